This design comes from an exercise in tuning for small area and a short achievable clock period on the open sky130 flow, not from production work. The RTL was checked by simulation tests, not by an equivalence proof against the original design. Order is by start time. A run may have started before the one above it ended, and the first run may already hold edits. Some runs may be left out. An edit can pass the tests and still lose a function that they never use. Power is estimated from default activity; no workload was simulated.

## flow/design.v

```verilog
module mux_2_x_1
	#(parameter N = 4)
	(input [N - 1 : 0] a, b, input logic s, output [N - 1 : 0] z);
	assign z = s ? b : a;
endmodule
module full_adder(input x, y, c_in, output s, c_out);
	assign s = (x ^ y) ^ c_in;
	assign c_out = (y & c_in) | (x & y) | (x & c_in);
endmodule 
module adder
 #(parameter N = 16)
 (input logic [N - 1 : 0] a, b, input carry_in, output logic [N - 1 : 0] s, output carry_out);	
   logic [N - 1:0] carry_arr;
   genvar i;
   generate for(i = 0; i < N; i = i + 1)
     begin: generate_N_bit_Adder
		if(i == 0) 
			full_adder f(a[0], b[0], carry_in, s[0], carry_arr[0]);
		else
			full_adder f(a[i], b[i], carry_arr[i - 1], s[i], carry_arr[i]);
     end
	  assign carry_out = carry_arr[N - 1];
   endgenerate
endmodule  
module n_mux
	#(parameter N = 32, M = $clog2(N))
	(input logic [N-1:0] a, input logic [M-1:0] b, output logic c);
	assign c = a[b];
endmodule 
module ror
  #(parameter N = 32, M = $clog2(N))
  (input logic  [N-1:0] a, input logic [M-1:0] b, output logic [N-1:0] c);
  logic [N-1:0] temp[N];
  assign temp[0] = a;
  genvar i;
   generate for(i = 0; i < N; i = i + 1)
     begin: generate_N_bit_ror
	    n_mux #(N) mux1(temp[i], b, c[i]);
		 if (i != N - 1) 
		   assign temp[i + 1] = {temp[i][0], temp[i][N-1:1]};
		 end
   endgenerate
endmodule 
module asl
	#(parameter N = 4)
	(input logic [N - 1 : 0] a, b, output logic [N - 1 : 0] z);
	assign z = a << b;
endmodule
module asr
	#(parameter N = 4)
	(input logic signed [N - 1 : 0] a, input logic [N - 1 : 0] b, output logic signed [N - 1 : 0] z);
	assign z = a >>> b;
endmodule
module lsr
	#(parameter N = 4)
	(input logic [N - 1 : 0] a, b, output logic [N - 1 : 0] z);
	assign z = a >> b;
endmodule
module mux_4_x_1
	#(parameter N = 33)
	(input [N - 1 : 0] a, b, c, d, input logic [1:0] selec, output logic [N - 1 : 0] z);
	logic [N - 1 : 0] m0, m1;
	mux_2_x_1 #(N) mux0(a, b, selec[0], m0);
	mux_2_x_1 #(N) mux1(c, d, selec[0], m1);
	mux_2_x_1 #(N) mux2(m0, m1, selec[1], z);
endmodule 
module mux_8_x_1
	#(parameter N = 4)
	(input logic [N - 1 :0] d0, d1, d2, d3, d4, d5, d6, d7, input logic [2:0] s, output logic [N - 1 : 0] z);
	logic [N - 1 : 0] m0, m1, m2, m3, m4, m5;
	mux_2_x_1 #(N) mux0(d0, d1, s[0], m0);
	mux_2_x_1 #(N) mux1(d2, d3, s[0], m1);
	mux_2_x_1 #(N) mux2(d4, d5, s[0], m2);
	mux_2_x_1 #(N) mux3(d6, d7, s[0], m3);
	mux_2_x_1 #(N) mux4(m0, m1, s[1], m4);
	mux_2_x_1 #(N) mux5(m2, m3, s[1], m5);
	mux_2_x_1 #(N) mux6(m4, m5, s[2], z);
endmodule
module add_sub_module
	#(parameter N = 4)
	(input [N - 1 : 0] a, b, input logic s, output [N - 1 : 0] z, output carry_out);
	logic [N - 1 : 0] m0;
	mux_2_x_1 #(N) mux0(b, ~b, s, m0);
	adder #(N) fa(a, m0, s, z, carry_out);
endmodule
module arithmetic_module
	#(parameter N = 4)
	(input logic [N - 1 : 0] a, b, input s, output logic [N - 1 : 0] d0, d1, d2, d3, output carry_out, msb_result);
	logic [N - 1 : 0] sum_wire;
	add_sub_module #(N) adder(a, b, s, sum_wire, carry_out);		
	assign msb_result = sum_wire[N - 1];	
	assign d0 = sum_wire;
	assign d1 = sum_wire;
	asl #(N) shift_left_a (a, b, d2);
	asr #(N) shift_right_a (a, b, d3);
endmodule 
module logic_module
	#(parameter N = 4)
	(input logic [N - 1 : 0] a, b, output logic [N : 1 - 0] d0, d1, d2, d3, d4, d5, d6);
	assign d0 = a & b;
	assign d1 = a | b;
	assign d2 = a ^ b;
	assign d3 = ~a;
	asl #(N) shift_left_a (a, b, d4);
	lsr #(N) shift_rigth_a (a, b, d5);
	ror #(N) rotate_right(a, b[4:0], d6);
endmodule
module flag_module	
	#(parameter N = 4)
	(input a, b, msb_sum, carry_out, input logic [N - 1 : 0] r, input logic [3:0] s, output logic [3:0] z);
	assign z[3] = r[N - 1];
	assign z[2] = &(~r);
	assign z[1] = ~s[3] & carry_out & ~s[2] & ~s[1];
	assign z[0] = ~s[3] & (a ^ msb_sum) & (~(a ^ b ^ s[0])) & ~s[2] & ~s[1];
endmodule 
module combinational_circuit_module
	#(parameter N = 4)
	(input logic [N - 1 : 0] a, b, input [3:0] s, output logic [N - 1 : 0] z, output logic carry_out, msb_sum);
	logic [N - 1 : 0] d0, d1, d4, d5;
	logic [N - 1 : 0] d8, d9, d10, d11, d12, d13, d14;
	logic [N - 1 : 0] m0, m1;
	arithmetic_module #(N) arithmetic (a, b, s[0], d0, d1, d4, d5, carry_out, msb_sum);
	logic_module #(N) logic_m (a, b, d8, d9, d10, d11, d12, d13, d14);
	mux_8_x_1 #(N) mux8_0 (d0, d1, 0, 0, d4, d5, 0, 0, s[2:0], m0);
	mux_8_x_1 #(N) mux8_1 (d8, d9, d10, d11, d12, d13, d14, 0, s[2:0], m1);
	mux_2_x_1 #(N) mux2_0 (m0, m1, s[3], z);	
endmodule 
module ALU
	#(parameter N = 4)
	(input logic [N - 1 : 0] a, b, input logic [3:0] s, output logic [N - 1 : 0] z, output logic [3:0] flags);
	logic carry_out, msb_sum;
	combinational_circuit_module #(N) comb_circuit (a, b, s, z, carry_out, msb_sum);
	flag_module #(N) flag_mod (a[N - 1], b[N - 1], msb_sum, carry_out, z, s, flags);
endmodule 
module extend(input logic [23:0] imm, input logic [1:0] imm_src,
				  output logic [31:0] imm_ext);
  logic [31:0] imm_dp, imm_j, imm_mem, imm_dp_0, imm_dp_0_ror, imm_sh;
  assign imm_dp_0[31:8] = 24'b0;
  assign imm_dp_0[7:0] = imm[7:0];  
  assign imm_j = {{6{imm[23]}}, imm[23:0], 2'b00};
  assign imm_mem[31:12] = 20'b0;
  assign imm_mem[11:0] = imm[11:0];
  assign imm_sh[31:5] = 27'b0;
  assign imm_sh[4:0] = imm[11:7];
  ror #(32) rotate(imm_dp_0, {imm[11:8], 1'b0}, imm_dp_0_ror); 
  mux_4_x_1 #(32) mux1(imm_dp_0_ror, imm_mem, imm_j, imm_sh, imm_src, imm_ext);
endmodule 
module register_file(input logic clk, rst,
							input logic we3,
							input logic [3:0] ra1, ra2, ra3,
							input logic [31:0] wd3, r15,
							output logic [31:0] rd1, rd2);
  logic [31:0] rf[14:0];
  always_ff @(posedge clk)
	 begin
		if (rst) rf[ra3] <= 'b0;
		else 
			begin
			  if (we3) rf[ra3] <= wd3;
			end		
		end    	 
  assign rd1 = (ra1 == 4'b1111) ? r15 : rf[ra1];
  assign rd2 = (ra2 == 4'b1111) ? r15 : rf[ra2];
endmodule 
module flip_flop_D	
	#(parameter N = 4)
	(input logic clk, reset, enb, input logic [N-1:0] d, output logic [N-1:0] q);
	always_ff @(posedge clk)
		begin
		if (reset) q <= 'b0;
		else 
			begin
			if (enb) q <= d;
			else q <= q;
			end		
		end
endmodule
module flip_flop_D_cu	
	#(parameter N = 4)
	(input logic clk, reset, enb, input logic [N-1:0] d, output logic [N-1:0] q);
	always_ff @(posedge clk)
		begin
		if (reset) q <= 'b0;
		else 
			begin
			if (enb) q <= d;
			else q <= q;
			end		
		end
endmodule
module data_path(input logic clk, rst,
					  input logic pc_src, reg_write, mem_reg, alu_src, sh_src, mov_src, mvn_src,
					  input logic [1:0] imm_src, reg_src,
					  input logic [3:0] alu_control,
					  input logic [31:0] instruction, read_data,
					  output logic [3:0] alu_flags,
					  output logic [31:0] pc, direction, write_data);
  logic carry_out, carry_out1;
  logic [3:0] a1, a2, a1_p, a2_p;
  logic [31:0] rd1, rd2, pc_mux, pc_plus_4, pc_plus_8, imm_ext, read_data_mux, rd2_mux, rd1_pp, rd1_p;
  adder #(32) adder1(pc, 32'h00000004, 1'b0, pc_plus_4, carry_out);
  adder #(32) adder2(pc_plus_4, 32'h00000004, 1'b0, pc_plus_8, carry_out1);
  mux_2_x_1 #(32) mux0(pc_plus_4, read_data_mux, pc_src, pc_mux);
  mux_2_x_1 #(32) mux1(direction, read_data, mem_reg, read_data_mux);
  flip_flop_D #(32) ff(clk, rst, 1'b1, pc_mux, pc);  
  mux_2_x_1 #(4) mux_a1_p(instruction[19:16], 4'b1111, reg_src[0], a1_p);
  mux_2_x_1 #(4) mux_a2_p(instruction[3:0], instruction[15:12], reg_src[1], a2_p);
  mux_2_x_1 #(4) mux_a1(a1_p, instruction[3:0], sh_src, a1);
  mux_2_x_1 #(4) mux_a2(a2_p, instruction[11:8], sh_src, a2);
  register_file rf(clk, rst, reg_write, a1, a2, instruction[15:12], read_data_mux, pc_plus_8, rd1, rd2);
  extend ext(instruction[23:0], imm_src, imm_ext);  
  mux_2_x_1 #(32) mux_rd2(rd2, imm_ext, alu_src, rd2_mux);
  mux_2_x_1 #(32) mux_rd1_p(rd1, 32'b0, mov_src, rd1_p);
  mux_2_x_1 #(32) mux_rd_pp(rd1_p, rd2_mux, mvn_src, rd1_pp);
  ALU #(32) alu(rd1_pp, rd2_mux, alu_control, direction, alu_flags);
  assign write_data = rd2;
endmodule 
module alu_deco(input logic [3:0] cmd, output logic [3:0] alu_control);
	always_comb
		case(cmd)		
			4'b0000: 
				alu_control = 4'b1000;				
			4'b0001:
				alu_control = 4'b1010;	
			4'b0010:
				alu_control = 4'b0001;
			4'b0100:
				alu_control = 4'b0000;
			4'b1010:
				alu_control = 4'b0001;
			4'b1011:
				alu_control = 4'b0000;
			4'b1100:
				alu_control = 4'b1001;
			4'b1111:
				alu_control = 4'b1011;
		default:
				alu_control = 4'b0000;			
		endcase
endmodule 
module alu_shift_deco(input logic [1:0] sh, output logic [3:0] alu_control);
	always_comb
		case(sh)		
			2'b00: 
				alu_control = 4'b1100;				
			2'b01:
				alu_control = 4'b1101;	
			2'b10:
				alu_control = 4'b0011;
			2'b11:
				alu_control = 4'b1110;
		default:
				alu_control = 4'b1100;			
		endcase
endmodule 
module deco(input logic i, input logic [3:0] cmd, input logic [1:0] sh, op, output logic [3:0] alu_control);
	logic [3:0] deco0_w, deco1_w, mux0_w, mux_1_w;
	logic shift, dp, mov;
	assign shift = cmd[3] & cmd[2] & ~cmd[1] & cmd[0];
   assign dp = ~op[1] & ~op[0];
	assign mov = shift & i & dp;
	alu_deco deco0(cmd, deco0_w);
	alu_shift_deco deco1(sh, deco1_w);
	mux_2_x_1 #(4) mux0(deco0_w, deco1_w, shift, mux0_w);
	mux_2_x_1 #(4) mux1(4'b0, mux0_w, dp, mux_1_w);
	mux_2_x_1 #(4) mux2(mux_1_w, 4'b0, mov, alu_control);
endmodule 
module cond_check(input logic [3:0] cond, input logic [3:0] flags, output logic cond_ex);
	logic neg, zero, _carry, overflow, ge;
	assign {neg, zero, _carry, overflow} = flags;
	assign ge = (neg == overflow);
	always_comb
		case(cond)
			4'b0000: cond_ex = zero;  
			4'b0001: cond_ex = ~zero;  
			4'b0010: cond_ex = _carry;  
			4'b0011: cond_ex = ~_carry;  
			4'b0100: cond_ex = neg;  
			4'b0101: cond_ex = ~neg;  
			4'b0110: cond_ex = overflow;  
			4'b0111: cond_ex = ~overflow;  
			4'b1000: cond_ex = _carry & ~zero;  
			4'b1001: cond_ex = ~(_carry & ~zero);  
			4'b1010: cond_ex = ge;  
			4'b1011: cond_ex = ~ge;  
			4'b1100: cond_ex = ~zero & ge;  
			4'b1101: cond_ex = ~(~zero & ge);  
			4'b1110: cond_ex = 1'b1;  
		default: cond_ex = 1'b0;  
		endcase
endmodule 
module cond_logic_cu(input logic clk, reset,
							input logic pc_src, reg_write, mem_write, no_write,
							input logic [1:0] flag_write,
							input logic [3:0] cond, alu_flags,
							output logic pc_src_p, reg_write_p, mem_write_p);
  logic [1:0] flag_write_p;
  logic [3:0] flags;
  logic cond_ex;
  flip_flop_D_cu #(2) ff0(clk, reset, flag_write_p[1], alu_flags[3:2], flags[3:2]);
  flip_flop_D_cu #(2) ff1(clk, reset, flag_write_p[0], alu_flags[1:0], flags[1:0]);
  cond_check cc(cond, flags, cond_ex);
  assign flag_write_p = flag_write & {2{cond_ex}};
  assign reg_write_p = reg_write & cond_ex & ~no_write;
  assign mem_write_p = mem_write & cond_ex;
  assign pc_src_p = pc_src & cond_ex;
endmodule 
module decoder_cu(input logic sh_imm,
						input logic [1:0] op, sh,
						input logic [5:0] funct,
						input logic [3:0] rd,
						output logic pc_src, reg_write, mem_write, mem_reg, alu_src, no_write, sh_src, mov_src, mvn_src,
						output logic [1:0] flag_write, imm_src, reg_src,
						output logic [3:0] alu_control);
  logic mem, rd_15, dp, branch, imm_src_p, shift, mvn;
  logic [1:0] flag_write_previous;
  assign mem = ~op[1] & op[0];
  assign rd_15 = rd[3] & rd[2] & rd[1] & rd[0];
  assign dp = ~op[1] & ~op[0];
  assign branch = op[1] & ~op[0];  
  assign shift = funct[4] & funct[3] & ~funct[2] & funct[1];
  assign mvn = funct[4] & funct[3] & funct[2] & funct[1];
  assign mem_reg = mem & funct[0];
  assign mem_write = mem & ~funct[0];
  assign alu_src = (~(dp & ~funct[5])) | ((funct[4] & funct[3] & ~funct[2] & funct[1]) & ~sh_imm & dp);
  assign reg_write = dp | mem_reg;
  assign pc_src = branch | (rd_15 & reg_write);
  assign imm_src_p = (funct[4] & funct[3] & ~funct[2] & funct[1]) & ~funct[5];
  assign imm_src[1] = op[1] | (~op[0] & imm_src_p);
  assign imm_src[0] = op[0] | (~op[1] & imm_src_p); 
  assign reg_src[0] = branch;
  assign reg_src[1] = mem_write;
  assign flag_write_previous[1] = funct[0];
  assign flag_write_previous[0] = funct[0] & ~(alu_control[3]); 
  mux_2_x_1 #(2) mux_flags(2'b0, flag_write_previous, dp, flag_write);
  deco deco0(funct[5], funct[4:1], sh, op, alu_control);
  assign no_write = ((funct[4] & ~funct[3] & funct[2] & ~funct[1]) | (funct[4] & ~funct[3] & funct[2] & funct[1])) & dp;
  assign sh_src = (shift & dp) | (mvn & dp);
  assign mov_src = shift & funct[5] & dp;
  assign mvn_src = mvn & dp & funct[5];  
endmodule 
module control_unit(input logic clk, reset, 
						  input logic sh_imm,
						  input logic [1:0] sh,
						  input logic [3:0] alu_flags,
						  input logic [31:12] instr,
						  output logic reg_write, alu_src, mem_write, mem_reg, pc_src, sh_src, mov_src, mvn_src,
						  output logic [1:0] reg_src, imm_src,
						  output logic [3:0] alu_control);
  logic [1:0] flag_write;
  logic pc_src_p, reg_write_p, mem_write_p, no_write;
  decoder_cu decoder(sh_imm, instr[27:26], sh, instr[25:20], instr[15:12], pc_src_p, reg_write_p, mem_write_p,
							mem_reg, alu_src, no_write, sh_src, mov_src, mvn_src, flag_write, imm_src, reg_src, alu_control);
  cond_logic_cu cl(clk, reset, pc_src_p, reg_write_p, mem_write_p, no_write, flag_write, instr[31:28], 
						 alu_flags, pc_src, reg_write, mem_write);
endmodule 
module processor(input logic clk,
					  input logic rst,
					  input logic [31:0] instruction, read_data,
					  output logic [31:0] pc, direction, write_data,
					  output logic mem_write);
  logic [3:0] alu_flags, alu_control;
  logic [1:0] reg_src, imm_src;
  logic reg_write, alu_src, mem_reg, pc_src, sh_src, mov_src, mvn_src;
  control_unit cu(clk, rst, instruction[4], instruction[6:5], alu_flags, instruction[31:12], reg_write, alu_src, mem_write,
						mem_reg, pc_src, sh_src, mov_src, mvn_src, reg_src, imm_src, alu_control);
  data_path path(clk, rst, pc_src, reg_write, mem_reg, alu_src, sh_src, mov_src, mvn_src, imm_src, reg_src,
					  alu_control, instruction, read_data, alu_flags, pc, direction, write_data);
endmodule 
```

## flow/run.sh

```bash
#!/bin/bash
# synth_recipe.tcl (not shown) runs the flow's synth.tcl, then flattens the netlist and writes it again
# the make line also repeats each setting of config.mk as NAME=value (left out here)
make -C /OpenROAD-flow-scripts/flow DESIGN_CONFIG=/design/flow/config.mk WORK_HOME=/design/flow/orfs CLKGATE_MAP_FILE= SYNTH_SCRIPT=/design/flow/synth_recipe.tcl finish
```

## flow/config.mk

```make
export PLATFORM = sky130hd
export DESIGN_NAME = processor
export DESIGN_NICKNAME = processor
export VERILOG_FILES = /design/flow/design.v
export SDC_FILE = /design/flow/constraint.sdc
export NUM_CORES = 4
export LEC_CHECK = 0
export CAP_MARGIN = 20
export CORE_MARGIN = 2
export CORE_UTILIZATION = 40
export SLEW_MARGIN = 20
```

## flow/constraint.sdc

```tcl
create_clock -name core_clock -period 30.0 [get_ports {clk}]
set_input_delay 6.0000 -clock core_clock [delete_from_list [all_inputs] [get_ports {clk}]]
set_output_delay 6.0000 -clock core_clock [all_outputs]
set_load 0.01 [all_outputs]
```

==> results of run 1 <==
==> worst min-delay path, stage by stage (launching register included) <==
cell,delay [ns]
dfxtp_1,0.33
nand2_1,0.06
a21oi_1,0.05
==> area by class of cell <==
cell class | instances | area, sq um | share of cell area (%)
diodes | 22 | 55.1 | 0.121
clock buffers | 76 | 1560 | 3.44
clock inverters | 32 | 256 | 0.565
inverters | 122 | 458 | 1.01
multi-input cells | 3352 | 22900 | 50.3
flip-flops and latches | 516 | 15100 | 33.3
well taps | 1287 | 1610 | 3.55
repair buffers | 409 | 3490 | 7.68
==> final timing paths <==
path / endpoint / slack, ns / depth (start not counted) / start
worst max-delay path: direction[31] / 0.48 / 54 / instruction[21]
worst min-delay path: cu.cl.ff1.q[1]$_SDFFE_PP0P_ / 0.48 / 2 / cu.cl.ff1.q[1]$_SDFFE_PP0P_
worst max register to register: path.rf.rf[9][31]$_DFFE_PP_ / 13.10 / 45 / path.ff.q[2]$_SDFF_PP0_
worst min register to register: cu.cl.ff1.q[1]$_SDFFE_PP0P_ / 0.48 / 2 / cu.cl.ff1.q[1]$_SDFFE_PP0P_
==> routing by layer <==
metal | up-vias | wire length (um)
met5 | - | 549
met2 | 4344 | 95100
met3 | 1169 | 39100
li1 | 17300 | -
met4 | 18 | 23600
met1 | 21000 | 82900
==> stage by stage <==
stage / utilization (%) / cell area [sq um]
6_report: 46.0 / 45400
5_1_grt: 46.0 / 45400
4_1_cts: 45.8 / 45200
3_5_place_dp: 44.0 / 43400
3_3_place_gp: 44.0 / 43400
2_1_floorplan: - / 40000
==> power groups by stage <==
stage	Combinational, mW	Clock [mW]	Sequential (mW)
6_report	1.19	0.694	0.811
5_1_grt	1.19	0.720	0.812
4_1_cts	1.10	0.694	0.810
3_5_place_dp	1.09	0	0.825
3_3_place_gp	1.10	0	0.825
2_1_floorplan	0.546	0	0.822
==> state kept, by name, summed over array words and instances, names as in the netlist <==
signal,count
cu.cl.ff0.q,2
cu.cl.ff1.q,2
path.ff.q,32
path.rf.rf,480
==> cell usage after synthesis, types with 25 or more instances <==
master | n | area share, %
o21ai_1 | 36 | 0.45
ha_1 | 127 | 4.0
fa_1 | 31 | 1.6
and3_1 | 98 | 1.5
clkbuf_1 | 165 | 1.5
nand2_1 | 388 | 3.6
nor2b_1 | 27 | 0.42
buf_1 | 33 | 0.31
nor2_1 | 309 | 2.9
a22oi_1 | 39 | 0.73
a31oi_1 | 65 | 1.0
o211ai_1 | 62 | 1.2
o21ai_0 | 307 | 3.8
nor3_1 | 131 | 1.6
a32oi_1 | 37 | 0.81
inv_1 | 117 | 1.1
a211oi_1 | 180 | 3.4
a21oi_1 | 345 | 4.3
nor4_1 | 33 | 0.52
a221oi_1 | 44 | 0.96
o22ai_1 | 67 | 1.0
nand3_1 | 177 | 2.2
buf_4 | 67 | 1.3
mux2_2 | 26 | 0.73
nand4_1 | 28 | 0.44
buf_2 | 137 | 1.7
a21o_1 | 44 | 0.83
dfxtp_1 | 36 | 1.8
mux2i_1 | 127 | 3.2
edfxtp_1 | 480 | 36
xnor2_1 | 36 | 0.79
a211o_1 | 25 | 0.55
==> cell families after synthesis <==
group / Yosys count / synth area share (%)
buf+inv: 536 / 6.32
mux: 170 / 4.77
xor+xnor: 39 / 0.855
compound gates: 1656 / 28.6
flops: 516 / 37.9
fa+ha+maj: 158 / 5.53
simple gates: 1329 / 16.1
==> out/summary.txt, run 1 <==
Nets = 4684
CP dominant cell by count = fa_1
Setup TNS = 0 ns
1st-iter DRT viols = 8777
routing usage on met3 = 20.4%
Routed Antenna Nets = 0
worst path arrival time = 23.52 ns
CTS Hold Bufs = 0
CTS clk-pin slew, worst paths = 0.05 ns
RSZ-0062 raised after global routing = false
Synth Net Count = 4628
gp weighted congestion = 1.13
DR vias = 43800
first-pass GRT wire length = 329000 um
Synth warnings = 9
PnR worst setup slack = 0.484 ns
commonest cells after routing, fill and taps aside = edfxtp_1 (480), nand2_1 (384), a21oi_1 (340)
Crit path max-delay family = adder cells
die area = 0.102 sq mm
Post-Syn Area = 0.0400 sq mm
Via density = 7.52
Final Skew = 0.0560 ns
ys async rst share = 0%
post-CTS setup buffer count = 0
dpl ws = 0.616 ns
total gr overflow = 0
Yosys cell types = 120
Worst-Margin Slew = 1.28 ns
CTS-repair resized insts = 0
Die X = 320 um
DRT Pass-1 Iters = 9
CP Launch Type = primary input
die height = 320 um
Clk network pwr share = 25.7%
Clock Sinks = 516
Mean Syn Cell Area = 9.08 sq um
final wirelength = 241000 um
layout cells sized above 1 = 12.0%
largest net degree at the start of global routing = 86
core region area = 0.0987 sq mm
IO Pins = 163
CP required = 24.00 ns
clock root buffer = clkbuf_16
most common cell after layout, fill and taps aside = edfxtp_1
crit path kind = in2out
Buf+Inv Stages, Crit Path = 11
Detail Placement HPWL = 171000 um
count of input and output buffers = 162
combinational power share = 44.2%
cts bufs inserted = 59
vias in the first global route = 40000
initial antenna violation count = 24
number of flops mapped to enable cells by yosys = 480
crit-path max FO = 36
status = finished clean
# DRC = 0
Final Hold Viols = 0
fin crit share = 98.4%
Final Slew Violations = 0
Initial Utilization = 40.5%
Seq cells post-synth = 516
met2 Usage GRT = 63.2%
worst hold path type = reg2reg
Layout Cells excl Fill = 5816
busiest grt layer = met2
Lkg Pwr = 16.4 nW
Critical Path Slowest Stage Cell = clkdlybuf4s50_1
dominant synthesized flop cell = edfxtp_1
endpoint type of the worst setup path = output port
Slowest Stage Delay on Critical Path = 0.63 ns
Worst VDD drop = 0.0475 mV
final-layout fill cell count = 9436
Seq pwr share = 30.1%
Cells after Synth = 4404
max_cap viols = 0
Site Rows = 115
WL/cell = 41.5 um
clk latency of the worst-skew pair = 0.70 ns
internal power = 1.52 mW
gr usage total = 45.6%
routing usage on met1 = 54.5%
sequential area share after synthesis = 37.9%
H-tree levels = 2
post-layout power = 2.70 mW
dpl cells = 5682
Worst slew margin = 12.2%
CTS tree = built
Switching Share = 43.6%
Final setup viols = 0
hold_ws = 0.484 ns
Longest Clk Path Bufs = 3
minimum clock period = 29.52 ns
area grow syn2layout = 13.6%
fmax = 33.9 MHz
Net Switching = 1.18 mW
pwr dens = 59.4 mW/mm^2
==> inputs of run 2 (changes only) <==
==> flow/design.v (replaced) <==
module processor(input logic clk,
                 input logic rst,
                 input logic [31:0] instruction, read_data,
                 output logic [31:0] pc, direction, write_data,
                 output logic mem_write);
  logic [3:0] cond, cmd, rn, rd, rs, rm;
  logic [1:0] op, sh;
  logic       ibit, sbit, sh_reg;
  assign cond   = instruction[31:28];
  assign op     = instruction[27:26];
  assign ibit   = instruction[25];
  assign cmd    = instruction[24:21];
  assign sbit   = instruction[20];
  assign rn     = instruction[19:16];
  assign rd     = instruction[15:12];
  assign rs     = instruction[11:8];
  assign sh     = instruction[6:5];
  assign sh_reg = instruction[4];
  assign rm     = instruction[3:0];
  logic dp, mem, br, load, store, is_shift, is_mvn, sh_src, mov_imm, mvn_imm;
  logic alu_src, no_write, shift_reg_op;
  assign dp       = (op == 2'b00);
  assign mem      = (op == 2'b01);
  assign br       = (op == 2'b10);
  assign load     = mem & sbit;
  assign store    = mem & ~sbit;
  assign is_shift = (cmd == 4'b1101);
  assign is_mvn   = (cmd == 4'b1111);
  assign sh_src   = dp & (is_shift | is_mvn);
  assign mov_imm  = dp & is_shift & ibit;
  assign mvn_imm  = dp & is_mvn & ibit;
  assign alu_src  = ~dp | ibit | (is_shift & ~sh_reg);
  assign no_write = dp & ((cmd == 4'b1010) | (cmd == 4'b1011));
  assign shift_reg_op = dp & is_shift & ~ibit;
  logic op_sub, op_and, op_eor, op_orr, op_not, op_lsl, op_lsr, op_ror, op_add, op_cv;
  assign op_sub = dp & ~is_shift & ((cmd == 4'b0010) | (cmd == 4'b1010));
  assign op_and = dp & ~is_shift & (cmd == 4'b0000);
  assign op_eor = dp & ~is_shift & (cmd == 4'b0001);
  assign op_orr = dp & ~is_shift & (cmd == 4'b1100);
  assign op_not = dp & ~is_shift & (cmd == 4'b1111);
  assign op_lsl = shift_reg_op & (sh == 2'b00);
  assign op_lsr = shift_reg_op & (sh == 2'b01);
  assign op_ror = shift_reg_op & (sh == 2'b11);
  assign op_add = ~(op_sub | op_and | op_eor | op_orr | op_not | shift_reg_op);
  assign op_cv  = ~(op_and | op_eor | op_orr | op_not | op_lsl | op_lsr | op_ror);
  logic flag_n, flag_z, flag_c, flag_v, cond_ex, ge;
  assign ge = (flag_n == flag_v);
  always_comb
    case (cond)
      4'b0000: cond_ex = flag_z;
      4'b0001: cond_ex = ~flag_z;
      4'b0010: cond_ex = flag_c;
      4'b0011: cond_ex = ~flag_c;
      4'b0100: cond_ex = flag_n;
      4'b0101: cond_ex = ~flag_n;
      4'b0110: cond_ex = flag_v;
      4'b0111: cond_ex = ~flag_v;
      4'b1000: cond_ex = flag_c & ~flag_z;
      4'b1001: cond_ex = ~(flag_c & ~flag_z);
      4'b1010: cond_ex = ge;
      4'b1011: cond_ex = ~ge;
      4'b1100: cond_ex = ~flag_z & ge;
      4'b1101: cond_ex = ~(~flag_z & ge);
      4'b1110: cond_ex = 1'b1;
      default: cond_ex = 1'b0;
    endcase
  logic [31:0] pc_plus_4, pc_plus_8;
  logic [28:0] pc_hi_inc;
  assign pc_hi_inc = pc[31:3] + 29'd1;
  assign pc_plus_8 = {pc_hi_inc, pc[2:0]};
  assign pc_plus_4 = pc[2] ? {pc_hi_inc, 1'b0, pc[1:0]} : {pc[31:3], 1'b1, pc[1:0]};
  logic [31:0] rf [0:14];
  logic [3:0]  a1, a2;
  logic [15:0] sel1, sel2;
  logic [31:0] rd1, rd2;
  assign a1 = sh_src ? rm : (br ? 4'b1111 : rn);
  assign a2 = sh_src ? rs : (store ? rd : rm);
  assign sel1 = 16'b1 << a1;
  assign sel2 = 16'b1 << a2;
  logic [31:0] g1 [0:4];
  logic [31:0] g2 [0:4];
  genvar gi, gj;
  generate
    for (gi = 0; gi < 5; gi++) begin : g_rd
      for (gj = 0; gj < 32; gj++) begin : g_bit
        ao222n c1(sel1[3*gi], rf[3*gi][gj], sel1[3*gi+1], rf[3*gi+1][gj], sel1[3*gi+2], rf[3*gi+2][gj], g1[gi][gj]);
        ao222n c2(sel2[3*gi], rf[3*gi][gj], sel2[3*gi+1], rf[3*gi+1][gj], sel2[3*gi+2], rf[3*gi+2][gj], g2[gi][gj]);
      end
    end
  endgenerate
  assign rd1 = ~(g1[0] & g1[1] & g1[2] & g1[3] & g1[4]) | ({32{sel1[15]}} & pc_plus_8);
  assign rd2 = ~(g2[0] & g2[1] & g2[2] & g2[3] & g2[4]) | ({32{sel2[15]}} & pc_plus_8);
  logic [31:0] imm_rot, imm_ext, imm8_ext;
  assign imm8_ext = {24'b0, instruction[7:0]};
  assign imm_rot  = {imm8_ext, imm8_ext} >> {instruction[11:8], 1'b0};
  assign imm_ext = mem ? {20'b0, instruction[11:0]}
                 : br  ? {{6{instruction[23]}}, instruction[23:0], 2'b00}
                 : (dp & ~(is_shift & ~ibit)) ? imm_rot
                 : {27'b0, instruction[11:7]};
  logic [31:0] a, b, bx, sum, rot, shres, res;
  logic [32:0] sum_full;
  logic [4:0]  n, r;
  logic        big, cout, ovf;
  logic [31:0] thermo, mask;
  assign b  = alu_src ? imm_ext : rd2;
  assign a  = mvn_imm ? b : (mov_imm ? 32'b0 : rd1);
  assign bx = op_sub ? ~b : b;
  assign sum_full = {1'b0, a} + {1'b0, bx} + {32'b0, op_sub};
  assign sum  = sum_full[31:0];
  assign cout = sum_full[32];
  assign ovf  = (a[31] ^ sum[31]) & ~(a[31] ^ b[31] ^ op_sub);
  assign n   = b[4:0];
  assign big = |b[31:5];
  assign r   = op_lsl ? (5'd0 - n) : n;
  logic [31:0] lv [0:5];
  assign lv[0] = a;
  generate
    for (gi = 0; gi < 5; gi++) begin : g_rot
      for (gj = 0; gj < 32; gj++) begin : g_bit
        mux2n m(lv[gi][gj], lv[gi][(gj + (1 << gi)) % 32], r[gi], lv[gi + 1][gj]);
      end
    end
  endgenerate
  assign rot = ~lv[5];
  assign thermo = ~32'b0 << n;
  assign mask = {32{op_ror}} | ({32{~big}} & (({32{op_lsl}} & thermo) | ({32{op_lsr}} & (~32'b0 >> n))));
  assign shres = rot & mask;
  assign res = ({32{op_add | op_sub}} & sum)
             | ({32{op_and}} & (a & b))
             | ({32{op_eor}} & (a ^ b))
             | ({32{op_orr}} & (a | b))
             | ({32{op_not}} & ~a)
             | ({32{op_lsl | op_lsr | op_ror}} & shres);
  assign direction = res;
  logic        we, pc_src, fw_nz, fw_cv;
  logic [31:0] wd;
  assign we     = (dp | load) & cond_ex & ~no_write;
  assign pc_src = (br | ((rd == 4'b1111) & (dp | load))) & cond_ex;
  assign fw_nz  = dp & sbit & cond_ex;
  assign fw_cv  = fw_nz & op_cv;
  assign wd     = load ? read_data : res;
  generate
    for (gi = 0; gi < 15; gi++) begin : g_wr
      always_ff @(posedge clk)
        if (we && rd == gi) rf[gi] <= wd;
    end
  endgenerate
  always_ff @(posedge clk)
    if (rst) pc <= 32'b0;
    else pc <= pc_src ? wd : pc_plus_4;
  always_ff @(posedge clk)
    if (rst) begin
      flag_n <= 1'b0;
      flag_z <= 1'b0;
      flag_c <= 1'b0;
      flag_v <= 1'b0;
    end else begin
      if (fw_nz) begin
        flag_n <= res[31];
        flag_z <= ~|res;
      end
      if (fw_cv) begin
        flag_c <= (op_add | op_sub) & cout;
        flag_v <= (op_add | op_sub) & ovf;
      end
    end
  assign write_data = rd2;
  assign mem_write  = store & cond_ex;
endmodule
module ao222n(input logic a0, b0, a1, b1, a2, b2, output logic y);
  assign y = ~((a0 & b0) | (a1 & b1) | (a2 & b2));
endmodule
module mux2n(input logic d0, d1, s, output logic y);
  assign y = ~(s ? d1 : d0);
endmodule
--- a/flow/config.mk
+++ b/flow/config.mk
@@ -9,3 +9,4 @@
 export CORE_MARGIN = 2
 export CORE_UTILIZATION = 40
 export SLEW_MARGIN = 20
+export SYNTH_HIERARCHICAL = 1
==> run 2 against run 1 <==
- non-clock buffer count shrank 143
- core utilization grew 0.93 points
- register-to-register slack gained 8.2 ns
- routed wire length shrank 36%
- total power shrank 12%
- via count shrank 32%
- sequential power grew about 10%
- sequential cell count is the same
- largest cell class unchanged
==> out/summary.txt, run 2 <==
max reg flops = 480 (unchanged)
CTS tree = built
Buf+Inv Stages, Crit Path = 6 (-5)
pwr dens = 64.3 mW/mm^2 (+8.2%)
Slowest Stage Delay on Critical Path = 0.82 ns (+0.19 ns)
clk latency of the worst-skew pair = 0.59 ns (-0.11 ns)
most common cell after layout, fill and taps aside = edfxtp_1
vias in the first global route = 27900 (-30%)
Die X = 286 um (-11%)
top routing layer used = met5
Synth Net Count = 3022 (-35%)
critical path depth = 29 (-46%)
Layout Utilization = 46.9% (+0.93 points)
ys async rst share = 0% (unchanged)
die height = 286 um (-11%)
Worst-Margin Slew = 1.25 ns (-0.0275 ns)
commonest cells after routing, fill and taps aside = edfxtp_1 (480), a222oi_1 (320), mux2i_1 (211)
Post-synth top cells = edfxtp_1 (480), a222oi_1 (320), nor2_1 (223)
area fraction of the dominant cell type after synthesis = 45.3% (+9.2 points)
Final Skew = 0.0276 ns (-0.0284 ns)
DRT Pass-1 Iters = 14 (+5)
core region area = 0.0789 sq mm (-20%)
Routed Antenna Nets = 0 (unchanged)
CP required = 24.00 ns (about the same)
RSZ-0062 raised after global routing = false
endpoint type of the worst setup path = output port
top-count cell post-synth = edfxtp_1
Site Rows = 103 (-10%)
die area = 0.0818 sq mm (-20%)
Clock Sinks = 516 (unchanged)
CP Launch Type = primary input
Yosys cell types = 109 (-9.2%)
Worst R2R Setup Slack = 21.28 ns (+8.18 ns)
met3 routed WL = 19800 um (-49%)
CTS Hold Bufs = 0 (unchanged)
Setup TNS = 0 ns (unchanged)
count of input and output buffers = 162 (unchanged)
Nets = 3207 (-32%)
cts bufs inserted = 48 (-19%)
1st-iter DRT viols = 6520 (-26%)
dominant synthesized flop cell = edfxtp_1
Most flops, register = rf
Final Hold Viols = 0 (unchanged)
worst path arrival time = 15.64 ns (-7.88 ns)
clock root buffer = clkbuf_16
max_cap viols = 0 (unchanged)
DR vias = 29800 (-32%)
Seq cells post-synth = 516 (unchanged)
area grow syn2layout = 16.4%
Placement Cell Area = 0.0354 sq mm (-19%)
fmax = 46.2 MHz (+36%)
layout cells sized above 1 = 10.9% (-1.1 points)
Worst VDD drop = 0.0496 mV (+4.4%)
CTS clk-pin slew, worst paths = 0.07 ns (+0.02 ns)
gp weighted congestion = 1.04 (-8.0%)
total gr overflow = 0 (unchanged)
Initial Utilization = 40.3% (-0.15 points)
Via density = 7.21 (-4.2%)
final instance area = 0.0370 sq mm (-18%)
largest net degree at the start of global routing = 61 (-29%)
status = finished clean
Post-Syn Area = 0.0318 sq mm (-20%)
gr usage total = 36.2% (-9.3 points)
Detail Placement HPWL = 109000 um (-36%)
CP startpoint = instruction[27]
post-layout power = 2.38 mW (-12%)
first-pass GRT wire length = 213000 um (-35%)
worst hold path type = reg2reg
Final setup viols = 0 (unchanged)
wl on met1 = 56800 um (-32%)
Longest Clk Path Bufs = 3 (unchanged)
dominant cell type by area after synthesis = edfxtp_1
number of flops mapped to enable cells by yosys = 480 (unchanged)
Mean Syn Cell Area = 11.1 sq um (+23%)
# DRC = 0 (unchanged)
Synth warnings = 13 (+4)
sequential area share after synthesis = 47.6% (+9.7 points)
Worst R2R End = flag_z$_SDFFE_PP0P_
IO Pins = 163 (unchanged)
final wirelength = 154000 um (-36%)
H-tree levels = 2 (unchanged)
initial antenna violation count = 8 (-67%)
FF-to-FF path depth = 24 (-47%)
Crit path max-delay family = compound AO/OA/AOI/OAI gates
crit-path max FO = 40 (+11%)
PnR worst setup slack = 8.36 ns (+7.88 ns)
post-CTS setup buffer count = 0 (unchanged)
Layout Cells excl Fill = 4127 (-29%)
routed wl met2 = 67800 um (-29%)
Critical Path Slowest Stage Cell = a221oi_1
worst r2r src = pc[3]$_SDFFE_PP0P_
CTS-repair resized insts = 0 (unchanged)
Worst slew margin = 15.7% (+3.6 points)
Final Slew Violations = 0 (unchanged)
Lkg Pwr = 12.7 nW (-22%)
dpl cells = 4038 (-29%)
crit path kind = in2out
hold_ws = 0.473 ns (-0.0105 ns)
minimum clock period = 21.64 ns (-7.88 ns)
WL/cell = 37.3 um (-10%)
top cells by area, synth = edfxtp_1 (45%), a222oi_1 (10%), mux2i_1 (6.6%)
dpl ws = 8.63 ns (+8.01 ns)
Top Registers = rf: 480 flops, pc: 32 flops
Cells after Synth = 2855 (-35%)
fin crit share = 72.1% (-26 points)
crit path to = direction[26]
run 2: cell count changes after synthesis, sizes merged, moves of 90 or more:
cell    previous run  this run
a211oi           184        57
a21oi            348       101
a222oi             5       320
buf              249        48
nand2            392       194
nand3            179        71
nor2             315       225
nor3             139        46
o21ai            344       126
run 2: worst min path at each step:
stage	from	to	slack, ns	depth (start not counted)
detailed placement	flag_c$_SDFFE_PP0P_	flag_c$_SDFFE_PP0P_	0.47	2
CTS	flag_c$_SDFFE_PP0P_	flag_c$_SDFFE_PP0P_	0.48	2
global route	flag_c$_SDFFE_PP0P_	flag_c$_SDFFE_PP0P_	0.52	2
finish	flag_c$_SDFFE_PP0P_	flag_c$_SDFFE_PP0P_	0.47	2
floorplan	flag_c$_SDFFE_PP0P_	flag_c$_SDFFE_PP0P_	0.44	2
global placement	flag_c$_SDFFE_PP0P_	flag_c$_SDFFE_PP0P_	0.46	2
run 2: power breakdown:
part	internal, mW	switching (mW)	total, mW
clock	0.366	0.274	0.640
combinational	0.261	0.584	0.844
sequential	0.879	0.0157	0.894
run 2: area by class of cell:
type / instances / area (sq um)
Tap cell: 1050 / 1310
Antenna cell: 2 / 5.00
Clock buffer: 53 / 1230
Inverter: 106 / 398
Clock inverter: 32 / 390
Multi-Input combinational cell: 2102 / 16200
Timing Repair Buffer: 266 / 2390
Sequential cell: 516 / 15100
Fill cell: 7276 / 41800
run 2: logic make-up after synthesis:
family                   Yosys count  share of synthesized area [%]
flip-flops                       516                           47.6
AO/OA/AOI/OAI                    903                           23.0
multiplexers                     245                           7.98
XOR/XNOR                         105                           2.89
adder cells (fa/ha/maj)          101                           4.00
buffers and inverters            237                           2.99
AND/OR/NAND/NOR                  748                           11.6
run 2: worst register-to-register path: stages (launching register included):
cell      delay [ns]
dfxtp_1         0.53
ha_1            0.59
nand3_1         0.33
nor4_1          0.77
nand2_1         0.15
xor2_1          0.76
nor2_1          0.08
nor3_1          0.61
o22ai_1         0.42
mux2i_1         0.33
mux2i_1         0.14
mux2i_1         0.24
mux2i_1         0.15
mux2i_1         0.58
o21ai_0         0.19
a221o_1         0.28
a21oi_1         0.40
nand3_1         0.15
nor4_1          0.42
o311ai_1        0.18
nor4_1          0.23
nand3b_1        0.29
nor4_1          0.37
and4_1          0.26
a41o_1          0.18
run 2: modules after synthesis, one instance, submodules excluded:
| module | copies in the design | flip-flops and latches | cells | cell area [sq um] |
|---|---|---|---|---|
| processor | 1 | 516 | 2375 | 27000 |
| ao222n | 320 | 0 | 1 | 10.0 |
| mux2n | 160 | 0 | 1 | 10.0 |
run 2: layer usage:
layer / track usage, % / vias to the layer above
met5: 0 / -
met4: 17.8 / 10
met3: 8.62 / 416
met2: 56.6 / 2417
met1: 47.1 / 14600
li1: - / 12300
==> inputs of run 3 (changes only) <==
--- a/flow/design.v
+++ b/flow/design.v
@@ -1,3 +1,291 @@
+module ks_adder(input logic [31:0] pn, gn, input logic cin, output logic [31:0] sum, output logic cout);
+  logic cin_n, g_l0_0, iv_g_l0_0, g_l1_1, g_l1_2, p_l1_2, g_l1_3, p_l1_3, g_l1_4, p_l1_4, g_l1_5, p_l1_5, g_l1_6, p_l1_6, g_l1_7, p_l1_7, g_l1_8, p_l1_8, g_l1_9, p_l1_9, g_l1_10, p_l1_10, g_l1_11, p_l1_11, g_l1_12, p_l1_12, g_l1_13, p_l1_13, g_l1_14, p_l1_14, g_l1_15, p_l1_15, g_l1_16, p_l1_16, g_l1_17, p_l1_17, g_l1_18, p_l1_18, g_l1_19, p_l1_19, g_l1_20, p_l1_20, g_l1_21, p_l1_21, g_l1_22, p_l1_22, g_l1_23, p_l1_23, g_l1_24, p_l1_24, g_l1_25, p_l1_25, g_l1_26, p_l1_26, g_l1_27, p_l1_27, g_l1_28, p_l1_28, g_l1_29, p_l1_29, g_l1_30, p_l1_30, g_l1_31, p_l1_31, g_l2_2, g_l2_3, g_l2_4, p_l2_4, g_l2_5, p_l2_5, g_l2_6, p_l2_6, g_l2_7, p_l2_7, g_l2_8, p_l2_8, g_l2_9, p_l2_9, g_l2_10, p_l2_10, g_l2_11, p_l2_11, g_l2_12, p_l2_12, g_l2_13, p_l2_13, g_l2_14, p_l2_14, g_l2_15, p_l2_15, g_l2_16, p_l2_16, g_l2_17, p_l2_17, g_l2_18, p_l2_18, g_l2_19, p_l2_19, g_l2_20, p_l2_20, g_l2_21, p_l2_21, g_l2_22, p_l2_22, g_l2_23, p_l2_23, g_l2_24, p_l2_24, g_l2_25, p_l2_25, g_l2_26, p_l2_26, g_l2_27, p_l2_27, g_l2_28, p_l2_28, g_l2_29, p_l2_29, g_l2_30, p_l2_30, g_l2_31, p_l2_31, g_l3_4, iv_g_l1_1, g_l3_5, g_l3_6, g_l3_7, g_l3_8, p_l3_8, g_l3_9, p_l3_9, g_l3_10, p_l3_10, g_l3_11, p_l3_11, g_l3_12, p_l3_12, g_l3_13, p_l3_13, g_l3_14, p_l3_14, g_l3_15, p_l3_15, g_l3_16, p_l3_16, g_l3_17, p_l3_17, g_l3_18, p_l3_18, g_l3_19, p_l3_19, g_l3_20, p_l3_20, g_l3_21, p_l3_21, g_l3_22, p_l3_22, g_l3_23, p_l3_23, g_l3_24, p_l3_24, g_l3_25, p_l3_25, g_l3_26, p_l3_26, g_l3_27, p_l3_27, g_l3_28, p_l3_28, g_l3_29, p_l3_29, g_l3_30, p_l3_30, g_l3_31, p_l3_31, g_l4_8, g_l4_9, iv_g_l2_2, g_l4_10, iv_g_l2_3, g_l4_11, g_l4_12, g_l4_13, g_l4_14, g_l4_15, g_l4_16, p_l4_16, g_l4_17, p_l4_17, g_l4_18, p_l4_18, g_l4_19, p_l4_19, g_l4_20, p_l4_20, g_l4_21, p_l4_21, g_l4_22, p_l4_22, g_l4_23, p_l4_23, g_l4_24, p_l4_24, g_l4_25, p_l4_25, g_l4_26, p_l4_26, g_l4_27, p_l4_27, g_l4_28, p_l4_28, g_l4_29, p_l4_29, g_l4_30, p_l4_30, g_l4_31, p_l4_31, g_l5_16, g_l5_17, g_l5_18, g_l5_19, iv_g_l3_4, g_l5_20, iv_g_l3_5, g_l5_21, iv_g_l3_6, g_l5_22, iv_g_l3_7, g_l5_23, g_l5_24, g_l5_25, g_l5_26, g_l5_27, g_l5_28, g_l5_29, g_l5_30, g_l5_31;
+  inv1 u_cin_n(cin, cin_n);
+  gcell_n u_g0(pn[0], cin_n, gn[0], g_l0_0);
+  inv1 u_iv_g_l0_0(g_l0_0, iv_g_l0_0);
+  gcell_n u_g1_1(pn[1], iv_g_l0_0, gn[1], g_l1_1);
+  gcell_n u_g1_2(pn[2], gn[1], gn[2], g_l1_2);
+  nor2c u_p1_2(pn[2], pn[1], p_l1_2);
+  gcell_n u_g1_3(pn[3], gn[2], gn[3], g_l1_3);
+  nor2c u_p1_3(pn[3], pn[2], p_l1_3);
+  gcell_n u_g1_4(pn[4], gn[3], gn[4], g_l1_4);
+  nor2c u_p1_4(pn[4], pn[3], p_l1_4);
+  gcell_n u_g1_5(pn[5], gn[4], gn[5], g_l1_5);
+  nor2c u_p1_5(pn[5], pn[4], p_l1_5);
+  gcell_n u_g1_6(pn[6], gn[5], gn[6], g_l1_6);
+  nor2c u_p1_6(pn[6], pn[5], p_l1_6);
+  gcell_n u_g1_7(pn[7], gn[6], gn[7], g_l1_7);
+  nor2c u_p1_7(pn[7], pn[6], p_l1_7);
+  gcell_n u_g1_8(pn[8], gn[7], gn[8], g_l1_8);
+  nor2c u_p1_8(pn[8], pn[7], p_l1_8);
+  gcell_n u_g1_9(pn[9], gn[8], gn[9], g_l1_9);
+  nor2c u_p1_9(pn[9], pn[8], p_l1_9);
+  gcell_n u_g1_10(pn[10], gn[9], gn[10], g_l1_10);
+  nor2c u_p1_10(pn[10], pn[9], p_l1_10);
+  gcell_n u_g1_11(pn[11], gn[10], gn[11], g_l1_11);
+  nor2c u_p1_11(pn[11], pn[10], p_l1_11);
+  gcell_n u_g1_12(pn[12], gn[11], gn[12], g_l1_12);
+  nor2c u_p1_12(pn[12], pn[11], p_l1_12);
+  gcell_n u_g1_13(pn[13], gn[12], gn[13], g_l1_13);
+  nor2c u_p1_13(pn[13], pn[12], p_l1_13);
+  gcell_n u_g1_14(pn[14], gn[13], gn[14], g_l1_14);
+  nor2c u_p1_14(pn[14], pn[13], p_l1_14);
+  gcell_n u_g1_15(pn[15], gn[14], gn[15], g_l1_15);
+  nor2c u_p1_15(pn[15], pn[14], p_l1_15);
+  gcell_n u_g1_16(pn[16], gn[15], gn[16], g_l1_16);
+  nor2c u_p1_16(pn[16], pn[15], p_l1_16);
+  gcell_n u_g1_17(pn[17], gn[16], gn[17], g_l1_17);
+  nor2c u_p1_17(pn[17], pn[16], p_l1_17);
+  gcell_n u_g1_18(pn[18], gn[17], gn[18], g_l1_18);
+  nor2c u_p1_18(pn[18], pn[17], p_l1_18);
+  gcell_n u_g1_19(pn[19], gn[18], gn[19], g_l1_19);
+  nor2c u_p1_19(pn[19], pn[18], p_l1_19);
+  gcell_n u_g1_20(pn[20], gn[19], gn[20], g_l1_20);
+  nor2c u_p1_20(pn[20], pn[19], p_l1_20);
+  gcell_n u_g1_21(pn[21], gn[20], gn[21], g_l1_21);
+  nor2c u_p1_21(pn[21], pn[20], p_l1_21);
+  gcell_n u_g1_22(pn[22], gn[21], gn[22], g_l1_22);
+  nor2c u_p1_22(pn[22], pn[21], p_l1_22);
+  gcell_n u_g1_23(pn[23], gn[22], gn[23], g_l1_23);
+  nor2c u_p1_23(pn[23], pn[22], p_l1_23);
+  gcell_n u_g1_24(pn[24], gn[23], gn[24], g_l1_24);
+  nor2c u_p1_24(pn[24], pn[23], p_l1_24);
+  gcell_n u_g1_25(pn[25], gn[24], gn[25], g_l1_25);
+  nor2c u_p1_25(pn[25], pn[24], p_l1_25);
+  gcell_n u_g1_26(pn[26], gn[25], gn[26], g_l1_26);
+  nor2c u_p1_26(pn[26], pn[25], p_l1_26);
+  gcell_n u_g1_27(pn[27], gn[26], gn[27], g_l1_27);
+  nor2c u_p1_27(pn[27], pn[26], p_l1_27);
+  gcell_n u_g1_28(pn[28], gn[27], gn[28], g_l1_28);
+  nor2c u_p1_28(pn[28], pn[27], p_l1_28);
+  gcell_n u_g1_29(pn[29], gn[28], gn[29], g_l1_29);
+  nor2c u_p1_29(pn[29], pn[28], p_l1_29);
+  gcell_n u_g1_30(pn[30], gn[29], gn[30], g_l1_30);
+  nor2c u_p1_30(pn[30], pn[29], p_l1_30);
+  gcell_n u_g1_31(pn[31], gn[30], gn[31], g_l1_31);
+  nor2c u_p1_31(pn[31], pn[30], p_l1_31);
+  gcell_p u_g2_2(p_l1_2, g_l0_0, g_l1_2, g_l2_2);
+  gcell_p u_g2_3(p_l1_3, g_l1_1, g_l1_3, g_l2_3);
+  gcell_p u_g2_4(p_l1_4, g_l1_2, g_l1_4, g_l2_4);
+  nand2c u_p2_4(p_l1_4, p_l1_2, p_l2_4);
+  gcell_p u_g2_5(p_l1_5, g_l1_3, g_l1_5, g_l2_5);
+  nand2c u_p2_5(p_l1_5, p_l1_3, p_l2_5);
+  gcell_p u_g2_6(p_l1_6, g_l1_4, g_l1_6, g_l2_6);
+  nand2c u_p2_6(p_l1_6, p_l1_4, p_l2_6);
+  gcell_p u_g2_7(p_l1_7, g_l1_5, g_l1_7, g_l2_7);
+  nand2c u_p2_7(p_l1_7, p_l1_5, p_l2_7);
+  gcell_p u_g2_8(p_l1_8, g_l1_6, g_l1_8, g_l2_8);
+  nand2c u_p2_8(p_l1_8, p_l1_6, p_l2_8);
+  gcell_p u_g2_9(p_l1_9, g_l1_7, g_l1_9, g_l2_9);
+  nand2c u_p2_9(p_l1_9, p_l1_7, p_l2_9);
+  gcell_p u_g2_10(p_l1_10, g_l1_8, g_l1_10, g_l2_10);
+  nand2c u_p2_10(p_l1_10, p_l1_8, p_l2_10);
+  gcell_p u_g2_11(p_l1_11, g_l1_9, g_l1_11, g_l2_11);
+  nand2c u_p2_11(p_l1_11, p_l1_9, p_l2_11);
+  gcell_p u_g2_12(p_l1_12, g_l1_10, g_l1_12, g_l2_12);
+  nand2c u_p2_12(p_l1_12, p_l1_10, p_l2_12);
+  gcell_p u_g2_13(p_l1_13, g_l1_11, g_l1_13, g_l2_13);
+  nand2c u_p2_13(p_l1_13, p_l1_11, p_l2_13);
+  gcell_p u_g2_14(p_l1_14, g_l1_12, g_l1_14, g_l2_14);
+  nand2c u_p2_14(p_l1_14, p_l1_12, p_l2_14);
+  gcell_p u_g2_15(p_l1_15, g_l1_13, g_l1_15, g_l2_15);
+  nand2c u_p2_15(p_l1_15, p_l1_13, p_l2_15);
+  gcell_p u_g2_16(p_l1_16, g_l1_14, g_l1_16, g_l2_16);
+  nand2c u_p2_16(p_l1_16, p_l1_14, p_l2_16);
+  gcell_p u_g2_17(p_l1_17, g_l1_15, g_l1_17, g_l2_17);
+  nand2c u_p2_17(p_l1_17, p_l1_15, p_l2_17);
+  gcell_p u_g2_18(p_l1_18, g_l1_16, g_l1_18, g_l2_18);
+  nand2c u_p2_18(p_l1_18, p_l1_16, p_l2_18);
+  gcell_p u_g2_19(p_l1_19, g_l1_17, g_l1_19, g_l2_19);
+  nand2c u_p2_19(p_l1_19, p_l1_17, p_l2_19);
+  gcell_p u_g2_20(p_l1_20, g_l1_18, g_l1_20, g_l2_20);
+  nand2c u_p2_20(p_l1_20, p_l1_18, p_l2_20);
+  gcell_p u_g2_21(p_l1_21, g_l1_19, g_l1_21, g_l2_21);
+  nand2c u_p2_21(p_l1_21, p_l1_19, p_l2_21);
+  gcell_p u_g2_22(p_l1_22, g_l1_20, g_l1_22, g_l2_22);
+  nand2c u_p2_22(p_l1_22, p_l1_20, p_l2_22);
+  gcell_p u_g2_23(p_l1_23, g_l1_21, g_l1_23, g_l2_23);
+  nand2c u_p2_23(p_l1_23, p_l1_21, p_l2_23);
+  gcell_p u_g2_24(p_l1_24, g_l1_22, g_l1_24, g_l2_24);
+  nand2c u_p2_24(p_l1_24, p_l1_22, p_l2_24);
+  gcell_p u_g2_25(p_l1_25, g_l1_23, g_l1_25, g_l2_25);
+  nand2c u_p2_25(p_l1_25, p_l1_23, p_l2_25);
+  gcell_p u_g2_26(p_l1_26, g_l1_24, g_l1_26, g_l2_26);
+  nand2c u_p2_26(p_l1_26, p_l1_24, p_l2_26);
+  gcell_p u_g2_27(p_l1_27, g_l1_25, g_l1_27, g_l2_27);
+  nand2c u_p2_27(p_l1_27, p_l1_25, p_l2_27);
+  gcell_p u_g2_28(p_l1_28, g_l1_26, g_l1_28, g_l2_28);
+  nand2c u_p2_28(p_l1_28, p_l1_26, p_l2_28);
+  gcell_p u_g2_29(p_l1_29, g_l1_27, g_l1_29, g_l2_29);
+  nand2c u_p2_29(p_l1_29, p_l1_27, p_l2_29);
+  gcell_p u_g2_30(p_l1_30, g_l1_28, g_l1_30, g_l2_30);
+  nand2c u_p2_30(p_l1_30, p_l1_28, p_l2_30);
+  gcell_p u_g2_31(p_l1_31, g_l1_29, g_l1_31, g_l2_31);
+  nand2c u_p2_31(p_l1_31, p_l1_29, p_l2_31);
+  gcell_n u_g3_4(p_l2_4, iv_g_l0_0, g_l2_4, g_l3_4);
+  inv1 u_iv_g_l1_1(g_l1_1, iv_g_l1_1);
+  gcell_n u_g3_5(p_l2_5, iv_g_l1_1, g_l2_5, g_l3_5);
+  gcell_n u_g3_6(p_l2_6, g_l2_2, g_l2_6, g_l3_6);
+  gcell_n u_g3_7(p_l2_7, g_l2_3, g_l2_7, g_l3_7);
+  gcell_n u_g3_8(p_l2_8, g_l2_4, g_l2_8, g_l3_8);
+  nor2c u_p3_8(p_l2_8, p_l2_4, p_l3_8);
+  gcell_n u_g3_9(p_l2_9, g_l2_5, g_l2_9, g_l3_9);
+  nor2c u_p3_9(p_l2_9, p_l2_5, p_l3_9);
+  gcell_n u_g3_10(p_l2_10, g_l2_6, g_l2_10, g_l3_10);
+  nor2c u_p3_10(p_l2_10, p_l2_6, p_l3_10);
+  gcell_n u_g3_11(p_l2_11, g_l2_7, g_l2_11, g_l3_11);
+  nor2c u_p3_11(p_l2_11, p_l2_7, p_l3_11);
+  gcell_n u_g3_12(p_l2_12, g_l2_8, g_l2_12, g_l3_12);
+  nor2c u_p3_12(p_l2_12, p_l2_8, p_l3_12);
+  gcell_n u_g3_13(p_l2_13, g_l2_9, g_l2_13, g_l3_13);
+  nor2c u_p3_13(p_l2_13, p_l2_9, p_l3_13);
+  gcell_n u_g3_14(p_l2_14, g_l2_10, g_l2_14, g_l3_14);
+  nor2c u_p3_14(p_l2_14, p_l2_10, p_l3_14);
+  gcell_n u_g3_15(p_l2_15, g_l2_11, g_l2_15, g_l3_15);
+  nor2c u_p3_15(p_l2_15, p_l2_11, p_l3_15);
+  gcell_n u_g3_16(p_l2_16, g_l2_12, g_l2_16, g_l3_16);
+  nor2c u_p3_16(p_l2_16, p_l2_12, p_l3_16);
+  gcell_n u_g3_17(p_l2_17, g_l2_13, g_l2_17, g_l3_17);
+  nor2c u_p3_17(p_l2_17, p_l2_13, p_l3_17);
+  gcell_n u_g3_18(p_l2_18, g_l2_14, g_l2_18, g_l3_18);
+  nor2c u_p3_18(p_l2_18, p_l2_14, p_l3_18);
+  gcell_n u_g3_19(p_l2_19, g_l2_15, g_l2_19, g_l3_19);
+  nor2c u_p3_19(p_l2_19, p_l2_15, p_l3_19);
+  gcell_n u_g3_20(p_l2_20, g_l2_16, g_l2_20, g_l3_20);
+  nor2c u_p3_20(p_l2_20, p_l2_16, p_l3_20);
+  gcell_n u_g3_21(p_l2_21, g_l2_17, g_l2_21, g_l3_21);
+  nor2c u_p3_21(p_l2_21, p_l2_17, p_l3_21);
+  gcell_n u_g3_22(p_l2_22, g_l2_18, g_l2_22, g_l3_22);
+  nor2c u_p3_22(p_l2_22, p_l2_18, p_l3_22);
+  gcell_n u_g3_23(p_l2_23, g_l2_19, g_l2_23, g_l3_23);
+  nor2c u_p3_23(p_l2_23, p_l2_19, p_l3_23);
+  gcell_n u_g3_24(p_l2_24, g_l2_20, g_l2_24, g_l3_24);
+  nor2c u_p3_24(p_l2_24, p_l2_20, p_l3_24);
+  gcell_n u_g3_25(p_l2_25, g_l2_21, g_l2_25, g_l3_25);
+  nor2c u_p3_25(p_l2_25, p_l2_21, p_l3_25);
+  gcell_n u_g3_26(p_l2_26, g_l2_22, g_l2_26, g_l3_26);
+  nor2c u_p3_26(p_l2_26, p_l2_22, p_l3_26);
+  gcell_n u_g3_27(p_l2_27, g_l2_23, g_l2_27, g_l3_27);
+  nor2c u_p3_27(p_l2_27, p_l2_23, p_l3_27);
+  gcell_n u_g3_28(p_l2_28, g_l2_24, g_l2_28, g_l3_28);
+  nor2c u_p3_28(p_l2_28, p_l2_24, p_l3_28);
+  gcell_n u_g3_29(p_l2_29, g_l2_25, g_l2_29, g_l3_29);
+  nor2c u_p3_29(p_l2_29, p_l2_25, p_l3_29);
+  gcell_n u_g3_30(p_l2_30, g_l2_26, g_l2_30, g_l3_30);
+  nor2c u_p3_30(p_l2_30, p_l2_26, p_l3_30);
+  gcell_n u_g3_31(p_l2_31, g_l2_27, g_l2_31, g_l3_31);
+  nor2c u_p3_31(p_l2_31, p_l2_27, p_l3_31);
+  gcell_p u_g4_8(p_l3_8, g_l0_0, g_l3_8, g_l4_8);
+  gcell_p u_g4_9(p_l3_9, g_l1_1, g_l3_9, g_l4_9);
+  inv1 u_iv_g_l2_2(g_l2_2, iv_g_l2_2);
+  gcell_p u_g4_10(p_l3_10, iv_g_l2_2, g_l3_10, g_l4_10);
+  inv1 u_iv_g_l2_3(g_l2_3, iv_g_l2_3);
+  gcell_p u_g4_11(p_l3_11, iv_g_l2_3, g_l3_11, g_l4_11);
+  gcell_p u_g4_12(p_l3_12, g_l3_4, g_l3_12, g_l4_12);
+  gcell_p u_g4_13(p_l3_13, g_l3_5, g_l3_13, g_l4_13);
+  gcell_p u_g4_14(p_l3_14, g_l3_6, g_l3_14, g_l4_14);
+  gcell_p u_g4_15(p_l3_15, g_l3_7, g_l3_15, g_l4_15);
+  gcell_p u_g4_16(p_l3_16, g_l3_8, g_l3_16, g_l4_16);
+  nand2c u_p4_16(p_l3_16, p_l3_8, p_l4_16);
+  gcell_p u_g4_17(p_l3_17, g_l3_9, g_l3_17, g_l4_17);
+  nand2c u_p4_17(p_l3_17, p_l3_9, p_l4_17);
+  gcell_p u_g4_18(p_l3_18, g_l3_10, g_l3_18, g_l4_18);
+  nand2c u_p4_18(p_l3_18, p_l3_10, p_l4_18);
+  gcell_p u_g4_19(p_l3_19, g_l3_11, g_l3_19, g_l4_19);
+  nand2c u_p4_19(p_l3_19, p_l3_11, p_l4_19);
+  gcell_p u_g4_20(p_l3_20, g_l3_12, g_l3_20, g_l4_20);
+  nand2c u_p4_20(p_l3_20, p_l3_12, p_l4_20);
+  gcell_p u_g4_21(p_l3_21, g_l3_13, g_l3_21, g_l4_21);
+  nand2c u_p4_21(p_l3_21, p_l3_13, p_l4_21);
+  gcell_p u_g4_22(p_l3_22, g_l3_14, g_l3_22, g_l4_22);
+  nand2c u_p4_22(p_l3_22, p_l3_14, p_l4_22);
+  gcell_p u_g4_23(p_l3_23, g_l3_15, g_l3_23, g_l4_23);
+  nand2c u_p4_23(p_l3_23, p_l3_15, p_l4_23);
+  gcell_p u_g4_24(p_l3_24, g_l3_16, g_l3_24, g_l4_24);
+  nand2c u_p4_24(p_l3_24, p_l3_16, p_l4_24);
+  gcell_p u_g4_25(p_l3_25, g_l3_17, g_l3_25, g_l4_25);
+  nand2c u_p4_25(p_l3_25, p_l3_17, p_l4_25);
+  gcell_p u_g4_26(p_l3_26, g_l3_18, g_l3_26, g_l4_26);
+  nand2c u_p4_26(p_l3_26, p_l3_18, p_l4_26);
+  gcell_p u_g4_27(p_l3_27, g_l3_19, g_l3_27, g_l4_27);
+  nand2c u_p4_27(p_l3_27, p_l3_19, p_l4_27);
+  gcell_p u_g4_28(p_l3_28, g_l3_20, g_l3_28, g_l4_28);
+  nand2c u_p4_28(p_l3_28, p_l3_20, p_l4_28);
+  gcell_p u_g4_29(p_l3_29, g_l3_21, g_l3_29, g_l4_29);
+  nand2c u_p4_29(p_l3_29, p_l3_21, p_l4_29);
+  gcell_p u_g4_30(p_l3_30, g_l3_22, g_l3_30, g_l4_30);
+  nand2c u_p4_30(p_l3_30, p_l3_22, p_l4_30);
+  gcell_p u_g4_31(p_l3_31, g_l3_23, g_l3_31, g_l4_31);
+  nand2c u_p4_31(p_l3_31, p_l3_23, p_l4_31);
+  gcell_n u_g5_16(p_l4_16, iv_g_l0_0, g_l4_16, g_l5_16);
+  gcell_n u_g5_17(p_l4_17, iv_g_l1_1, g_l4_17, g_l5_17);
+  gcell_n u_g5_18(p_l4_18, g_l2_2, g_l4_18, g_l5_18);
+  gcell_n u_g5_19(p_l4_19, g_l2_3, g_l4_19, g_l5_19);
+  inv1 u_iv_g_l3_4(g_l3_4, iv_g_l3_4);
+  gcell_n u_g5_20(p_l4_20, iv_g_l3_4, g_l4_20, g_l5_20);
+  inv1 u_iv_g_l3_5(g_l3_5, iv_g_l3_5);
+  gcell_n u_g5_21(p_l4_21, iv_g_l3_5, g_l4_21, g_l5_21);
+  inv1 u_iv_g_l3_6(g_l3_6, iv_g_l3_6);
+  gcell_n u_g5_22(p_l4_22, iv_g_l3_6, g_l4_22, g_l5_22);
+  inv1 u_iv_g_l3_7(g_l3_7, iv_g_l3_7);
+  gcell_n u_g5_23(p_l4_23, iv_g_l3_7, g_l4_23, g_l5_23);
+  gcell_n u_g5_24(p_l4_24, g_l4_8, g_l4_24, g_l5_24);
+  gcell_n u_g5_25(p_l4_25, g_l4_9, g_l4_25, g_l5_25);
+  gcell_n u_g5_26(p_l4_26, g_l4_10, g_l4_26, g_l5_26);
+  gcell_n u_g5_27(p_l4_27, g_l4_11, g_l4_27, g_l5_27);
+  gcell_n u_g5_28(p_l4_28, g_l4_12, g_l4_28, g_l5_28);
+  gcell_n u_g5_29(p_l4_29, g_l4_13, g_l4_29, g_l5_29);
+  gcell_n u_g5_30(p_l4_30, g_l4_14, g_l4_30, g_l5_30);
+  gcell_n u_g5_31(p_l4_31, g_l4_15, g_l4_31, g_l5_31);
+  assign sum[0] = ~(pn[0] ^ cin);
+  assign sum[1] = ~(pn[1] ^ g_l0_0);
+  assign sum[2] = ~(pn[2] ^ g_l1_1);
+  assign sum[3] = pn[3] ^ g_l2_2;
+  assign sum[4] = pn[4] ^ g_l2_3;
+  assign sum[5] = ~(pn[5] ^ g_l3_4);
+  assign sum[6] = ~(pn[6] ^ g_l3_5);
+  assign sum[7] = ~(pn[7] ^ g_l3_6);
+  assign sum[8] = ~(pn[8] ^ g_l3_7);
+  assign sum[9] = pn[9] ^ g_l4_8;
+  assign sum[10] = pn[10] ^ g_l4_9;
+  assign sum[11] = pn[11] ^ g_l4_10;
+  assign sum[12] = pn[12] ^ g_l4_11;
+  assign sum[13] = pn[13] ^ g_l4_12;
+  assign sum[14] = pn[14] ^ g_l4_13;
+  assign sum[15] = pn[15] ^ g_l4_14;
+  assign sum[16] = pn[16] ^ g_l4_15;
+  assign sum[17] = ~(pn[17] ^ g_l5_16);
+  assign sum[18] = ~(pn[18] ^ g_l5_17);
+  assign sum[19] = ~(pn[19] ^ g_l5_18);
+  assign sum[20] = ~(pn[20] ^ g_l5_19);
+  assign sum[21] = ~(pn[21] ^ g_l5_20);
+  assign sum[22] = ~(pn[22] ^ g_l5_21);
+  assign sum[23] = ~(pn[23] ^ g_l5_22);
+  assign sum[24] = ~(pn[24] ^ g_l5_23);
+  assign sum[25] = ~(pn[25] ^ g_l5_24);
+  assign sum[26] = ~(pn[26] ^ g_l5_25);
+  assign sum[27] = ~(pn[27] ^ g_l5_26);
+  assign sum[28] = ~(pn[28] ^ g_l5_27);
+  assign sum[29] = ~(pn[29] ^ g_l5_28);
+  assign sum[30] = ~(pn[30] ^ g_l5_29);
+  assign sum[31] = ~(pn[31] ^ g_l5_30);
+  assign cout = g_l5_31;
+endmodule
+module gcell_p(input logic ph, gl, gh, output logic y);
+  assign y = ~((ph & gl) | gh);
+endmodule
+module gcell_n(input logic phn, gln, ghn, output logic y);
+  assign y = ~((phn | gln) & ghn);
+endmodule
+module nand2c(input logic a, b, output logic y);
+  assign y = ~(a & b);
+endmodule
+module nor2c(input logic a, b, output logic y);
+  assign y = ~(a | b);
+endmodule
+module inv1(input logic a, output logic y);
+  assign y = ~a;
+endmodule
 module processor(input logic clk,
                  input logic rst,
                  input logic [31:0] instruction, read_data,
@@ -73,10 +361,19 @@
   logic [3:0]  a1, a2;
   logic [15:0] sel1, sel2;
   logic [31:0] rd1, rd2;
-  assign a1 = sh_src ? rm : (br ? 4'b1111 : rn);
-  assign a2 = sh_src ? rs : (store ? rd : rm);
-  assign sel1 = 16'b1 << a1;
-  assign sel2 = 16'b1 << a2;
+  logic [15:0] dec_rn, dec_rm, dec_rs, dec_rd;
+  logic        s1_rm, s1_rn, s2_rs, s2_rd, s2_rm;
+  assign dec_rn = 16'b1 << rn;
+  assign dec_rm = 16'b1 << rm;
+  assign dec_rs = 16'b1 << rs;
+  assign dec_rd = 16'b1 << rd;
+  assign s1_rm  = sh_src & ~ibit;
+  assign s1_rn  = ~sh_src & ~br;
+  assign s2_rs  = sh_src;
+  assign s2_rd  = ~sh_src & store;
+  assign s2_rm  = ~sh_src & ~store;
+  assign sel1 = ({16{s1_rm}} & dec_rm) | ({16{s1_rn}} & dec_rn) | {br, 15'b0};
+  assign sel2 = ({16{s2_rs}} & dec_rs) | ({16{s2_rd}} & dec_rd) | ({16{s2_rm}} & dec_rm);
   logic [31:0] g1 [0:4];
   logic [31:0] g2 [0:4];
   genvar gi, gj;
@@ -88,7 +385,8 @@
       end
     end
   endgenerate
-  assign rd1 = ~(g1[0] & g1[1] & g1[2] & g1[3] & g1[4]) | ({32{sel1[15]}} & pc_plus_8);
+  assign rd1 = ~(g1[0] & g1[1] & g1[2] & g1[3] & g1[4]) | ({32{sel1[15]}} & pc_plus_8)
+             | ({32{mvn_imm}} & imm_ext);
   assign rd2 = ~(g2[0] & g2[1] & g2[2] & g2[3] & g2[4]) | ({32{sel2[15]}} & pc_plus_8);
   logic [31:0] imm_rot, imm_ext, imm8_ext;
   assign imm8_ext = {24'b0, instruction[7:0]};
@@ -98,19 +396,22 @@
                  : (dp & ~(is_shift & ~ibit)) ? imm_rot
                  : {27'b0, instruction[11:7]};
   logic [31:0] a, b, bx, sum, rot, shres, res;
-  logic [32:0] sum_full;
   logic [4:0]  n, r;
   logic        big, cout, ovf;
   logic [31:0] thermo, mask;
-  assign b  = alu_src ? imm_ext : rd2;
-  assign a  = mvn_imm ? b : (mov_imm ? 32'b0 : rd1);
-  assign bx = op_sub ? ~b : b;
-  assign sum_full = {1'b0, a} + {1'b0, bx} + {32'b0, op_sub};
-  assign sum  = sum_full[31:0];
-  assign cout = sum_full[32];
+  assign bx = alu_src ? (imm_ext ^ {32{op_sub}}) : (rd2 ^ {32{op_sub}});
+  assign b  = bx ^ {32{op_sub}};
+  assign a  = rd1;
+  logic [31:0] pn, gn;
+  generate
+    for (gj = 0; gj < 32; gj++) begin : g_pg
+      pgcell pg(a[gj], bx[gj], pn[gj], gn[gj]);
+    end
+  endgenerate
+  ks_adder add(pn, gn, op_sub, sum, cout);
   assign ovf  = (a[31] ^ sum[31]) & ~(a[31] ^ b[31] ^ op_sub);
-  assign n   = b[4:0];
-  assign big = |b[31:5];
+  assign n   = bx[4:0];
+  assign big = |bx[31:5];
   assign r   = op_lsl ? (5'd0 - n) : n;
   logic [31:0] lv [0:5];
   assign lv[0] = a;
@@ -125,12 +426,18 @@
   assign thermo = ~32'b0 << n;
   assign mask = {32{op_ror}} | ({32{~big}} & (({32{op_lsl}} & thermo) | ({32{op_lsr}} & (~32'b0 >> n))));
   assign shres = rot & mask;
-  assign res = ({32{op_add | op_sub}} & sum)
-             | ({32{op_and}} & (a & b))
-             | ({32{op_eor}} & (a ^ b))
-             | ({32{op_orr}} & (a | b))
-             | ({32{op_not}} & ~a)
-             | ({32{op_lsl | op_lsr | op_ror}} & shres);
+  logic [31:0] rest;
+  logic        arith;
+  assign arith = op_add | op_sub;
+  assign rest = ({32{op_and | op_orr}} & ~gn)
+              | ({32{op_eor | op_orr}} & ~pn)
+              | ({32{op_not}} & ~a)
+              | ({32{op_lsl | op_lsr | op_ror}} & shres);
+  generate
+    for (gj = 0; gj < 32; gj++) begin : g_res
+      ao21 fin(arith, sum[gj], rest[gj], res[gj]);
+    end
+  endgenerate
   assign direction = res;
   logic        we, pc_src, fw_nz, fw_cv;
   logic [31:0] wd;
@@ -173,3 +480,10 @@
 module mux2n(input logic d0, d1, s, output logic y);
   assign y = ~(s ? d1 : d0);
 endmodule
+module pgcell(input logic a, b, output logic pn, gn);
+  assign pn = ~(a ^ b);
+  assign gn = ~(a & b);
+endmodule
+module ao21(input logic a, b, c, output logic y);
+  assign y = (a & b) | c;
+endmodule
==> flow/flow/run.sh (new file) <==
#!/bin/bash
# The standard ORFS flow (standard.sh), with two changes to how the layout is made:
# - repair_timing aims for more setup slack than zero (SETUP_SLACK_MARGIN), so the
#   resizer shortens the critical paths instead of stopping at the 30 ns clock;
# - the port buffers are buf_2 cells instead of the slow delay buffers buffer_ports picks.
# The SDC, clock period, floorplan, power grid, tap cells, CTS and routing are as standard.
set -euo pipefail
MARGIN=$(cat flow/margin.txt)
bash standard.sh "SETUP_SLACK_MARGIN=${MARGIN}" \
  "BUFFER_PORTS_ARGS=-buffer_cell sky130_fd_sc_hd__buf_2" finish > flow_make.log 2>&1
==> flow/flow/margin.txt (new file) <==
12
==> flow/standard.sh (new file) <==
#!/bin/bash
# synth_recipe.tcl (not shown) runs the flow's synth.tcl, then flattens the netlist and writes it again
# the make line also repeats each setting of config.mk as NAME=value (left out here)
make -C /OpenROAD-flow-scripts/flow DESIGN_CONFIG=/design/flow/config.mk WORK_HOME=/design/flow/orfs CLKGATE_MAP_FILE= SYNTH_SCRIPT=/design/flow/synth_recipe.tcl "${@:-finish}"
removed: flow/run.sh
==> run 3 against run 2 <==
- sequential share of layout area rose by 0.93 points
- core utilization grew 0.72 points
- die area shrank 3.4%
- via count decreased by 1.8%
- critical path type unchanged
- largest power group unchanged
==> out/summary.txt, run 3 <==
worst hold path type = reg2reg
Die X = 281 um (-1.7%)
Synth warnings = 13 (unchanged)
max_cap viols = 0 (unchanged)
Post-Synth Adder-Cell Area = 1.51% (-2.5 points)
Nets = 3058 (-4.6%)
# DRC = 0 (unchanged)
diode count = 0 (-2)
Mean Syn Cell Area = 11.2 sq um (+0.59%)
routed wl met2 = 67500 um (-0.47%)
total gr overflow = 0 (unchanged)
die area = 0.0791 sq mm (-3.4%)
largest net degree at the start of global routing = 43 (-30%)
Final Hold Viols = 0 (unchanged)
area grow syn2layout = 17.8%
cts bufs inserted = 56 (+17%)
CTS tree = built
H-tree levels = 2 (unchanged)
CP Launch Type = primary input
met3 routed WL = 18900 um (-4.7%)
IO Pins = 163 (unchanged)
Seq pwr share = 38.7% (+1.1 points)
crit-path max FO = 32 (-20%)
dpl cells = 3906 (-3.3%)
Clk network pwr share = 30.8% (+3.9 points)
Yosys cell types = 100 (-8.3%)
Routed Antenna Nets = 0 (unchanged)
fin crit share = 60.0% (-12 points)
Hold Crit Start = flag_v$_SDFFE_PP0P_
DRT Pass-1 Iters = 13 (-1)
Initial Utilization = 40.5% (+0.12 points)
max reg flops = 480 (unchanged)
endpoint type of the worst setup path = output port
worst path arrival time = 11.99 ns (-3.65 ns)
gr usage total = 36.6% (+0.36 points)
Seq cells post-synth = 516 (unchanged)
combinational power share = 30.5% (-5.0 points)
Detail Placement HPWL = 105000 um (-3.4%)
WL/cell = 37.4 um (+0.28%)
count of input and output buffers = 162 (unchanged)
Worst VDD drop = 0.0504 mV (+1.6%)
Post-synth top cells = edfxtp_1 (480), a222oi_1 (321), nor2_1 (213)
RSZ-0062 raised after global routing = true
Most flops, register = rf
top routing layer used = met4
Switching Share = 35.7% (-1.0 points)
final-layout fill cell count = 6983 (-4.0%)
Worst slew margin = 13.8% (-1.9 points)
Final Slew Violations = 0 (unchanged)
core region area = 0.0759 sq mm (-3.7%)
top cells by area, synth = edfxtp_1 (47%), a222oi_1 (10%), mux2i_1 (5.9%)
Cells after Synth = 2741 (-4.0%)
Synth Area in Simple Gates = 11.2% (-0.45 points)
layout cells sized above 1 = 19.9% (+9.0 points)
CTS Hold Bufs = 0 (unchanged)
Final Skew = 0.0511 ns (+0.0235 ns)
fmax = 55.6 MHz (+20%)
sequential area share after synthesis = 49.3% (+1.7 points)
DR vias = 29200 (-1.8%)
dominant synthesized flop cell = edfxtp_1
dominant cell type by area after synthesis = edfxtp_1
worst r2r src = pc[3]$_SDFFE_PP0P_
Lkg Pwr = 12.2 nW (-4.1%)
top-count cell post-synth = edfxtp_1
Net Switching = 0.822 mW (-5.9%)
Post-Syn Area = 0.0307 sq mm (-3.4%)
CP startpoint = instruction[10]
Longest Clk Path Bufs = 3 (unchanged)
Layout Cells excl Fill = 4031 (-2.3%)
Via density = 7.25 (+0.51%)
Worst-Margin Slew = 1.29 ns (+0.0390 ns)
most common cell after layout, fill and taps aside = edfxtp_1
Setup TNS = 0 ns (unchanged)
Synth Area in Compound Gates = 24.4% (+1.5 points)
CP required = 24.00 ns (about the same)
vias in the first global route = 27300 (-2.0%)
1st-iter DRT viols = 6422 (-1.5%)
wl on met1 = 54800 um (-3.4%)
Synth Net Count = 2844 (-5.9%)
CTS clk-pin slew, worst paths = 0.05 ns (-0.02 ns)
number of flops mapped to enable cells by yosys = 480 (unchanged)
final wirelength = 151000 um (-2.1%)
largest family of logic cells by synthesized area = compound AO/OA/AOI/OAI gates
Final setup viols = 0 (unchanged)
commonest cells after routing, fill and taps aside = edfxtp_1 (480), a222oi_1 (321), nor2_1 (198)
crit path kind = in2out
minimum clock period = 17.99 ns (-3.65 ns)
area fraction of the dominant cell type after synthesis = 46.9% (+1.6 points)
Site Rows = 101 (-1.9%)
ys async rst share = 0% (unchanged)
first-pass GRT wire length = 205000 um (-3.6%)
clk latency of the worst-skew pair = 0.66 ns (+0.07 ns)
die height = 281 um (-1.7%)
Clock Sinks = 516 (unchanged)
gp weighted congestion = 0.994 (-4.4%)
mux cell area share after synthesis = 7.44% (-0.54 points)
status = finished clean
internal power = 1.48 mW (-1.7%)
Top Registers = rf: 480 flops, pc: 32 flops
clock root buffer = clkbuf_16
pwr dens = 63.6 mW/mm^2 (-1.1%)
initial antenna violation count = 4 (-4)
xor and xnor area share after synthesis = 3.39% (+0.50 points)
==> run 3: worst max-delay path, stage by stage <==
cell and delay, ns:
buf_2 0.36, nor4bb_2 0.54, nand2_1 0.37, o221ai_4 0.28, buf_4 0.51, a222oi_1 0.14, nand4_1 0.18, nor2_1 0.12
a21oi_2 0.27, xnor2_4 0.16, buf_12 0.21, inv_1 0.06, ha_1 0.25, ha_1 0.30, nand2_1 0.08, o21ai_4 0.09
buf_12 0.25, mux2i_1 0.36, mux2i_1 0.16, mux2i_1 0.49, o31ai_2 0.14, a21o_1 0.38, buf_2 0.23
==> run 3: cell type report <==
class | count | area, sq um | share of cell area [%]
Clock buffer | 82 | 1560 | 4.31
Multi-Input combinational cell | 2013 | 15800 | 43.5
Sequential cell | 516 | 15100 | 41.8
Inverter | 101 | 382 | 1.05
Tap cell | 1030 | 1290 | 3.56
Clock inverter | 22 | 322 | 0.888
Timing Repair Buffer | 267 | 1760 | 4.86
==> run 3: modules after synthesis (local to each module, per instance), a selection <==
| module | cell area, sq um | cells inside |
|---|---|---|
| ao21 | 7.51 | 1 |
| ao222n | 10.0 | 1 |
| gcell_n | 5.00 | 1 |
| gcell_p | 8.76 | 1 |
| inv1 | 3.75 | 1 |
| ks_adder | 280 | 32 |
| nand2c | 3.75 | 1 |
| nor2c | 3.75 | 1 |
| processor | 23500 | 1864 |
==> run 3: power groups by stage <==
stage / Combinational (mW) / Clock [mW] / Sequential [mW]
floorplan: 0.371 / 0 / 0.897
global placement: 0.651 / 0 / 0.904
detailed placement: 0.655 / 0 / 0.905
CTS: 0.667 / 0.711 / 0.890
global route: 0.722 / 0.737 / 0.891
finish: 0.702 / 0.709 / 0.891
==> run 3: per-layer routing <==
| metal | GRT usage (%) | vias to the layer above |
|---|---|---|
| met2 | 58.0 | 2400 |
| met1 | 46.8 | 14400 |
| met3 | 8.11 | 444 |
| li1 | - | 11900 |
| met5 | 0 | - |
| met4 | 19.3 | 0 |
==> run 3: final timing paths <==
path | end | slack, ns | cells past startpoint
setup / recovery | direction[4] | 12.01 | 23
hold / removal | flag_v$_SDFFE_PP0P_ | 0.50 | 2
hold reg to reg | flag_v$_SDFFE_PP0P_ | 0.50 | 2
setup reg to reg | flag_z$_SDFFE_PP0P_ | 22.53 | 21
==> run 3: cell families (layout without fill, tap and decap cells) <==
| family | Yosys count | in the layout |
|---|---|---|
| compound gates | 931 | 932 |
| simple gates | 704 | 704 |
| flops | 516 | 516 |
| mux | 222 | 222 |
| buf+inv | 213 | 472 |
| xor+xnor | 118 | 118 |
| fa+ha+maj | 37 | 37 |
==> run 3: through the flow <==
stage	cell area [sq um]	utilization (%)	hold WS, ns	worst slack (ns)	power (mW)
final	36200	47.7	0.498	12.01	2.30
after global routing	36200	47.7	0.535	11.95	2.35
after floorplan	31100	-	0.449	12.04	1.27
after global placement	33700	44.4	0.485	10.59	1.56
after CTS	35900	47.3	0.500	12.00	2.27
after detailed placement	33700	44.4	0.493	10.58	1.56
==> run 3: what timing repair did <==
| item | 4_1_cts | 5_1_grt |
|---|---|---|
| pin swaps | 3 | 5 |
| setup buffers | 6 | 13 |
| gates resized for setup | 54 | 31 |
| gates cloned | 0 | 2 |
| endpoints found under the setup margin | 32 | 26 |
==> inputs of run 4 (changes only) <==
--- a/flow/design.v
+++ b/flow/design.v
@@ -412,17 +412,19 @@
   assign ovf  = (a[31] ^ sum[31]) & ~(a[31] ^ b[31] ^ op_sub);
   assign n   = bx[4:0];
   assign big = |bx[31:5];
-  assign r   = op_lsl ? (5'd0 - n) : n;
+  assign r   = n ^ {5{op_lsl}};
   logic [31:0] lv [0:5];
-  assign lv[0] = a;
   generate
+    for (gj = 0; gj < 32; gj++) begin : g_pre
+      mux2n m(a[gj], a[(gj + 1) % 32], op_lsl, lv[0][gj]);
+    end
     for (gi = 0; gi < 5; gi++) begin : g_rot
       for (gj = 0; gj < 32; gj++) begin : g_bit
         mux2n m(lv[gi][gj], lv[gi][(gj + (1 << gi)) % 32], r[gi], lv[gi + 1][gj]);
       end
     end
   endgenerate
-  assign rot = ~lv[5];
+  assign rot = lv[5];
   assign thermo = ~32'b0 << n;
   assign mask = {32{op_ror}} | ({32{~big}} & (({32{op_lsl}} & thermo) | ({32{op_lsr}} & (~32'b0 >> n))));
   assign shres = rot & mask;
==> flow/flow/margin.txt (replaced) <==
12.5
--- a/flow/config.mk
+++ b/flow/config.mk
@@ -7,6 +7,8 @@
 export LEC_CHECK = 0
 export CAP_MARGIN = 20
 export CORE_MARGIN = 2
-export CORE_UTILIZATION = 40
+export CORE_UTILIZATION = 55
+export CTS_CLUSTER_DIAMETER = 100
+export CTS_CLUSTER_SIZE = 20
 export SLEW_MARGIN = 20
 export SYNTH_HIERARCHICAL = 1
==> run 4 against run 3 <==
- highest routed layer is now met5
- synthesized cell count rose by 3.0%
- critical path depth did not move
- synthesized area rose by 1.1%
- first-iteration DRC count rose by 19%
- final area fell by 2.5%
- global-route usage rose by 11 points
==> out/summary.txt, run 4 <==
layout cells sized above 1 = 19.0% (-0.88 points)
count of input and output buffers = 162 (unchanged)
Layout Cells excl Fill = 3785 (-6.1%)
H-tree levels = 1 (-1)
gp weighted congestion = 1.08 (+8.6%)
CP required = 24.00 ns (about the same)
sequential area share after synthesis = 48.7% (-0.52 points)
PnR worst setup slack = 12.44 ns (+0.429 ns)
worst r2r src = pc[16]$_SDFFE_PP0P_
max_cap viols = 0 (unchanged)
# DRC = 0 (unchanged)
Lkg Pwr = 11.9 nW (-2.3%)
Yosys cell types = 82 (-18%)
IO Pins = 163 (unchanged)
Site Rows = 87 (-14%)
final-layout fill cell count = 4411 (-37%)
1st-iter DRT viols = 7661 (+19%)
DRT Pass-1 Iters = 16 (+3)
Multi-input gate area = 0.0162 sq mm (+3.1%)
max reg flops = 480 (unchanged)
Via density = 8.12 (+12%)
Hold Crit Depth = 2 (unchanged)
clock root buffer = clkbuf_16
CP startpoint = instruction[23]
Synth Area in Compound Gates = 23.8% (-0.62 points)
Setup TNS = 0 ns (unchanged)
Switching Share = 38.0% (+2.3 points)
Hold EP = flag_c$_SDFFE_PP0P_
register area = 0.0151 sq mm (unchanged)
pwr dens = 58.0 mW/mm^2 (-8.8%)
CTS clk-pin slew, worst paths = 0.10 ns (+0.05 ns)
crit-path max FO = 32 (unchanged)
Net Switching = 0.779 mW (-5.3%)
core region area = 0.0561 sq mm (-26%)
Clk network pwr share = 20.3% (-10 points)
Worst VDD drop = 0.0610 mV (+21%)
Seq cells post-synth = 516 (unchanged)
WL/cell = 38.1 um (+1.8%)
area fraction of the dominant cell type after synthesis = 46.4% (-0.49 points)
vias in the first global route = 28700 (+4.9%)
status = finished clean
commonest cells after routing, fill and taps aside = edfxtp_1 (480), a222oi_1 (321), nand2_1 (217)
Final Skew = 0.0389 ns (-0.0122 ns)
worst hold path type = reg2reg
Post-synth top cells = edfxtp_1 (480), a222oi_1 (321), nand2_1 (221)
Final Hold Viols = 0 (unchanged)
crit path kind = in2out
DR vias = 30700 (+5.3%)
Mean Syn Cell Area = 11.0 sq um (-1.9%)
CP Cell Sequence = buf_2, nand3_4, mux2i_1, a21o_4, buf_4, o21ai_4, buf_4, a222oi_1, nand3_1, nor2_1, o21ai_0, o21bai_1, xnor2_1, ha_1, inv_1, nor2_1, nand2_1, nor2_1, nand2_1, o21ai_2, xnor2_2, a21o_1, buf_2
ys async rst share = 0% (unchanged)
internal power = 1.27 mW (-14%)
Post-Synth Adder-Cell Area = 1.37% (-0.14 points)
Top Registers = rf: 480 flops, pc: 32 flops
xor and xnor area share after synthesis = 3.19% (-0.20 points)
Layout Utilization = 63.0% (+15 points)
largest family of logic cells by synthesized area = compound AO/OA/AOI/OAI gates
Post-Syn Area = 0.0311 sq mm (+1.1%)
CP dominant cell by count = nor2_1
most common cell after layout, fill and taps aside = edfxtp_1
Synth Area in Simple Gates = 11.8% (+0.65 points)
Routed Antenna Nets = 0 (unchanged)
Hold Crit Start = flag_c$_SDFFE_PP0P_
Critical Path Slowest Stage Cell = o21ai_0
initial antenna violation count = 12 (+8)
dominant cell type by area after synthesis = edfxtp_1
Worst slew margin = 10.6% (-3.3 points)
number of flops mapped to enable cells by yosys = 480 (unchanged)
Final setup viols = 0 (unchanged)
Initial Utilization = 55.4% (+15 points)
endpoint type of the worst setup path = output port
Worst R2R Setup Slack = 23.39 ns (+0.86 ns)
die height = 242 um (-14%)
CTS tree = built
fin crit share = 58.5% (-1.4 points)
CP Launch Type = primary input
area grow syn2layout = 13.7%
top cells by area, synth = edfxtp_1 (46%), a222oi_1 (10%), mux2i_1 (6.8%)
mux cell area share after synthesis = 8.25% (+0.82 points)
Slowest Stage Delay on Critical Path = 0.46 ns (-0.08 ns)
fmax = 56.9 MHz (+2.4%)
CTS Hold Bufs = 0 (unchanged)
FF-to-FF path depth = 23 (+9.5%)
total gr overflow = 0 (unchanged)
RSZ-0062 raised after global routing = true
gr usage total = 47.5% (+11 points)
Longest Clk Path Bufs = 3 (unchanged)
final wirelength = 144000 um (-4.4%)
largest net degree at the start of global routing = 51 (+19%)
dominant synthesized flop cell = edfxtp_1
Clock Sinks = 516 (unchanged)
Final Slew Violations = 0 (unchanged)
Nets = 3101 (+1.4%)
Most flops, register = rf
Detail Placement HPWL = 101000 um (-4.2%)
dpl cells = 3702 (-5.2%)
Synth warnings = 12 (-1)
combinational power share = 36.1% (+5.6 points)
top-count cell post-synth = edfxtp_1
dpl ws = 11.44 ns (+0.851 ns)
Seq pwr share = 43.6% (+4.9 points)
cts bufs inserted = 29 (-48%)
Worst R2R End = flag_z$_SDFFE_PP0P_
Synth Net Count = 2924 (+2.8%)
Worst-Margin Slew = 1.34 ns (+0.0491 ns)
worst path arrival time = 11.56 ns (-0.43 ns)
die area = 0.0584 sq mm (-26%)
Die X = 242 um (-14%)
first-pass GRT wire length = 203000 um (-1.0%)
Cells after Synth = 2824 (+3.0%)
minimum clock period = 17.56 ns (-0.429 ns)
clk latency of the worst-skew pair = 0.63 ns (-0.03 ns)
run 4: cell count changes after synthesis, sizes merged, moves of 11 or more:
cell and delta:
and3 -12, buf -14, mux2i +30, o21a -11, a211oi +25, nand3 +28, o31ai -22, clkbuf +24
nand2 +43, o211ai +13, o311a -11
run 4: logic make-up (layout without fill, tap and decap cells):
group / Yosys count / after routing
other: 0 / 5
buffers and inverters: 221 / 421
AO/OA/AOI/OAI: 921 / 921
adder cells (fa/ha/maj): 34 / 34
flip-flops: 516 / 516
XOR/XNOR: 113 / 113
multiplexers: 250 / 250
AND/OR/NAND/NOR: 769 / 769
run 4: area by class of cell:
type | instances | area share, %
Multi-Input combinational cell | 2087 | 46.0
Clock buffer | 53 | 2.37
Clock inverter | 1 | 0.0248
Inverter | 99 | 1.06
Tap cell | 756 | 2.68
Sequential cell | 516 | 42.9
Antenna cell | 5 | 0.0354
Timing Repair Buffer | 268 | 4.98
run 4: layer usage:
| layer | wire length (um) | GRT usage, % | vias up |
|---|---|---|---|
| met4 | 13300 | 28.7 | 10 |
| met1 | 45000 | 56.3 | 14500 |
| met5 | 248 | 2.04 | - |
| li1 | - | - | 12100 |
| met2 | 62500 | 74.5 | 3211 |
| met3 | 23000 | 16.4 | 873 |
run 4: power by group through the flow:
stage / logic (mW) / clock network (mW) / registers (mW)
6_report: 0.739 / 0.417 / 0.893
5_1_grt: 0.750 / 0.434 / 0.893
4_1_cts: 0.677 / 0.409 / 0.891
3_5_place_dp: 0.663 / 0 / 0.907
3_3_place_gp: 0.655 / 0 / 0.906
2_1_floorplan: 0.379 / 0 / 0.900
run 4: worst max path at each step:
stage,endpoint,cells past startpoint
after global routing,direction[31],21
final,direction[31],23
after CTS,direction[7],25
after floorplan,direction[28],21
after global placement,direction[7],22
after detailed placement,direction[7],23
run 4: timing repair:
| item | CTS | global route |
|---|---|---|
| setup endpoints to repair | 32 | 32 |
| resized for setup | 79 | 73 |
| gates cloned | 0 | 2 |
| pin swaps | 2 | 9 |
| buffers inserted | 7 | 15 |
run 4: stage by stage:
stage               hold WS [ns]  cell area (sq um)  total power, mW
floorplan                  0.432              31200             1.28
global placement           0.489              33600             1.56
detailed placement         0.516              33600             1.57
CTS                        0.530              34800             1.98
global route               0.554              35300             2.08
finish                     0.544              35300             2.05
run 4: modules after synthesis, one instance, submodules excluded:
module	flops+latches	copies in the design	cell area, sq um	cells
gcell_p	0	54	8.76	1
ao222n	0	320	10.0	1
gcell_n	0	76	5.00	1
nand2c	0	44	3.75	1
processor	516	1	23500	1915
pgcell	0	32	20.0	3
nor2c	0	54	3.75	1
ks_adder	0	1	280	32
inv1	0	9	3.75	1
mux2n	0	192	10.0	1
ao21	0	32	7.51	1
run 4: critical path, delay by kind of cell:
kind | cells | cell delay, ns
AOI/OAI and AO/OA | 7 | 2.05
and+or+nand+nor | 7 | 1.58
buffers and inverters | 5 | 1.04
xor gates and xnor gates | 2 | 0.29
adders and majority gates | 1 | 0.29
muxes | 1 | 0.24
==> inputs of run 5 (changes only) <==
--- a/flow/design.v
+++ b/flow/design.v
@@ -307,6 +307,8 @@
   assign rm     = instruction[3:0];
   logic dp, mem, br, load, store, is_shift, is_mvn, sh_src, mov_imm, mvn_imm;
   logic alu_src, no_write, shift_reg_op;
+  logic bs_imm, bs_pos, bs_neg;
+  logic [31:0] immx;
   assign dp       = (op == 2'b00);
   assign mem      = (op == 2'b01);
   assign br       = (op == 2'b10);
@@ -361,6 +363,7 @@
   logic [3:0]  a1, a2;
   logic [15:0] sel1, sel2;
   logic [31:0] rd1, rd2;
+  genvar gi, gj;
   logic [15:0] dec_rn, dec_rm, dec_rs, dec_rd;
   logic        s1_rm, s1_rn, s2_rs, s2_rd, s2_rm;
   assign dec_rn = 16'b1 << rn;
@@ -372,11 +375,23 @@
   assign s2_rs  = sh_src;
   assign s2_rd  = ~sh_src & store;
   assign s2_rm  = ~sh_src & ~store;
-  assign sel1 = ({16{s1_rm}} & dec_rm) | ({16{s1_rn}} & dec_rn) | {br, 15'b0};
-  assign sel2 = ({16{s2_rs}} & dec_rs) | ({16{s2_rd}} & dec_rd) | ({16{s2_rm}} & dec_rm);
+  logic [15:0] u1m, u1n, u2s, u2d, u2m;
+  generate
+    for (gi = 0; gi < 16; gi++) begin : g_sel
+      nand2c n1m(s1_rm, dec_rm[gi], u1m[gi]);
+      nand2c n1n(s1_rn, dec_rn[gi], u1n[gi]);
+      nand2c n2s(s2_rs, dec_rs[gi], u2s[gi]);
+      nand2c n2d(s2_rd, dec_rd[gi], u2d[gi]);
+      nand2c n2m(s2_rm, dec_rm[gi], u2m[gi]);
+      nand3c s2(u2s[gi], u2d[gi], u2m[gi], sel2[gi]);
+    end
+    for (gi = 0; gi < 15; gi++) begin : g_sel1
+      nand2c s1(u1m[gi], u1n[gi], sel1[gi]);
+    end
+  endgenerate
+  nand3c s1_15(u1m[15], u1n[15], ~br, sel1[15]);
   logic [31:0] g1 [0:4];
   logic [31:0] g2 [0:4];
-  genvar gi, gj;
   generate
     for (gi = 0; gi < 5; gi++) begin : g_rd
       for (gj = 0; gj < 32; gj++) begin : g_bit
@@ -385,9 +400,21 @@
       end
     end
   endgenerate
-  assign rd1 = ~(g1[0] & g1[1] & g1[2] & g1[3] & g1[4]) | ({32{sel1[15]}} & pc_plus_8)
-             | ({32{mvn_imm}} & imm_ext);
-  assign rd2 = ~(g2[0] & g2[1] & g2[2] & g2[3] & g2[4]) | ({32{sel2[15]}} & pc_plus_8);
+  logic [31:0] t1x, t2x, h1a, h1b, h2a, h2b, rd2n, bx_n;
+  generate
+    for (gj = 0; gj < 32; gj++) begin : g_comb
+      ao22n  x1(sel1[15], pc_plus_8[gj], mvn_imm, imm_ext[gj], t1x[gj]);
+      nand2c x2(sel2[15], pc_plus_8[gj], t2x[gj]);
+      nand3c c1a(g1[0][gj], g1[1][gj], g1[2][gj], h1a[gj]);
+      nand3c c1b(g1[3][gj], g1[4][gj], t1x[gj], h1b[gj]);
+      nand3c c2a(g2[0][gj], g2[1][gj], g2[2][gj], h2a[gj]);
+      nand3c c2b(g2[3][gj], g2[4][gj], t2x[gj], h2b[gj]);
+      or2c   o1(h1a[gj], h1b[gj], rd1[gj]);
+      or2c   o2(h2a[gj], h2b[gj], rd2[gj]);
+      nor2c  o2n(h2a[gj], h2b[gj], rd2n[gj]);
+      ao222n bs(bs_imm, immx[gj], bs_pos, rd2[gj], bs_neg, rd2n[gj], bx_n[gj]);
+    end
+  endgenerate
   logic [31:0] imm_rot, imm_ext, imm8_ext;
   assign imm8_ext = {24'b0, instruction[7:0]};
   assign imm_rot  = {imm8_ext, imm8_ext} >> {instruction[11:8], 1'b0};
@@ -395,24 +422,28 @@
                  : br  ? {{6{instruction[23]}}, instruction[23:0], 2'b00}
                  : (dp & ~(is_shift & ~ibit)) ? imm_rot
                  : {27'b0, instruction[11:7]};
+  assign bs_imm = alu_src;
+  assign bs_pos = ~alu_src & ~op_sub;
+  assign bs_neg = ~alu_src & op_sub;
+  assign immx   = imm_ext ^ {32{op_sub}};
   logic [31:0] a, b, bx, sum, rot, shres, res;
   logic [4:0]  n, r;
   logic        big, cout, ovf;
   logic [31:0] thermo, mask;
-  assign bx = alu_src ? (imm_ext ^ {32{op_sub}}) : (rd2 ^ {32{op_sub}});
+  assign bx = ~bx_n;
   assign b  = bx ^ {32{op_sub}};
   assign a  = rd1;
   logic [31:0] pn, gn;
   generate
     for (gj = 0; gj < 32; gj++) begin : g_pg
-      pgcell pg(a[gj], bx[gj], pn[gj], gn[gj]);
+      pgcell_n pg(a[gj], bx_n[gj], pn[gj], gn[gj]);
     end
   endgenerate
   ks_adder add(pn, gn, op_sub, sum, cout);
   assign ovf  = (a[31] ^ sum[31]) & ~(a[31] ^ b[31] ^ op_sub);
   assign n   = bx[4:0];
   assign big = |bx[31:5];
-  assign r   = n ^ {5{op_lsl}};
+  assign r   = alu_src ? (instruction[11:7] ^ {5{op_lsl}}) : (rd2[4:0] ^ {5{op_lsl}});
   logic [31:0] lv [0:5];
   generate
     for (gj = 0; gj < 32; gj++) begin : g_pre
@@ -427,17 +458,17 @@
   assign rot = lv[5];
   assign thermo = ~32'b0 << n;
   assign mask = {32{op_ror}} | ({32{~big}} & (({32{op_lsl}} & thermo) | ({32{op_lsr}} & (~32'b0 >> n))));
-  assign shres = rot & mask;
   logic [31:0] rest;
   logic        arith;
   assign arith = op_add | op_sub;
   assign rest = ({32{op_and | op_orr}} & ~gn)
               | ({32{op_eor | op_orr}} & ~pn)
-              | ({32{op_not}} & ~a)
-              | ({32{op_lsl | op_lsr | op_ror}} & shres);
+              | ({32{op_not}} & ~a);
   generate
     for (gj = 0; gj < 32; gj++) begin : g_res
-      ao21 fin(arith, sum[gj], rest[gj], res[gj]);
+      logic res_n;
+      ao221n fin(arith, sum[gj], rot[gj], mask[gj], rest[gj], res_n);
+      inv1 fo(res_n, res[gj]);
     end
   endgenerate
   assign direction = res;
@@ -486,6 +517,19 @@
   assign pn = ~(a ^ b);
   assign gn = ~(a & b);
 endmodule
-module ao21(input logic a, b, c, output logic y);
-  assign y = (a & b) | c;
+module ao221n(input logic a0, b0, a1, b1, c, output logic y);
+  assign y = ~((a0 & b0) | (a1 & b1) | c);
+endmodule
+module pgcell_n(input logic a, bn, output logic pn, gn);
+  assign pn = a ^ bn;
+  assign gn = ~a | bn;
+endmodule
+module nand3c(input logic a, b, c, output logic y);
+  assign y = ~(a & b & c);
+endmodule
+module or2c(input logic a, b, output logic y);
+  assign y = a | b;
+endmodule
+module ao22n(input logic a0, b0, a1, b1, output logic y);
+  assign y = ~((a0 & b0) | (a1 & b1));
 endmodule
==> flow/flow/margin.txt (replaced) <==
13
--- a/flow/config.mk
+++ b/flow/config.mk
@@ -6,8 +6,9 @@
 export NUM_CORES = 4
 export LEC_CHECK = 0
 export CAP_MARGIN = 20
+export CELL_PAD_IN_SITES_DETAIL_PLACEMENT = 1
 export CORE_MARGIN = 2
-export CORE_UTILIZATION = 55
+export CORE_UTILIZATION = 50
 export CTS_CLUSTER_DIAMETER = 100
 export CTS_CLUSTER_SIZE = 20
 export SLEW_MARGIN = 20
==> run 5 against run 4 <==
- still clean
- cell count increased by 7.7%
- final area increased by 4.0%
- core utilization decreased by 4.5 points
- highest routed layer unchanged
- critical path type unchanged
- count of clock-buffer cells in the layout unchanged
- non-clock buffer count increased by 75
- clock power increased by 6.7%
- first-iteration DRC count decreased by 15%
- sequential cell count unchanged
- sequential share of layout area decreased by 1.7 points
- synthesized area increased by 1.9%
- routed wire length increased by 6.0%
- die area increased by 12%
==> out/summary.txt, run 5 <==
DR vias = 31200 (+1.4%)
CTS tree = built
Synth warnings = 12 (unchanged)
final-layout fill cell count = 6718 (+52%)
Post-synth top cells = edfxtp_1 (480), a222oi_1 (352), nand2_1 (267)
endpoint type of the worst setup path = output port
fin crit share = 57.0% (-1.5 points)
area fraction of the dominant cell type after synthesis = 45.5% (-0.87 points)
Routed Antenna Nets = 0 (unchanged)
DRT Pass-1 Iters = 12 (-4)
die area = 0.0653 sq mm (+12%)
clk latency of the worst-skew pair = 0.63 ns (about the same)
Clock Sinks = 516 (unchanged)
worst r2r src = pc[3]$_SDFFE_PP0P_
largest net degree at the start of global routing = 46 (-9.8%)
register area = 0.0151 sq mm (unchanged)
CP startpoint = instruction[23]
Worst-Margin Slew = 1.17 ns (-0.170 ns)
status = finished clean
Worst slew margin = 21.3% (+11 points)
worst hold path type = reg2reg
RSZ-0062 raised after global routing = true
top cells by area, synth = edfxtp_1 (46%), a222oi_1 (11%), mux2i_1 (6.5%)
Placement Cell Area = 0.0339 sq mm (+0.72%)
Mean Syn Cell Area = 10.8 sq um (-1.7%)
Initial Utilization = 50.4% (-5.0 points)
Final Slew Violations = 0 (unchanged)
Synth Net Count = 3026 (+3.5%)
most common cell after layout, fill and taps aside = edfxtp_1
Site Rows = 92 (+5.7%)
CP required = 24.00 ns (about the same)
crit-path max FO = 32 (unchanged)
ys async rst share = 0% (unchanged)
Final setup viols = 0 (unchanged)
IO Pins = 163 (unchanged)
Top Registers = rf: 480 flops, pc: 32 flops
dominant synthesized flop cell = edfxtp_1
die height = 256 um (+5.8%)
area grow syn2layout = 16.1%
crit path kind = in2out
layout cells sized above 1 = 23.2% (+4.1 points)
Hold Crit Start = flag_c$_SDFFE_PP0P_
final wirelength = 153000 um (+6.0%)
gp weighted congestion = 1.05 (-2.7%)
dominant cell type by area after synthesis = edfxtp_1
final instance area = 0.0367 sq mm (+4.0%)
fmax = 58.5 MHz (+2.7%)
clock root buffer = clkbuf_16
Via density = 7.65 (-5.9%)
# DRC = 0 (unchanged)
Lkg Pwr = 13.0 nW (+9.3%)
max_cap viols = 0 (unchanged)
core region area = 0.0629 sq mm (+12%)
minimum clock period = 17.10 ns (-0.461 ns)
Multi-input gate area = 0.0165 sq mm (+1.4%)
max reg flops = 480 (unchanged)
Post-Syn Area = 0.0316 sq mm (+1.9%)
gr usage total = 43.9% (-3.6 points)
CP Launch Type = primary input
total gr overflow = 0 (unchanged)
Nets = 3304 (+6.5%)
CTS clk-pin slew, worst paths = 0.09 ns (about the same)
Cells after Synth = 2927 (+3.6%)
sequential area share after synthesis = 47.8% (-0.91 points)
commonest cells after routing, fill and taps aside = edfxtp_1 (480), a222oi_1 (352), nand2_1 (255)
first-pass GRT wire length = 213000 um (+4.8%)
H-tree levels = 1 (unchanged)
cts bufs inserted = 31 (+6.9%)
Longest Clk Path Bufs = 3 (unchanged)
Worst VDD drop = 0.0507 mV (-17%)
Final Hold Viols = 0 (unchanged)
top-count cell post-synth = edfxtp_1
count of input and output buffers = 162 (unchanged)
Die X = 256 um (+5.8%)
Most flops, register = rf
CTS Hold Bufs = 0 (unchanged)
initial antenna violation count = 10 (-2)
Seq cells post-synth = 516 (unchanged)
WL/cell = 37.5 um (-1.6%)
1st-iter DRT viols = 6513 (-15%)
pwr dens = 56.9 mW/mm^2 (-1.9%)
vias in the first global route = 30000 (+4.6%)
Final Skew = 0.0244 ns (-0.0144 ns)
Setup TNS = 0 ns (unchanged)
Yosys cell types = 74 (-9.8%)
number of flops mapped to enable cells by yosys = 480 (unchanged)
Detail Placement HPWL = 104000 um (+3.1%)
worst path arrival time = 11.10 ns (-0.46 ns)
-- run 5: cell count changes in the layout (fill, tap and decap cells not counted), sizes merged, moves of 47 or more --
| cell | previous run | this run |
|---|---|---|
| buf | 263 | 328 |
| inv | 100 | 153 |
| nand2 | 222 | 269 |
| nand3 | 104 | 171 |
| nor3 | 33 | 115 |
| or2 | 6 | 74 |
-- run 5: kinds of logic (layout without fill, tap and decap cells) --
family / after synthesis / count (layout) / share of synthesized area [%]
buffers and inverters: 252 / 552 / 3.41
xor gates and xnor gates: 125 / 125 / 3.46
DFF: 516 / 516 / 47.8
AOI/OAI and AO/OA: 820 / 820 / 22.2
and+or+nand+nor: 940 / 942 / 14.1
other: 0 / 1 / 0
adders and majority gates: 33 / 33 / 1.30
muxes: 241 / 241 / 7.76
-- run 5: what timing repair did --
item,CTS,global route
gates cloned,2,10
setup endpoints to repair,32,32
buffers inserted,42,50
pin swaps,45,56
resized for setup,113,135
-- run 5: power by group --
part / total (mW) / switching, mW / internal (mW)
clock: 0.445 / 0.247 / 0.198
sequential: 0.890 / 0.0174 / 0.872
combinational: 0.755 / 0.533 / 0.222
-- run 5: final timing paths --
path / slack (ns) / depth (start not counted) / to
worst max register to register: 22.07 / 25 / flag_z$_SDFFE_PP0P_
worst max-delay path: 12.90 / 23 / direction[10]
worst min-delay path: 0.55 / 2 / flag_c$_SDFFE_PP0P_
worst min register to register: 0.55 / 2 / flag_c$_SDFFE_PP0P_
-- run 5: cell type report --
class,instances,area share [%]
Tap cell,846,2.88
Clock buffer,53,2.34
Antenna cell,1,0.00681
Clock inverter,4,0.157
Multi-Input combinational cell,2161,44.8
Timing Repair Buffer,343,6.99
Sequential cell,516,41.2
Inverter,152,1.60
-- run 5: per-layer routing --
metal	global-route usage [%]	part of all wire [%]
met1	56.2	35
met4	21.9	7.6
met3	10.6	14
met5	0	0.022
met2	69.9	44
-- run 5: per-stage QoR --
| step | setup WS [ns] | util [%] | total power, mW | instances | hold slack [ns] |
|---|---|---|---|---|---|
| after global placement | 10.43 | 53.9 | 1.53 | 3912 | 0.503 |
| after detailed placement | 10.35 | 53.9 | 1.55 | 3913 | 0.535 |
| after CTS | 13.01 | 56.6 | 2.01 | 4014 | 0.548 |
| after floorplan | 13.07 | - | 1.27 | 2927 | 0.471 |
| final | 12.90 | 58.4 | 2.09 | 4076 | 0.547 |
| after global routing | 12.77 | 58.4 | 2.13 | 4075 | 0.571 |
-- run 5: modules after synthesis (local to each module, per instance), excerpt --
module	times used	cells inside
gcell_p	54	1
mux2n	192	1
pgcell_n	32	4
ao222n	352	1
nand3c	145	1
ao221n	32	1
processor	1	1522
inv1	41	1
ks_adder	1	32
nor2c	86	1
-- run 5: worst max-delay path, cell delays in order --
cell and delay [ns]:
clkbuf_4 0.19, nand3_4 0.13, nor2_4 0.06, buf_12 0.12
bufbuf_16 0.27, nand2_1 0.13, nand3_2 0.11, buf_8 0.20
a222oi_1 0.52, nand3_1 0.36, or2_1 0.34, a222oi_1 0.27
buf_4 0.19, nand4_1 0.18, nor4_4 0.28, buf_4 0.19
and2_4 0.28, o2111ai_1 0.19, or3_1 0.36, a21oi_2 0.25
a221oi_2 0.10, inv_1 0.16, buf_2 0.16
==> inputs of run 6 (changes only) <==
--- a/flow/design.v
+++ b/flow/design.v
@@ -307,8 +307,6 @@
   assign rm     = instruction[3:0];
   logic dp, mem, br, load, store, is_shift, is_mvn, sh_src, mov_imm, mvn_imm;
   logic alu_src, no_write, shift_reg_op;
-  logic bs_imm, bs_pos, bs_neg;
-  logic [31:0] immx;
   assign dp       = (op == 2'b00);
   assign mem      = (op == 2'b01);
   assign br       = (op == 2'b10);
@@ -375,21 +373,17 @@
   assign s2_rs  = sh_src;
   assign s2_rd  = ~sh_src & store;
   assign s2_rm  = ~sh_src & ~store;
-  logic [15:0] u1m, u1n, u2s, u2d, u2m;
+  logic [15:0] sel1_n, sel2_n;
   generate
-    for (gi = 0; gi < 16; gi++) begin : g_sel
-      nand2c n1m(s1_rm, dec_rm[gi], u1m[gi]);
-      nand2c n1n(s1_rn, dec_rn[gi], u1n[gi]);
-      nand2c n2s(s2_rs, dec_rs[gi], u2s[gi]);
-      nand2c n2d(s2_rd, dec_rd[gi], u2d[gi]);
-      nand2c n2m(s2_rm, dec_rm[gi], u2m[gi]);
-      nand3c s2(u2s[gi], u2d[gi], u2m[gi], sel2[gi]);
-    end
-    for (gi = 0; gi < 15; gi++) begin : g_sel1
-      nand2c s1(u1m[gi], u1n[gi], sel1[gi]);
+    for (gi = 0; gi < 15; gi++) begin : g_sel
+      ao22n  c1(s1_rm, dec_rm[gi], s1_rn, dec_rn[gi], sel1_n[gi]);
+      ao222n c2(s2_rs, dec_rs[gi], s2_rd, dec_rd[gi], s2_rm, dec_rm[gi], sel2_n[gi]);
     end
   endgenerate
-  nand3c s1_15(u1m[15], u1n[15], ~br, sel1[15]);
+  ao222n c1_15(s1_rm, dec_rm[15], s1_rn, dec_rn[15], br, 1'b1, sel1_n[15]);
+  ao222n c2_15(s2_rs, dec_rs[15], s2_rd, dec_rd[15], s2_rm, dec_rm[15], sel2_n[15]);
+  assign sel1 = ~sel1_n;
+  assign sel2 = ~sel2_n;
   logic [31:0] g1 [0:4];
   logic [31:0] g2 [0:4];
   generate
@@ -400,21 +394,9 @@
       end
     end
   endgenerate
-  logic [31:0] t1x, t2x, h1a, h1b, h2a, h2b, rd2n, bx_n;
-  generate
-    for (gj = 0; gj < 32; gj++) begin : g_comb
-      ao22n  x1(sel1[15], pc_plus_8[gj], mvn_imm, imm_ext[gj], t1x[gj]);
-      nand2c x2(sel2[15], pc_plus_8[gj], t2x[gj]);
-      nand3c c1a(g1[0][gj], g1[1][gj], g1[2][gj], h1a[gj]);
-      nand3c c1b(g1[3][gj], g1[4][gj], t1x[gj], h1b[gj]);
-      nand3c c2a(g2[0][gj], g2[1][gj], g2[2][gj], h2a[gj]);
-      nand3c c2b(g2[3][gj], g2[4][gj], t2x[gj], h2b[gj]);
-      or2c   o1(h1a[gj], h1b[gj], rd1[gj]);
-      or2c   o2(h2a[gj], h2b[gj], rd2[gj]);
-      nor2c  o2n(h2a[gj], h2b[gj], rd2n[gj]);
-      ao222n bs(bs_imm, immx[gj], bs_pos, rd2[gj], bs_neg, rd2n[gj], bx_n[gj]);
-    end
-  endgenerate
+  assign rd1 = ~(g1[0] & g1[1] & g1[2] & g1[3] & g1[4]) | ({32{sel1[15]}} & pc_plus_8)
+             | ({32{mvn_imm}} & imm_ext);
+  assign rd2 = ~(g2[0] & g2[1] & g2[2] & g2[3] & g2[4]) | ({32{sel2[15]}} & pc_plus_8);
   logic [31:0] imm_rot, imm_ext, imm8_ext;
   assign imm8_ext = {24'b0, instruction[7:0]};
   assign imm_rot  = {imm8_ext, imm8_ext} >> {instruction[11:8], 1'b0};
@@ -422,21 +404,17 @@
                  : br  ? {{6{instruction[23]}}, instruction[23:0], 2'b00}
                  : (dp & ~(is_shift & ~ibit)) ? imm_rot
                  : {27'b0, instruction[11:7]};
-  assign bs_imm = alu_src;
-  assign bs_pos = ~alu_src & ~op_sub;
-  assign bs_neg = ~alu_src & op_sub;
-  assign immx   = imm_ext ^ {32{op_sub}};
   logic [31:0] a, b, bx, sum, rot, shres, res;
   logic [4:0]  n, r;
   logic        big, cout, ovf;
   logic [31:0] thermo, mask;
-  assign bx = ~bx_n;
+  assign bx = alu_src ? (imm_ext ^ {32{op_sub}}) : (rd2 ^ {32{op_sub}});
   assign b  = bx ^ {32{op_sub}};
   assign a  = rd1;
   logic [31:0] pn, gn;
   generate
     for (gj = 0; gj < 32; gj++) begin : g_pg
-      pgcell_n pg(a[gj], bx_n[gj], pn[gj], gn[gj]);
+      pgcell pg(a[gj], bx[gj], pn[gj], gn[gj]);
     end
   endgenerate
   ks_adder add(pn, gn, op_sub, sum, cout);
@@ -466,9 +444,7 @@
               | ({32{op_not}} & ~a);
   generate
     for (gj = 0; gj < 32; gj++) begin : g_res
-      logic res_n;
-      ao221n fin(arith, sum[gj], rot[gj], mask[gj], rest[gj], res_n);
-      inv1 fo(res_n, res[gj]);
+      ao221 fin(arith, sum[gj], rot[gj], mask[gj], rest[gj], res[gj]);
     end
   endgenerate
   assign direction = res;
@@ -517,18 +493,8 @@
   assign pn = ~(a ^ b);
   assign gn = ~(a & b);
 endmodule
-module ao221n(input logic a0, b0, a1, b1, c, output logic y);
-  assign y = ~((a0 & b0) | (a1 & b1) | c);
-endmodule
-module pgcell_n(input logic a, bn, output logic pn, gn);
-  assign pn = a ^ bn;
-  assign gn = ~a | bn;
-endmodule
-module nand3c(input logic a, b, c, output logic y);
-  assign y = ~(a & b & c);
-endmodule
-module or2c(input logic a, b, output logic y);
-  assign y = a | b;
+module ao221(input logic a0, b0, a1, b1, c, output logic y);
+  assign y = (a0 & b0) | (a1 & b1) | c;
 endmodule
 module ao22n(input logic a0, b0, a1, b1, output logic y);
   assign y = ~((a0 & b0) | (a1 & b1));
==> flow/flow/margin.txt (replaced) <==
12.5
--- a/flow/config.mk
+++ b/flow/config.mk
@@ -6,9 +6,8 @@
 export NUM_CORES = 4
 export LEC_CHECK = 0
 export CAP_MARGIN = 20
-export CELL_PAD_IN_SITES_DETAIL_PLACEMENT = 1
 export CORE_MARGIN = 2
-export CORE_UTILIZATION = 50
+export CORE_UTILIZATION = 55
 export CTS_CLUSTER_DIAMETER = 100
 export CTS_CLUSTER_SIZE = 20
 export SLEW_MARGIN = 20
==> run 6 against run 5 <==
- largest cell class unchanged
- die area decreased by 11%
- total power down 5.5%
- critical path depth fell by 8
- maximum frequency is 2.5% lower
- global-route usage rose by 4.6 points
- routed wire length is 4.2% lower
- clock skew is 0.015 ns higher
- cell count down 8.0%
- non-clock buffer count down 81
==> out/summary.txt, run 6 <==
CTS tree = built
CTS Hold Bufs = 0 (unchanged)
Worst R2R Setup Slack = 23.02 ns (+0.95 ns)
area grow syn2layout = 13.0%
worst hold path type = reg2reg
top-count cell post-synth = edfxtp_1
pwr dens = 56.6 mW/mm^2 (-0.59%)
core region area = 0.0553 sq mm (-12%)
CTS clk-pin slew, worst paths = 0.09 ns (about the same)
max reg flops = 480 (unchanged)
vias in the first global route = 27700 (-7.6%)
sequential area share after synthesis = 49.0% (+1.2 points)
Hold EP = flag_c$_SDFFE_PP0P_
count of input and output buffers = 162 (unchanged)
dpl ws = 10.38 ns (+0.0330 ns)
final wirelength = 146000 um (-4.2%)
Initial Utilization = 55.9% (+5.5 points)
PnR worst setup slack = 12.46 ns (-0.440 ns)
Via density = 7.97 (+4.3%)
initial antenna violation count = 12 (+2)
commonest cells after routing, fill and taps aside = edfxtp_1 (480), a222oi_1 (337), nor2_1 (208)
clock root buffer = clkbuf_16
fin crit share = 58.5% (+1.5 points)
Worst R2R End = flag_z$_SDFFE_PP0P_
Hold Crit Depth = 2 (unchanged)
Layout Cells excl Fill = 3751 (-8.0%)
die height = 241 um (-5.7%)
fmax = 57.0 MHz (-2.5%)
area fraction of the dominant cell type after synthesis = 46.6% (+1.1 points)
minimum clock period = 17.54 ns (+0.440 ns)
Longest Clk Path Bufs = 3 (unchanged)
Synth warnings = 12 (unchanged)
largest net degree at the start of global routing = 62 (+35%)
cts bufs inserted = 29 (-6.5%)
Nets = 3075 (-6.9%)
worst r2r src = pc[3]$_SDFFE_PP0P_
H-tree levels = 1 (unchanged)
Site Rows = 86 (-6.5%)
Hold Crit Start = flag_c$_SDFFE_PP0P_
clk latency of the worst-skew pair = 0.63 ns (about the same)
total gr overflow = 0 (unchanged)
CP required = 24.00 ns (about the same)
Most flops, register = rf
1st-iter DRT viols = 7081 (+8.7%)
Final Hold Viols = 0 (unchanged)
endpoint type of the worst setup path = output port
RSZ-0062 raised after global routing = false
max_cap viols = 0 (unchanged)
gr usage total = 48.6% (+4.6 points)
final-layout fill cell count = 4504 (-33%)
Final Slew Violations = 0 (unchanged)
Detail Placement HPWL = 100000 um (-3.9%)
Setup TNS = 0 ns (unchanged)
Post-synth top cells = edfxtp_1 (480), a222oi_1 (337), nor2_1 (238)
Routed Antenna Nets = 0 (unchanged)
Final Skew = 0.0399 ns (+0.0155 ns)
number of flops mapped to enable cells by yosys = 480 (unchanged)
Cells after Synth = 2787 (-4.8%)
crit-path max FO = 33 (+3.1%)
layout cells sized above 1 = 19.1% (-4.1 points)
Mean Syn Cell Area = 11.1 sq um (+2.6%)
top cells by area, synth = edfxtp_1 (47%), a222oi_1 (11%), mux2i_1 (6.8%)
Synth Net Count = 2886 (-4.6%)
first-pass GRT wire length = 200000 um (-6.0%)
Die X = 241 um (-5.7%)
Top Registers = rf: 480 flops, pc: 32 flops
Worst-Margin Slew = 1.23 ns (+0.0600 ns)
dominant cell type by area after synthesis = edfxtp_1
ys async rst share = 0% (unchanged)
Worst VDD drop = 0.0618 mV (+22%)
status = finished clean
die area = 0.0581 sq mm (-11%)
Clock Sinks = 516 (unchanged)
# DRC = 0 (unchanged)
Lkg Pwr = 11.7 nW (-10%)
FF-to-FF path depth = 24 (-4.0%)
WL/cell = 39.0 um (+4.1%)
Post-Syn Area = 0.0309 sq mm (-2.3%)
gp weighted congestion = 1.12 (+6.4%)
Yosys cell types = 78 (+5.4%)
worst path arrival time = 11.54 ns (+0.44 ns)
dpl cells = 3652 (-6.7%)
dominant synthesized flop cell = edfxtp_1
crit path kind = in2out
register area = 0.0151 sq mm (unchanged)
DR vias = 29900 (-4.0%)
Seq cells post-synth = 516 (unchanged)
CP Launch Type = primary input
IO Pins = 163 (unchanged)
Multi-input gate area = 0.0156 sq mm (-5.0%)
Worst slew margin = 17.3% (-4.0 points)
DRT Pass-1 Iters = 14 (+2)
most common cell after layout, fill and taps aside = edfxtp_1
Layout Utilization = 63.1% (+4.7 points)
Final setup viols = 0 (unchanged)
==> run 6: area by class of cell <==
class / count / area share, %
antenna: 4 / 0.0287
sequential: 516 / 43.3
clock inverter: 1 / 0.0251
tap: 748 / 2.68
inverter: 134 / 2.04
clock buffer: 53 / 2.37
timing repair inverter: 5 / 0.0896
timing repair buffer: 262 / 4.63
multi-input combinational: 2028 / 44.8
==> run 6: repair_timing <==
| action | 4_1_cts | 5_1_grt |
|---|---|---|
| resized for setup | 80 | 98 |
| cloned | 1 | 5 |
| pin swaps | 6 | 29 |
| setup endpoints to repair | 32 | 32 |
| setup buffers | 7 | 28 |
==> run 6: worst max-delay path by stage <==
stage	from	endpoint	slack [ns]	cells after the start
2_1_floorplan	instruction[27]	direction[24]	12.60	21
3_3_place_gp	instruction[27]	direction[31]	10.51	24
3_5_place_dp	instruction[27]	direction[31]	10.38	24
4_1_cts	instruction[26]	direction[31]	12.48	24
5_1_grt	instruction[26]	direction[31]	12.37	25
6_report	instruction[26]	direction[6]	12.46	15
==> run 6: cells by family after synthesis <==
group | after synthesis | synth area share (%)
compound gates | 914 | 24.1
xor+xnor | 115 | 3.26
other cells | 1 | 0.0121
simple gates | 715 | 10.9
mux | 249 | 8.22
fa+ha+maj | 33 | 1.34
flops | 516 | 49.0
buf+inv | 244 | 3.17
==> run 6: critical path, stage by stage <==
cell,delay [ns]
buf_2,0.11
buf_8,0.18
or2_4,0.32
buf_4,0.19
nor3_1,0.94
nand2_2,0.65
o21ai_0,0.90
mux2i_1,0.26
mux2i_2,0.37
mux2i_1,0.16
mux2i_1,0.31
mux2i_1,0.17
mux2i_1,0.49
a221o_1,0.31
buf_2,0.16
==> run 6: stage by stage <==
stage,hold WS [ns],power (mW),area (sq um)
floorplan,0.432,1.24,31000
global placement,0.457,1.49,32900
detailed placement,0.465,1.50,32900
CTS,0.479,1.90,34300
global route,0.511,2.01,34900
finish,0.479,1.98,34900
==> run 6: report_power, final <==
group | switching (mW) | internal [mW] | leakage, nW | total (mW)
Sequential | 0.0159 | 0.872 | 4.63 | 0.888
Clock | 0.233 | 0.186 | 0.396 | 0.419
Combinational | 0.481 | 0.187 | 6.65 | 0.668
Total | 0.730 | 1.25 | 11.7 | 1.98
==> run 6: metal layers <==
layer	global-route usage, %	wire [um]	part of all wire [%]
met5	0	100	0.068
met4	36.0	15300	10
met3	18.8	24300	17
met2	72.2	60700	41
met1	57.2	45900	31
==> run 6: per-module statistics from Yosys (local to each module, per instance) <==
| module | cells | flip-flops and latches |
|---|---|---|
| gcell_n | 1 | 0 |
| nand2c | 1 | 0 |
| gcell_p | 1 | 0 |
| inv1 | 1 | 0 |
| nor2c | 1 | 0 |
| pgcell | 3 | 0 |
| ao221 | 1 | 0 |
| ks_adder | 32 | 0 |
| ao222n | 1 | 0 |
| ao22n | 1 | 0 |
| processor | 1846 | 516 |
| mux2n | 1 | 0 |

[re-timing with driven ports]
How much do the figures lean on ideal ports? The routed layouts below were timed once more, with nothing changed but the port constraints. Step 1 sets driving cells, clkbuf_16 on the clock port and buf_2 on the other inputs (assumed; they add their load-dependent delay and slew). Step 2 moves the port delays by t, midway between the first and last clock arrival at a register: inputs arrive t later, outputs are due t later. That takes back most of the time a late clock gives input paths. Slacks: ideal / step 1 / step 2; pairs: ideal / step 1.
run	t, ns	setup slack, ns	latest minus earliest clock arrival (ns)	slew at the worst register clock pin (ns)	cell pins on the clock port's net
run 1	0.744	0.484 / 0.424 / 0.424	0.056 / 0.056	0.08 / 0.08	1
run 2	0.631	8.362 / 8.333 / 8.333	0.027 / 0.028	0.07 / 0.07	1
run 3	0.706	12.011 / 11.986 / 11.986	0.051 / 0.051	0.06 / 0.06	1
run 4	0.669	12.439 / 12.407 / 12.407	0.039 / 0.039	0.10 / 0.10	1
run 5	0.680	12.900 / 12.806 / 12.806	0.025 / 0.024	0.10 / 0.10	1
run 6	0.674	12.460 / 12.416 / 12.416	0.040 / 0.040	0.10 / 0.10	1
After both steps every run listed still meets setup and hold. For run 5, which loses most, drivers alone change the setup slack by -0.094 ns; drivers and shift together by -0.094 ns.
